Source: an optimization exercise on an open RTL-to-GDS flow (aim: small area). Production flows keep margins and buffers that such runs may drop. At most, simulation tests tie the RTL to the original design; equivalence was not proved. Order is by start time. A run may have started before the one above it ended, and the first run may already hold edits. The series may have gaps, and a smaller design here may also do less where the tests do not look. The RTL of run 8 was laid out without a check of its function. Power is estimated from default activity; no workload was simulated.

==> design/flow/design.v <==
module weakcore(
	input wire clk, input wire rst,
	input wire [31:0] bus_in,
	output wire [31:0] bus_out,
	output wire [31:0] bus_addr,
	output wire bus_req,
	input wire bus_ack,
	output wire bus_wr,
	output wire [3:0] bus_wr_mask);
	reg [31:0] regs [0:31];
	always @ (posedge clk) begin
		if (~rst)
			regs[0] <= 32'h0;
	end
	reg [4:0] stage_state;
	wire stage_if = stage_state[0];
	wire stage_id = stage_state[2];
	wire stage_exe = stage_state[3];
	wire stage_wb = stage_state[4];
	wire ready_if;
	wire ready_exe;
	wire [4:0] stage_ready = { 1'b1, ready_exe, 1'b1, 1'b1, ready_if };
	always @ (posedge clk) begin
		if (~rst)
			stage_state <= 5'b0001;
		else if (|(stage_ready & stage_state))
			stage_state <= { stage_state[3:0], stage_state[4] };
	end
	reg [31:0] pc;
	reg [31:0] instr_pc;
	reg [31:0] instr;
	always @ (posedge clk) begin
		if (~rst) begin
			instr_pc <= 32'h0;
			instr <= 32'h0;
		end else if (stage_if & bus_ack) begin
			instr_pc <= pc;
			instr <= bus_in;
		end
	end
	assign ready_if	= bus_ack;
	wire [6:0] instr_opcode = instr[6:0];
	wire [2:0] instr_func3 = instr[14:12];
	wire [6:0] instr_func7 = instr[31:25];
	wire is_cond_branch	= instr_opcode == 7'b1100011;
	wire is_load		= instr_opcode == 7'b0000011;
	wire is_store		= instr_opcode == 7'b0100011;
	wire is_imm_arith	= instr_opcode == 7'b0010011;
	wire is_reg_arith	= instr_opcode == 7'b0110011;
	wire is_lui		= instr_opcode == 7'b0110111;
	wire is_auipc		= instr_opcode == 7'b0010111;
	wire is_jal		= instr_opcode == 7'b1101111;
	wire is_jalr		= instr_opcode == 7'b1100111;
	wire is_beq	= is_cond_branch && instr_func3 == 3'b000;
	wire is_bne	= is_cond_branch && instr_func3 == 3'b001;
	wire is_blt	= is_cond_branch && instr_func3 == 3'b100;
	wire is_bge	= is_cond_branch && instr_func3 == 3'b101;
	wire is_bltu	= is_cond_branch && instr_func3 == 3'b110;
	wire is_bgeu	= is_cond_branch && instr_func3 == 3'b111;
	wire is_addi	= is_imm_arith && instr_func3 == 3'b000;
	wire is_slti	= is_imm_arith && instr_func3 == 3'b010;
	wire is_sltiu	= is_imm_arith && instr_func3 == 3'b011;
	wire is_xori	= is_imm_arith && instr_func3 == 3'b100;
	wire is_ori	= is_imm_arith && instr_func3 == 3'b110;
	wire is_andi	= is_imm_arith && instr_func3 == 3'b111;
	wire is_slli	= is_imm_arith && instr_func3 == 3'b001;
	wire is_srli	= is_imm_arith && instr_func3 == 3'b101 &&
			  instr_func7 == 7'b0000000;
	wire is_srai	= is_imm_arith && instr_func3 == 3'b101 &&
			  instr_func7 == 7'b0100000;
	wire is_imm_shift = is_slli | is_srli | is_srai;
	wire is_add	= is_reg_arith && instr_func3 == 3'b000 &&
			  instr_func7 == 7'b0000000;
	wire is_sub	= is_reg_arith && instr_func3 == 3'b000 &&
			  instr_func7 == 7'b0100000;
	wire is_sll	= is_reg_arith && instr_func3 == 3'b001 &&
			  instr_func7 == 7'b0000000;
	wire is_slt	= is_reg_arith && instr_func3 == 3'b010 &&
			  instr_func7 == 7'b0000000;
	wire is_sltu	= is_reg_arith && instr_func3 == 3'b011 &&
			  instr_func7 == 7'b0000000;
	wire is_xor	= is_reg_arith && instr_func3 == 3'b100 &&
			  instr_func7 == 7'b0000000;
	wire is_srl	= is_reg_arith && instr_func3 == 3'b101 &&
			  instr_func7 == 7'b0000000;
	wire is_sra	= is_reg_arith && instr_func3 == 3'b101 &&
			  instr_func7 == 7'b0100000;
	wire is_or	= is_reg_arith && instr_func3 == 3'b110 &&
			  instr_func7 == 7'b0000000;
	wire is_and	= is_reg_arith && instr_func3 == 3'b111 &&
			  instr_func7 == 7'b0000000;
	wire is_reg_shift = is_sll | is_srl | is_sra;
	wire is_lb	= is_load && instr_func3 == 3'b000;
	wire is_lh	= is_load && instr_func3 == 3'b001;
	wire is_lw	= is_load && instr_func3 == 3'b010;
	wire is_lbu	= is_load && instr_func3 == 3'b100;
	wire is_lhu	= is_load && instr_func3 == 3'b101;
	wire is_sb	= is_store && instr_func3 == 3'b000;
	wire is_sh	= is_store && instr_func3 == 3'b001;
	wire is_sw	= is_store && instr_func3 == 3'b010;
	wire [4:0] instr_rd	= instr[11:7];
	wire [4:0] instr_rs1	= instr[19:15];
	wire [4:0] instr_rs2	= instr[24:20];
	wire [31:0] instr_i_imm = {{20{instr[31]}}, instr[31:20]};
	wire [31:0] instr_s_imm = {{20{instr[31]}}, instr[31:25], instr_rd};
	wire [31:0] instr_b_imm =
		{{19{instr[31]}},
		 instr[31], instr[7], instr[30:25], instr[11:8],
		 1'b0 };
	wire [31:0] instr_u_imm = {instr[31:12], 12'b0};
	wire [31:0] instr_j_imm =
		{{11{instr[31]}},
		 instr[31], instr[19:12], instr[20], instr[30:21],
		 1'b0};
	wire [4:0] instr_shift_shamt = instr_rs2;
	wire is_r_type = is_reg_arith | is_imm_shift;
	wire is_s_type = is_store;
	wire is_b_type = is_cond_branch;
	wire is_i_type = (is_imm_arith & ~is_imm_shift) | is_load | is_jalr;
	wire is_u_type = is_lui | is_auipc;
	wire is_j_type = is_jal;
	wire is_reg_arg1 = is_r_type | is_s_type | is_b_type | is_i_type;
	wire is_reg_arg2 = is_r_type | is_s_type | is_b_type;
	wire is_with_imm = is_i_type | is_u_type | is_j_type;
	wire [31:0] instr_imm = ({32{is_s_type}} & instr_s_imm) |
				({32{is_b_type}} & instr_b_imm) |
				({32{is_i_type}} & instr_i_imm) |
				({32{is_u_type}} & instr_u_imm) |
				({32{is_j_type}} & instr_j_imm);
	wire op_add_tmp		= is_add | is_addi | is_lui | is_auipc;
	wire op_sub_tmp		= is_sub;
	wire op_load_tmp	= is_load;
	wire op_store_tmp	= is_store;
	wire op_cmp_less_tmp	= is_blt | is_slti | is_slt |
				  is_bge;
	wire op_cmp_less_u_tmp	= is_sltiu | is_sltu | is_bltu |
				  is_bgeu;
	wire op_cmp_eq_tmp	= is_beq |
				  is_bne;
	wire op_xor_tmp		= is_xori | is_xor;
	wire op_or_tmp		= is_ori | is_or;
	wire op_and_tmp		= is_andi | is_and;
	wire op_shift_left_tmp	= is_slli | is_sll;
	wire op_shift_right_l_tmp = is_srli | is_srl;
	wire op_shift_right_a_tmp = is_srai | is_sra;
	wire [31:0] op_arg1_tmp = ({32{is_reg_arg1}} & regs[instr_rs1]) |
				  ({32{is_auipc}} & instr_pc);
	wire [31:0] op_arg2_tmp = ({32{is_reg_arg2}} & regs[instr_rs2]) |
				  ({32{is_with_imm}} & instr_imm);
	wire [4:0] op_shamt_tmp = ({5{is_imm_shift}} & instr_shift_shamt) |
				  ({5{is_reg_shift}} & regs[instr_rs2][4:0]);
	wire op_mem_1b_tmp = is_lb | is_lbu | is_sb;
	wire op_mem_2b_tmp = is_lh | is_lhu | is_sh;
	wire op_mem_4b_tmp = is_lw | is_sw;
	wire op_mem_signext_tmp = is_lb | is_lh;
	wire [31:0] op_addr_base_tmp = ({32{is_load}} & regs[instr_rs1])  |
				       ({32{is_store}} & regs[instr_rs1]) |
				       ({32{is_jalr}} & regs[instr_rs1])  |
				       ({32{is_cond_branch}} & instr_pc)  |
				       ({32{is_jal}} & instr_pc);
	wire [31:0] op_addr_disp_tmp = instr_imm;
	wire [31:0] op_addr_tmp = op_addr_base_tmp + op_addr_disp_tmp;
	wire op_wb_tmp = is_imm_arith | is_reg_arith | is_load |
			 is_lui | is_auipc;
	wire op_cond_jump_tmp = is_cond_branch;
	wire op_expected_res_tmp = is_bne | is_bge | is_bgeu ? 1'b0 : 1'b1;
	wire op_jump_tmp = is_jal | is_jalr;
	reg op_add, op_sub;
	reg op_load, op_store;
	reg op_cmp_less, op_cmp_less_u, op_cmp_eq;
	reg op_xor, op_or, op_and;
	reg op_shift_left, op_shift_right_l, op_shift_right_a;
	reg [31:0] op_arg1;
	reg [31:0] op_arg2;
	reg [4:0] op_shamt;
	reg op_mem_1b, op_mem_2b, op_mem_4b;
	reg op_mem_signext;
	reg [31:0] op_addr;
	reg op_wb, op_cond_jump, op_expected_res, op_jump;
	always @ (posedge clk) begin
		if (~rst) begin
			op_add <= 1'b0;
			op_sub <= 1'b0;
			op_load <= 1'b0;
			op_store <= 1'b0;
			op_cmp_less <= 1'b0;
			op_cmp_less_u <= 1'b0;
			op_cmp_eq <= 1'b0;
			op_xor <= 1'b0;
			op_or <= 1'b0;
			op_and <= 1'b0;
			op_shift_left <= 1'b0;
			op_shift_right_l <= 1'b0;
			op_shift_right_a <= 1'b0;
			op_arg1 <= 32'b0;
			op_arg2 <= 32'b0;
			op_shamt <= 5'b0;
			op_mem_1b <= 1'b0;
			op_mem_2b <= 1'b0;
			op_mem_4b <= 1'b0;
			op_mem_signext <= 1'b0;
			op_addr <= 32'b0;
			op_wb <= 1'b0;
			op_cond_jump <= 1'b0;
			op_expected_res <= 1'b0;
			op_jump <= 1'b0;
		end else if (stage_id) begin
			op_add <= op_add_tmp;
			op_sub <= op_sub_tmp;
			op_load <= op_load_tmp;
			op_store <= op_store_tmp;
			op_cmp_less <= op_cmp_less_tmp;
			op_cmp_less_u <= op_cmp_less_u_tmp;
			op_cmp_eq <= op_cmp_eq_tmp;
			op_xor <= op_xor_tmp;
			op_or <= op_or_tmp;
			op_and <= op_and_tmp;
			op_shift_left <= op_shift_left_tmp;
			op_shift_right_l <= op_shift_right_l_tmp;
			op_shift_right_a <= op_shift_right_a_tmp;
			op_arg1 <= op_arg1_tmp;
			op_arg2 <= op_arg2_tmp;
			op_shamt <= op_shamt_tmp;
			op_mem_1b <= op_mem_1b_tmp;
			op_mem_2b <= op_mem_2b_tmp;
			op_mem_4b <= op_mem_4b_tmp;
			op_mem_signext <= op_mem_signext_tmp;
			op_addr <= op_addr_tmp;
			op_wb <= op_wb_tmp;
			op_cond_jump <= op_cond_jump_tmp;
			op_expected_res <= op_expected_res_tmp;
			op_jump <= op_jump_tmp;
		end
	end
	reg [31:0] op_result;
	wire exe_adder_submode = op_cmp_less | op_cmp_less_u | op_sub;
	wire [31:0] exe_adder_src1 = op_arg1;
	wire [31:0] exe_adder_src2 = ({32{op_add}} & op_arg2)		|
				     ({32{exe_adder_submode}} & ~op_arg2);
	wire exe_adder_cin = exe_adder_submode;
	wire exe_adder_cout;
	wire [31:0] exe_adder_res;
	assign {exe_adder_cout, exe_adder_res} =
		exe_adder_src1 + exe_adder_src2 + {{31'b0, exe_adder_cin}};
	wire exe_cmp_less =
		(op_arg1[31] & ~op_arg2[31])	|
		(~(op_arg1[31] ^ op_arg2[31]) & exe_adder_res[31]);
	wire exe_cmp_less_u = ~exe_adder_cout;
	wire exe_cmp_eq = op_arg1 == op_arg2;
	wire [31:0] exe_xor = op_arg1 ^ op_arg2;
	wire [31:0] exe_or = op_arg1 | op_arg2;
	wire [31:0] exe_and = op_arg1 & op_arg2;
	wire [31:0] exe_shift_left	= op_arg1 << op_shamt;
	wire [31:0] exe_shift_right_l	= op_arg1 >> op_shamt;
	wire [31:0] exe_shift_right_a	= $signed(op_arg1) >>> op_shamt;
	wire exe_bus_req = op_load | op_store;
	wire exe_bus_wr = op_store;
	wire [31:0] exe_load_mask = ({24'b0, {8{op_mem_1b}}})	|
				    ({16'b0, {16{op_mem_2b}}})	|
				    ({32{op_mem_4b}});
	wire [4:0] exe_mem_shift = {op_addr[1:0], 3'b000};
	wire [31:0] exe_load_data = (bus_in >> exe_mem_shift) & exe_load_mask;
	wire [31:0] exe_load_res = exe_load_data | (op_mem_signext ?
		{{24{op_mem_1b & exe_load_data[7]}}, 8'b0}	|
		{{16{op_mem_2b & exe_load_data[15]}}, 16'b0} : 0);
	wire [31:0] exe_bus_out = op_arg2 << exe_mem_shift;
	wire [3:0] exe_bus_wr_mask =
		({3'b0, op_mem_1b}		|
		 {2'b0, {2{op_mem_2b}}}		|
		 {4{op_mem_4b}}) << op_addr[1:0];
	wire [31:0] op_tmp_result =
		({32{op_add}} & exe_adder_res)				|
		({32{op_sub}} & exe_adder_res)				|
		({32{op_cmp_less}} & {{31'b0, exe_cmp_less}})		|
		({32{op_load}} & exe_load_res)				|
		({32{op_cmp_less_u}} & {{31'b0, exe_cmp_less_u}})	|
		({32{op_xor}} & exe_xor)				|
		({32{op_or}} & exe_or)					|
		({32{op_and}} & exe_and)				|
		({32{op_shift_left}} & exe_shift_left)			|
		({32{op_shift_right_l}} & exe_shift_right_l)		|
		({32{op_shift_right_a}} & exe_shift_right_a)		|
		({32{op_cmp_eq}} & {{31'b0, exe_cmp_eq}});
	assign ready_exe = (~op_load & ~op_store) | bus_ack;
	always @ (posedge clk) begin
		if (~rst)
			op_result <= 32'h0;
		else if (stage_exe)
			op_result <= op_tmp_result;
	end
	always @ (posedge clk) begin
		if (stage_wb & op_wb & (|instr_rd)) begin
			regs[instr_rd] <= op_result;
		end
	end
	always @ (posedge clk) begin
		if (~rst) begin
			pc <= 32'h0;
		end else if (stage_if & bus_ack) begin
			pc <= pc + 32'd4;
		end else if (stage_wb & op_cond_jump &
			 op_result[0] == op_expected_res) begin
			pc <= op_addr;
		end else if (stage_wb & op_jump) begin
			if (|instr_rd)
				regs[instr_rd] <= pc;	 
			pc <= op_addr;
		end
	end
	assign bus_req	= stage_if | (stage_exe & exe_bus_req);
	assign bus_addr	= ({32{stage_if}} & pc) |
			  ({32{stage_exe & exe_bus_req}} & op_addr & ~32'b11);
	assign bus_wr	= stage_exe & exe_bus_wr;
	assign bus_out	= {32{stage_exe & exe_bus_req}} & exe_bus_out;
	assign bus_wr_mask = exe_bus_wr_mask;
endmodule
==> design/flow/run.sh <==
#!/bin/bash
# synth_recipe.tcl (not shown) runs the flow's synth.tcl, then flattens the netlist and writes it again
# the make line also repeats each setting of config.mk as NAME=value (left out here)
make -C /OpenROAD-flow-scripts/flow DESIGN_CONFIG=/design/flow/config.mk WORK_HOME=/design/flow/orfs CLKGATE_MAP_FILE= SYNTH_SCRIPT=/design/flow/synth_recipe.tcl finish
==> design/flow/config.mk <==
export PLATFORM = sky130hd
export DESIGN_NAME = weakcore
export DESIGN_NICKNAME = weakcore
export VERILOG_FILES = /design/flow/design.v
export SDC_FILE = /design/flow/constraint.sdc
export NUM_CORES = 4
export LEC_CHECK = 0
export CAP_MARGIN = 20
export CORE_MARGIN = 2
export CORE_UTILIZATION = 40
export SLEW_MARGIN = 20
==> design/flow/constraint.sdc <==
create_clock -name core_clock -period 10.0 [get_ports {clk}]
set_input_delay 2.0000 -clock core_clock [delete_from_list [all_inputs] [get_ports {clk}]]
set_output_delay 2.0000 -clock core_clock [all_outputs]
set_load 0.01 [all_outputs]
==> flow_metrics.tcl, run 1 <==
set metrics [dict create \
    num_vias 47300 \
    place_ws_ps 3220 \
    max_stage_delay_ps 710 \
    path_cells "buf_4 -> mux4_2 -> mux4_2 -> mux2_2 -> a32o_1 -> ha_1 -> fa_1 -> a211o_1 -> a2111oi_2 -> nor2_1 -> a2111oi_1 -> o21ai_1 -> a2111oi_2 -> o21bai_1 -> a31oi_1 -> xor2_1 -> o21ai_1" \
    viasPerCell 6.59 \
    fin_crit_ps 6520 \
    tightest_slew_ps 1210 \
    place_congestion 1.03 \
    antenna_found_initial 9 \
    hpwl_um 160000 \
    initial_utilization 0.403 \
    die_x_um 418 \
    drc_errors 0 \
    drt-pass1-iter-count 9 \
    cts-resized-gates 0 \
    synth_common_cells "edfxtp_1, mux4_2, nor2_1" \
    setup_viol_count_final 0 \
    yosysUniqueCellTypes 84 \
    power.internal_w 0.00924 \
    layout_setup_ws_ps 3480 \
    yosysMostFrequentCell "edfxtp_1" \
    timing.fmax_mhz 153 \
    maxCapViolCount 0 \
    critical_path_arrival_ps 7180 \
    cp_max_fo 45 \
    pwr_density_cell_nw_per_um2 164 \
    groute.usage.overall 0.279 \
    critPathKind "flip-flop to flip-flop" \
    grt_pass1_wl_um 346000 \
    synth_area_sq_um 68500 \
    dieHeight_um 418 \
    clk_pin_slew_worst_paths_ps 60 \
    layout.nets 5003 \
    comb_power_share 0.111 \
    startpoint_type "flip-flop" \
    synthFlopType "edfxtp_1" \
    tritoncts "done" \
    synth_warnings 1 \
    seq_power_share 0.473 \
    sw_frac_of_total 0.266 \
    ys_ff_latch 1289 \
    leakage_nw 25.5 \
    p_total_w 0.0126 \
    core-area_sq_um 170000 \
    clock-root-buffer "clkbuf_16" \
    io_buffers 104 \
    fin_worst_skew_ps 64.5 \
    design.portCount 105 \
    clock_path_buffers 3 \
    grt_max_degree 103 \
    clock-sinks 1289 \
    cts_max_level 4 \
    gr-total-overflow 0 \
    ant_nets 0 \
    slowest_stage "dfxtp_4" \
    hold_buffers 0 \
    placed_cells 6911 \
    hold_viol 0 \
    tns_ps 0 \
    relSlewSlack 0.195 \
    drv_slew 0 \
    drive_above_1_share 0.244 \
    insertion_delay_ps 830 \
    die-area_sq_um 175000 \
    wire_per_inst_um 34.3 \
    syn_area_per_cell_sq_um 14.1 \
    clockPowerShare 0.416 \
    netlist_top_cells_area "edfxtp_1, mux4_2, dfxtp_1, mux2i_1, ha_1" \
    synth_seq_area_share 0.522 \
    drt_iter0_markers 6443 \
    first_global_vias 45300 \
    rsz0062_at_grt "no" \
    async_flop_share 0 \
    synth_top_cell_area_share 0.435 \
    required_ps 10660 \
    placementRows 151 \
    synth_edf_count 992 \
    synth_top_cell_by_area "edfxtp_1" \
    p_sw_w 0.00335 \
    outcome "complete, no violations" \
    syn_inst 4856 \
    period_share 0.652 \
    utilization 0.452 \
    final_cells 7172 \
    num-fill-cells 14900 \
    peakVddDrop_uv 154 \
    cts_made_buffers 139 \
    hp-class "flip-flop to flip-flop" \
    area_delta_synth_final_pct 12.1 \
    finalWirelength_um 246000 \
    post_cts_buffers 0 \
    cp-end-kind "flip-flop" \
]
sequential cells by signal, summed over array words and instances, names as in the netlist, 5 cells and up, named ones only:
name	count
regs	1024
instr	32
instr_pc	32
op_addr	32
op_arg1	32
op_arg2	32
op_result	32
pc	32
op_shamt	5
stage_state	5
per-layer routing:
metal	vias to the layer above	wire length, um	track usage
met4	2	15100	0.149
met5	-	8	0
met3	506	24200	0.0588
li1	19400	-	-
met1	24600	98300	0.391
met2	2748	108000	0.408
kinds of logic (layout without fill, tap and decap cells):
family / Yosys count / in the layout / share of synthesized area
flip-flops: 1289 / 1289 / 0.522
AO/OA/AOI/OAI: 994 / 994 / 0.0969
multiplexers: 955 / 955 / 0.262
AND/OR/NAND/NOR: 952 / 952 / 0.0617
buffers and inverters: 486 / 582 / 0.0277
adder cells (fa/ha/maj): 131 / 131 / 0.0243
XOR/XNOR: 49 / 49 / 0.00626
other: 0 / 2 / 0
final cells by class:
type | instances | area, sq um | share of cell area
Inverter | 103 | 392 | 0.00510
Sequential cell | 1289 | 35800 | 0.466
Antenna cell | 2 | 5.00 | 0.0000652
Multi-Input combinational cell | 3081 | 31200 | 0.406
Tap cell | 2218 | 2780 | 0.0361
Timing Repair Buffer | 223 | 2010 | 0.0261
Clock buffer | 187 | 3890 | 0.0506
Clock inverter | 69 | 752 | 0.00979
metrics by stage:
step	area (sq um)	hold slack, ps
2_1_floorplan	68500	425
3_3_place_gp	72100	447
3_5_place_dp	72100	452
4_1_cts	76700	466
5_1_grt	76800	493
6_report	76800	471
power groups by stage:
stage | Sequential [W] | Combinational, W | Clock (W)
after floorplan | 0.00594 | 0.000967 | 0
after detailed placement | 0.00607 | 0.00137 | 0
after global routing | 0.00595 | 0.00147 | 0.00551
final | 0.00595 | 0.00140 | 0.00524
after global placement | 0.00607 | 0.00136 | 0
after CTS | 0.00595 | 0.00137 | 0.00529
cells in the final DEF, fill, tap and decap left out, types with 48 or more instances in the layout:
cell / synthesis / layout
dfxtp_1: 297 / 279
edfxtp_1: 992 / 992
inv_1: 99 / 99
mux2i_1: 193 / 192
ha_1: 128 / 128
mux4_2: 658 / 658
nand2_1: 321 / 320
a211oi_1: 106 / 106
nor2_1: 361 / 327
o21ai_0: 213 / 213
a22oi_1: 48 / 48
a21oi_1: 264 / 263
mux2_2: 104 / 104
buf_4: 0 / 113
clkbuf_16: 0 / 143
clkdlybuf4s50_1: 0 / 103
worst paths after layout:
path	slack, ps	startpoint	cells past startpoint	endpoint
max	3480	flip-flop	17	op_addr[30]$_SDFFE_PN0P_
max reg2reg	3480	flip-flop	17	op_addr[30]$_SDFFE_PN0P_
min	470	op_or$_SDFFE_PN0P_	2	op_or$_SDFFE_PN0P_
min reg2reg	470	op_or$_SDFFE_PN0P_	2	op_or$_SDFFE_PN0P_
worst max-delay path, delay by kind of cell (launching register included):
kind            cells  cell delay, ps
flops               1             710
mux                 3            1190
simple gates        1             120
fa+ha+maj           2             740
buf+inv             1             700
compound gates      9            2600
xor+xnor            1             190
==> run 2: changes to the inputs <==
==> design/flow/design.v (replaced) <==
module weakcore(
	input wire clk, input wire rst,
	input wire [31:0] bus_in,
	output wire [31:0] bus_out,
	output wire [31:0] bus_addr,
	output wire bus_req,
	input wire bus_ack,
	output wire bus_wr,
	output wire [3:0] bus_wr_mask);
	reg s_if, s_idle, s_id, s_exe, s_wb;
	reg [31:2] ir;
	reg [31:2] pc;
	reg [31:0] A;
	reg tk;
	wire [2:0] f3 = ir[14:12];
	wire [4:0] rd = ir[11:7];
	wire [4:0] rs1 = ir[19:15];
	wire [4:0] rs2 = ir[24:20];
	wire is_u	= ir[4] & ir[2];		 
	wire is_auipc	= is_u & ~ir[5];
	wire is_alu	= ir[4] & ~ir[2];		 
	wire is_op	= is_alu & ir[5];
	wire is_jump	= ir[6] & ir[2];		 
	wire is_jal	= ir[3];
	wire is_jalr	= is_jump & ~ir[3];
	wire is_br	= ir[6] & ~ir[2];
	wire is_mem	= ~ir[6] & ~ir[4];		 
	wire is_ld	= is_mem & ~ir[5];
	wire is_st	= is_mem & ir[5];
	wire no_wb	= ir[5] & ~ir[4] & ~ir[2];	 
	wire [4:0] ra = s_id ? rs1 : rs2;
	wire [31:0] wdata;
	wire exe_done = ~is_mem | bus_ack;
	wire we = s_exe & ~no_wb & exe_done;
	wire [31:0] rfq [1:31];
	genvar g;
	generate
		for (g = 1; g < 32; g = g + 1) begin : R
			reg [31:0] q;
			always @ (posedge clk)
				if (we && rd == g)
					q <= wdata;
			assign rfq[g] = q;
		end
	endgenerate
	reg [31:0] port;
	integer k;
	always @ (*) begin
		port = 32'b0;
		for (k = 1; k < 32; k = k + 1)
			port = port | (rfq[k] & {32{ra == k}});
	end
	wire [31:0] imm_i = {{21{ir[31]}}, ir[30:20]};
	wire [31:0] imm_s = {{21{ir[31]}}, ir[30:25], ir[11:7]};
	wire [31:0] imm_b = {{20{ir[31]}}, ir[7], ir[30:25], ir[11:8], 1'b0};
	wire [31:0] imm_u = {ir[31:12], 12'b0};
	wire [31:0] imm_j = {{12{ir[31]}}, ir[19:12], ir[20], ir[30:21], 1'b0};
	wire sel_i = (s_exe & ((is_alu & ~is_op) | is_ld)) |
		     (s_wb & is_jalr);
	wire sel_s = s_exe & is_st;
	wire sel_b = s_wb & is_br & tk;
	wire sel_u = s_exe & is_u;
	wire sel_j = s_wb & is_jal;
	wire sel_4 = (s_exe & is_jump) |
		     (s_wb & ~is_jump & ~(is_br & tk));
	wire sel_p = s_exe & (is_op | is_br);
	wire [31:0] imm = ({32{sel_i}} & imm_i) |
			  ({32{sel_s}} & imm_s) |
			  ({32{sel_b}} & imm_b) |
			  ({32{sel_u}} & imm_u) |
			  ({32{sel_j}} & imm_j) |
			  {29'b0, sel_4, 2'b0};
	wire [31:0] opb = ({32{sel_p}} & port) | imm;
	wire sub = s_exe & (is_br |
		(is_alu & ((f3[2:1] == 2'b01) |
			   (is_op & ir[30] & f3 == 3'b000))));
	wire sel_a = (s_exe & ~is_u & ~is_jump) | (s_wb & is_jalr);
	wire sel_pc = s_if | (s_exe & (is_auipc | is_jump)) |
		      (s_wb & ~is_jalr);
	wire [31:0] op1 = ({32{sel_a}} & A) | ({32{sel_pc}} & {pc, 2'b00});
	wire [31:0] op2 = opb ^ {32{sub}};
	wire [32:0] sum = {1'b0, op1} + {1'b0, op2} + {32'b0, sub};
	wire lt = (A[31] ^ opb[31]) ? A[31] : sum[31];
	wire ltu = ~sum[32];
	wire [31:0] x_xor = A ^ opb;
	wire eq = ~|x_xor;
	wire br_cond = f3[2] ? (f3[1] ? ltu : lt) : eq;
	wire taken = br_cond ^ f3[0];
	wire sh_left = ~f3[2];
	wire [31:0] a_rev;
	generate
		for (g = 0; g < 32; g = g + 1) begin : REV
			assign a_rev[g] = A[31 - g];
		end
	endgenerate
	wire [31:0] sh_in = sh_left ? a_rev : A;
	wire sh_fill = ~sh_left & ir[30] & A[31];
	wire [32:0] sh_ext = {sh_fill, sh_in};
	wire [32:0] sh_out = $signed(sh_ext) >>> opb[4:0];
	wire [31:0] sh_rev;
	generate
		for (g = 0; g < 32; g = g + 1) begin : REV2
			assign sh_rev[g] = sh_out[31 - g];
		end
	endgenerate
	reg [31:0] alu;
	always @ (*) begin
		case (f3)
		3'b000: alu = sum[31:0];
		3'b001: alu = sh_rev;
		3'b010: alu = {31'b0, lt};
		3'b011: alu = {31'b0, ltu};
		3'b100: alu = x_xor;
		3'b101: alu = sh_out[31:0];
		3'b110: alu = A | opb;
		default: alu = A & opb;
		endcase
	end
	wire [1:0] ea = sum[1:0];
	wire [15:0] ld_h = ea[1] ? bus_in[31:16] : bus_in[15:0];
	wire [7:0] ld_b = ea[0] ? ld_h[15:8] : ld_h[7:0];
	wire ld_sign = ~f3[2] & (f3[0] ? ld_h[15] : ld_b[7]);
	wire [31:0] ld = {f3[1] ? bus_in[31:16] : {16{ld_sign}},
			  (f3[1:0] == 2'b00) ? {8{ld_sign}} : ld_h[15:8],
			  (f3[1:0] == 2'b00) ? ld_b : ld_h[7:0]};
	assign wdata = is_ld ? ld : (is_alu ? alu : sum[31:0]);
	always @ (posedge clk) begin
		if (~rst) begin
			s_if <= 1'b1;
			s_idle <= 1'b0;
			s_id <= 1'b0;
			s_exe <= 1'b0;
			s_wb <= 1'b0;
		end else begin
			s_if <= s_wb | (s_if & ~bus_ack);
			s_idle <= s_if & bus_ack;
			s_id <= s_idle;
			s_exe <= s_id | (s_exe & ~exe_done);
			s_wb <= s_exe & exe_done;
		end
	end
	always @ (posedge clk) begin
		if (~rst)
			pc <= 30'b0;
		else if (s_wb)
			pc <= sum[31:2];
	end
	always @ (posedge clk) begin
		if (s_if)
			ir <= bus_in[31:2];
		if (s_id)
			A <= port;
		tk <= taken;
	end
	assign bus_req = s_if | (s_exe & is_mem);
	assign bus_wr = s_exe & is_st;
	assign bus_addr = {sum[31:2], 2'b00};
	assign bus_out = {f3[1] ? port[31:24] : (f3[0] ? port[15:8] : port[7:0]),
			  f3[1] ? port[23:16] : port[7:0],
			  (f3[1] | f3[0]) ? port[15:8] : port[7:0],
			  port[7:0]};
	assign bus_wr_mask = f3[1] ? 4'b1111 :
			     f3[0] ? (ea[1] ? 4'b1100 : 4'b0011) :
			     (4'b0001 << ea);
endmodule
==> flow_metrics.tcl, run 2 <==
set metrics [dict create \
    clk_pin_slew_worst_paths_ps 60 \
    largestRegisters "R.q x992, A x32" \
    rsz0062_at_grt "no" \
    reg2reg_depth 26 \
    relSlewSlack 0.169 \
    synth_compound_area_frac 0.167 \
    critPathKind "flip-flop to output port" \
    timing.fmax_mhz 103 \
    min-delay-start "pc[2]$_SDFFE_PN0P_" \
    hp-class "flip-flop to flip-flop" \
    synth_xor_area_frac 0.0103 \
    die-area_sq_um 126000 \
    hold_end "pc[2]$_SDFFE_PN0P_" \
    viasPerCell 6.77 \
    groute.usage.overall 0.341 \
    r2r_setup_slack_ps 1820 \
    synth_seq_area_share 0.657 \
    final_cells 5562 \
    synth_area_sq_um 49200 \
    slowest_stage "or3_1" \
    max_stage_delay_ps 540 \
    synth_warnings 1 \
    finalWirelength_um 222000 \
    cts_max_level 3 \
    first_global_vias 34800 \
    tightest_slew_ps 1240 \
    synth_edf_count 1054 \
    clock-root-buffer "clkbuf_16" \
    synth_top_cell_by_area "edfxtp_1" \
    top_register "R.q" \
    maxCapViolCount 0 \
    die_x_um 355 \
    synth_adder_area_share 0.0245 \
    syn_inst 3641 \
    path_buf_inv 5 \
    ys_ff_latch 1090 \
    cp-end-kind "output port" \
    netlist_top_cells_area "edfxtp_1, a22oi_1, ha_1, a22o_1, mux2i_1" \
    r2r-end "R[28].q[0]$_DFFE_PP_" \
    tns_ps 0 \
    yosysMostFrequentCell "edfxtp_1" \
    core-area_sq_um 122000 \
    fin_worst_skew_ps 63.2 \
    synthSimpleGateAreaFrac 0.0832 \
    clock-sinks 1090 \
    place_congestion 1.02 \
    largest_register_ffs 992 \
    design.portCount 105 \
    grt_max_degree 66 \
    cts_made_buffers 109 \
    synth_top_cell_area_share 0.643 \
    io_buffers 102 \
    cp_max_fo 19 \
    placed_cells 5320 \
    hpwl_um 144000 \
    placementRows 128 \
    fin_crit_ps 9720 \
    grt_pass1_wl_um 295000 \
    clock_path_buffers 3 \
    num_vias 37600 \
    dieHeight_um 355 \
    syn_area_per_cell_sq_um 13.5 \
    ant_nets 0 \
    critical_path_arrival_ps 7720 \
    min_path_cells 1 \
    hold_viol 0 \
    async_flop_share 0 \
    synthMuxAreaShare 0.0288 \
    required_ps 8000 \
    rr_startpoint "ir[18]$_DFFE_PP_" \
    insertion_delay_ps 750 \
    layout.nets 3972 \
    critical-path-top-delay-family "compound AO/OA/AOI/OAI gates" \
    synth_common_cells "edfxtp_1, a22oi_1, nand2_1" \
    antenna_found_initial 8 \
    leakage_nw 19.5 \
    yosysUniqueCellTypes 104 \
    peakVddDrop_uv 170 \
    initial_utilization 0.404 \
    drive_above_1_share 0.152 \
    gr-total-overflow 0 \
    drv_slew 0 \
    startpoint_type "flip-flop" \
    synth_top_family_by_area "compound AO/OA/AOI/OAI gates" \
    pwr_density_cell_nw_per_um2 184 \
    synthFlopType "edfxtp_1" \
    drt-pass1-iter-count 8 \
    drt_iter0_markers 6170 \
    tritoncts "done" \
    hold_buffers 0 \
    path_common_cell "buf_4" \
    area_delta_synth_final_pct 17.0 \
    wire_per_inst_um 39.9 \
    layout.cells.most_common_list "edfxtp_1, a22oi_1, buf_4" \
    outcome "complete, no violations" \
    period_share 0.972 \
    setup_viol_count_final 0 \
    final_common_cell "edfxtp_1" \
    drc_errors 0 \
]
[run 2: cell families (layout without fill, tap and decap cells)]
group	Yosys count	after routing
AOI/OAI and AO/OA	1124	1124
DFF	1090	1090
and+or+nand+nor	804	808
buffers and inverters	346	632
muxes	122	122
adders and majority gates	96	96
xor gates and xnor gates	58	58
other	1	7
[run 2: per-layer routing]
layer	up-vias	GRT usage	routed length, um
met5	-	0	28
met1	19200	0.439	82400
met2	2765	0.538	101000
met3	623	0.0666	22800
li1	15000	-	-
met4	4	0.198	15700
[run 2: layout make-up]
cell class / count / area [sq um]
fillers: 10800 / 64400
flip-flops and latches: 1090 / 32400
multi-input cells: 2210 / 16300
repair buffers: 340 / 3030
clock buffers: 119 / 2770
well taps: 1625 / 2030
clock inverters: 83 / 713
inverters: 90 / 352
diodes: 5 / 12.5
[run 2: power by group]
group          internal, W  switching, W  leakage [nW]  total [W]
clock              0.00219       0.00183          1.68    0.00403
sequential         0.00515     0.0000410          9.96    0.00519
combinational     0.000387       0.00101          7.86    0.00140
[run 2: repair_timing]
| action | in CTS | in global routing |
|---|---|---|
| pin swaps | 0 | 10 |
| endpoints found under the setup margin | 2 | 8 |
| setup buffers | 0 | 29 |
| gates resized for setup | 2 | 27 |
| cloned | 0 | 4 |
[run 2: metrics by stage]
| stage | worst slack (ps) | hold slack, ps | utilization | total power [W] | cell area (sq um) |
|---|---|---|---|---|---|
| 5_1_grt | 7.64 | 503 | 0.472 | 0.0108 | 57600 |
| 6_report | 280 | 481 | 0.472 | 0.0106 | 57600 |
| 3_3_place_gp | 603 | 462 | 0.439 | 0.00659 | 53600 |
| 4_1_cts | 19.3 | 483 | 0.468 | 0.0106 | 57100 |
| 3_5_place_dp | 616 | 463 | 0.439 | 0.00659 | 53600 |
| 2_1_floorplan | 1560 | 412 | - | 0.00586 | 49200 |
[run 2: how the worst max path moves through the flow]
stage | startpoint | endpoint | slack [ps] | cells after the start
final | ir[18]$_DFFE_PP_ | bus_addr[30] | 280 | 25
after floorplan | s_id$_SDFF_PN0_ | bus_addr[30] | 1560 | 27
after global placement | s_id$_SDFF_PN0_ | bus_addr[30] | 600 | 22
after CTS | ir[22]$_DFFE_PP_ | bus_addr[30] | 20 | 25
after detailed placement | s_id$_SDFF_PN0_ | bus_addr[30] | 620 | 22
after global routing | ir[18]$_DFFE_PP_ | bus_addr[30] | 8 | 24
==> run 3: changes to the inputs <==
==> design/flow/flow/run.sh (new file) <==
#!/bin/bash
set -e
cp standard.sh standard_sh_copy.log
export BUFFER_PORTS_ARGS="-buffer_cell sky130_fd_sc_hd__buf_1"
export CTS_ARGS="-sink_clustering_enable -repair_clock_nets -dont_use_dummy_load"
bash standard.sh finish > standard.log 2>&1
==> design/flow/standard.sh (new file) <==
#!/bin/bash
# synth_recipe.tcl (not shown) runs the flow's synth.tcl, then flattens the netlist and writes it again
# the make line also repeats each setting of config.mk as NAME=value (left out here)
make -C /OpenROAD-flow-scripts/flow DESIGN_CONFIG=/design/flow/config.mk WORK_HOME=/design/flow/orfs CLKGATE_MAP_FILE= SYNTH_SCRIPT=/design/flow/synth_recipe.tcl "${@:-finish}"
removed: design/flow/run.sh
==> flow_metrics.tcl, run 3 <==
set metrics [dict create \
    placementRows 128 \
    synth_edf_count 1054 \
    critical_path_arrival_ps 7750 \
    finalWirelength_um 219000 \
    timing.fmax_mhz 103 \
    synth_top_cell_by_area "edfxtp_1" \
    ys_ff_latch 1090 \
    period_share 0.975 \
    crit_cells 24 \
    hpwl_um 145000 \
    core-area_sq_um 122000 \
    drt-pass1-iter-count 6 \
    drt_iter0_markers 6182 \
    max_stage_delay_ps 700 \
    rsz0062_at_grt "no" \
    reg2reg_depth 22 \
    cp-end-kind "output port" \
    p_total_w 0.0100 \
    final_common_cell "edfxtp_1" \
    syn_area_per_cell_sq_um 13.5 \
    critPathKind "flip-flop to output port" \
    io_buffers 102 \
    tightest_slew_ps 1260 \
    yosysMostFrequentCell "edfxtp_1" \
    place_congestion 1.08 \
    leakage_nw 18.9 \
    cts_max_level 3 \
    dieHeight_um 355 \
    drc_errors 0 \
    top_register "R.q" \
    async_flop_share 0 \
    grt_pass1_wl_um 296000 \
    largest_register_ffs 992 \
    insertion_delay_ps 730 \
    hold_viol 0 \
    cts_made_buffers 110 \
    num_vias 37400 \
    synthFlopType "edfxtp_1" \
    drv_slew 0 \
    pwr_density_cell_nw_per_um2 179 \
    synth_warnings 1 \
    tritoncts "done" \
    hold_buffers 0 \
    setup_viol_count_final 0 \
    clock-sinks 1090 \
    synth_seq_area_share 0.657 \
    die_x_um 355 \
    syn_inst 3641 \
    synth_common_cells "edfxtp_1, a22oi_1, nand2_1" \
    drive_above_1_share 0.139 \
    startpoint_type "flip-flop" \
    path_cells "buf_4 -> nor4bb_1 -> nor2_2 -> nor2_4 -> buf_4 -> a22o_1 -> nor3_1 -> nand4_1 -> a221oi_2 -> xnor2_1 -> ha_1 -> a21o_1 -> a21o_1 -> a21o_1 -> a21o_1 -> a211oi_1 -> o41a_1 -> o21ai_0 -> a41o_1 -> a31oi_1 -> nor2b_1 -> mux2i_1 -> or2_2 -> buf_1" \
    maxCapViolCount 0 \
    initial_utilization 0.404 \
    die-area_sq_um 126000 \
    area_delta_synth_final_pct 13.7 \
    slowest_stage "nor2_4" \
    path_common_cell "a21o_1" \
    viasPerCell 6.84 \
    layout.nets 3968 \
    critical-path-top-delay-family "compound AO/OA/AOI/OAI gates" \
    layout.cells.most_common_list "edfxtp_1, a22oi_1, buf_4" \
    path_buf_inv 3 \
    antenna_found_initial 11 \
    yosysUniqueCellTypes 104 \
    design.portCount 105 \
    groute.usage.overall 0.342 \
    utilization 0.459 \
    first_global_vias 34900 \
    gr-total-overflow 0 \
    min_path_cells 1 \
    synth_top_cell_area_share 0.643 \
    wire_per_inst_um 40.2 \
    clock-root-buffer "clkbuf_16" \
    outcome "complete, no violations" \
    clock_path_buffers 3 \
    required_ps 8000 \
    grt_max_degree 54 \
    synth_area_sq_um 49200 \
    cp_max_fo 13 \
    clk_pin_slew_worst_paths_ps 60 \
    fin_crit_ps 9750 \
    ant_nets 0 \
    fin_worst_skew_ps 95.0 \
    relSlewSlack 0.162 \
    hp-class "flip-flop to flip-flop" \
    largestRegisters "R.q x992, A x32" \
    netlist_top_cells_area "edfxtp_1, a22oi_1, ha_1, a22o_1, mux2i_1" \
    peakVddDrop_uv 126 \
    tns_ps 0 \
    num-fill-cells 10900 \
]
[run 3: cell counts after synthesis]
No cell type changed its count.
[run 3: area by class of cell]
| class | instances | area, sq um | area share |
|---|---|---|---|
| flip-flops and latches | 1090 | 32400 | 0.578 |
| multi-input cells | 2206 | 16200 | 0.290 |
| clock buffers | 110 | 2750 | 0.0492 |
| repair buffers | 339 | 2210 | 0.0395 |
| well taps | 1625 | 2030 | 0.0363 |
| inverters | 90 | 355 | 0.00635 |
| diodes | 3 | 7.51 | 0.000134 |
[run 3: cells by family (layout without fill, tap and decap cells)]
kind of cell,count (synthesis),after routing,share of synthesized area
multiplexers,122,122,0.0288
XOR/XNOR,58,58,0.0103
buffers and inverters,346,539,0.0291
flip-flops,1090,1090,0.657
AND/OR/NAND/NOR,804,804,0.0832
AO/OA/AOI/OAI,1124,1124,0.167
other,1,5,0.0000762
adder cells (fa/ha/maj),96,96,0.0245
[run 3: power by group]
group	internal [W]	leakage, nW	switching (W)
sequential	0.00515	9.96	0.0000441
clock	0.00191	1.36	0.00159
combinational	0.000321	7.53	0.00102
[run 3: repair_timing]
item,in CTS,in global routing
buffers inserted,0,22
resized for setup,1,12
endpoints found under the setup margin,1,9
pin swaps,0,2
[run 3: routing by layer]
metal,global-route usage,share of wire,vias up
met1,0.437,0.37,18900
met3,0.0718,0.11,640
met2,0.531,0.45,2830
met4,0.213,0.076,8
met5,0,0.00025,-
li1,-,-,15000
[run 3: path summary, 6_finish.rpt]
path                     endpoint         startpoint  slack, ps
min reg2reg       s_id$_SDFF_PN0_  s_idle$_SDFF_PN0_        440
max                  bus_addr[30]   ir[19]$_DFFE_PP_        250
min               s_id$_SDFF_PN0_  s_idle$_SDFF_PN0_        440
max reg2reg  R[13].q[0]$_DFFE_PP_   ir[21]$_DFFE_PP_       1210
[run 3: through the flow]
stage	area [sq um]	worst slack, ps	hold WS, ps	cells
after detailed placement	52900	732	428	5325
after floorplan	49200	1560	412	3642
after global routing	56000	7.23	465	5462
after global placement	52900	733	451	5325
after CTS	55700	30.8	443	5435
final	56000	249	436	5463
==> run 4: changes to the inputs <==
==> design/flow/run.sh (new file) <==
#!/bin/bash
# synth_recipe.tcl (not shown) runs the flow's synth.tcl, then flattens the netlist and writes it again
# the make line also repeats each setting of config.mk as NAME=value (left out here)
make -C /OpenROAD-flow-scripts/flow DESIGN_CONFIG=/design/flow/config.mk WORK_HOME=/design/flow/orfs CLKGATE_MAP_FILE= SYNTH_SCRIPT=/design/flow/synth_recipe.tcl finish
--- a/design/flow/config.mk
+++ b/design/flow/config.mk
@@ -8,4 +8,5 @@
 export CAP_MARGIN = 20
 export CORE_MARGIN = 2
 export CORE_UTILIZATION = 40
+export CTS_BUF_LIST = sky130_fd_sc_hd__clkbuf_4 sky130_fd_sc_hd__clkbuf_8
 export SLEW_MARGIN = 20
removed: design/flow/flow/run.sh
removed: design/flow/standard.sh
==> flow_metrics.tcl, run 4 <==
set metrics [dict create \
    ant_nets 0 \
    cts_made_buffers 178 \
    tightest_slew_ps 1160 \
    leakage_nw 19.7 \
    layout.cells.most_common_list "edfxtp_1, a22oi_1, buf_4" \
    syn_area_per_cell_sq_um 13.5 \
    clockPowerShare 0.368 \
    dieHeight_um 355 \
    use_met2 0.541 \
    ys_ff_latch 1090 \
    pwr_density_cell_nw_per_um2 181 \
    clock-root-buffer "clkbuf_8" \
    yosysUniqueCellTypes 104 \
    seq_power_share 0.498 \
    hp-class "flip-flop to flip-flop" \
    num-fill-cells 10800 \
    utilization 0.473 \
    syn_inst 3641 \
    top_usage_layer "met2" \
    insertion_delay_ps 900 \
    setup_viol_count_final 0 \
    drv_slew 0 \
    hpwl_um 144000 \
    netlist_top_cells_area "edfxtp_1, a22oi_1, ha_1, a22o_1, mux2i_1" \
    cts_max_level 4 \
    timing.fmax_mhz 102 \
    holdWs_ps 480 \
    synth_common_cells "edfxtp_1, a22oi_1, nand2_1" \
    grt_pass1_wl_um 299000 \
    drt-pass1-iter-count 6 \
    place_congestion 1.02 \
    peakVddDrop_uv 130 \
    synth_area_sq_um 49200 \
    p_total_w 0.0104 \
    maxCapViolCount 0 \
    cp-end-kind "output port" \
    final_common_cell "edfxtp_1" \
    relSlewSlack 0.213 \
    comb_power_share 0.135 \
    viasPerCell 6.69 \
    synth_edf_count 1054 \
    drc_errors 0 \
    design.portCount 105 \
    synth_top_cell_area_share 0.643 \
    critPathKind "flip-flop to output port" \
    grt_max_degree 66 \
    synth_top_cell_by_area "edfxtp_1" \
    placementRows 128 \
    synth_warnings 1 \
    required_ps 8000 \
    outcome "complete, no violations" \
    wire_per_inst_um 39.3 \
    cp_max_fo 21 \
    largestRegisters "R.q x992, A x32" \
    yosysMostFrequentCell "edfxtp_1" \
    synth_seq_area_share 0.657 \
    largest_register_ffs 992 \
    gr-total-overflow 0 \
    antenna_found_initial 8 \
    drive_above_1_share 0.180 \
    drt_iter0_markers 5840 \
    critical_path_arrival_ps 7770 \
    layout.nets 4054 \
    synthFlopType "edfxtp_1" \
    die-area_sq_um 126000 \
    core-area_sq_um 122000 \
    first_global_vias 35500 \
    clk_pin_slew_worst_paths_ps 60 \
    hold_viol 0 \
    startpoint_type "flip-flop" \
    num_vias 38000 \
    area_delta_synth_final_pct 17.1 \
    clock_path_buffers 3 \
    clock-sinks 1090 \
    initial_utilization 0.404 \
    hold_buffers 0 \
    grt_util_met3 0.0724 \
    p_sw_w 0.00292 \
    post-route-cell-area_sq_um 57700 \
    power.internal_w 0.00751 \
    fin_crit_ps 9770 \
    sw_frac_of_total 0.280 \
    die_x_um 355 \
    grt_util_met1 0.441 \
    tritoncts "done" \
    period_share 0.977 \
    postPlaceCellArea_sq_um 53600 \
    fin_worst_skew_ps 61.1 \
    io_buffers 102 \
    top_register "R.q" \
    async_flop_share 0 \
    groute.usage.overall 0.345 \
    finalWirelength_um 223000 \
]
==> run 4: cell families (layout without fill, tap and decap cells) <==
kind of cell | count (synthesis) | in the layout | share of synthesized area
muxes | 122 | 122 | 0.0288
other | 1 | 6 | 0.0000762
and+or+nand+nor | 804 | 808 | 0.0832
xor gates and xnor gates | 58 | 58 | 0.0103
AOI/OAI and AO/OA | 1124 | 1124 | 0.167
buffers and inverters | 346 | 754 | 0.0291
DFF | 1090 | 1090 | 0.657
adders and majority gates | 96 | 96 | 0.0245
==> run 4: worst max-delay path, stage by stage (launching register included) <==
cell             delay, ps
edfxtp_1               360
buf_4                  200
or4b_2                 730
a2bb2oi_4              500
buf_4                  510
a22oi_1                160
nand4_1                150
nor2_1                  80
nand4_1                250
a221oi_2               150
xnor2_1                190
ha_1                   430
a21o_1                 210
a21o_1                 170
a21o_1                 180
a21o_1                 190
a211oi_1               230
o41a_1                 240
o21ai_0                110
buf_4                  150
a41o_1                 270
a31oi_2                290
nor2b_1                100
mux2i_1                160
or2_2                  320
clkdlybuf4s50_1        510
==> run 4: per-layer routing <==
layer,part of all wire,vias up
li1,-,15200
met1,0.37,19400
met2,0.45,2718
met3,0.10,618
met4,0.072,10
met5,0.00029,-
==> run 4: through the flow <==
stage	setup TNS, ps	cells	setup slack [ps]
2_1_floorplan	0	3642	1560
3_5_place_dp	0	5320	616
5_1_grt	-24.6	5680	-24.6
4_1_cts	0	5641	1.29
6_report	0	5683	234
3_3_place_gp	0	5320	603
==> run 4: repair_timing <==
action / 4_1_cts / 5_1_grt
cloned: 2 / 2
pin swaps: 5 / 13
setup endpoints to repair: 7 / 8
gates resized for setup: 15 / 24
buffers inserted: 8 / 33
endpoints found under the hold margin: 0 / 0
==> run 4: area by class of cell <==
class | instances | area (sq um) | area share
inverter | 90 | 352 | 0.00610
multi-input combinational | 2210 | 16400 | 0.284
antenna | 4 | 10.0 | 0.000174
sequential | 1090 | 32400 | 0.561
clock inverter | 72 | 509 | 0.00883
clock buffer | 239 | 2920 | 0.0506
tap | 1625 | 2030 | 0.0352
timing repair buffer | 353 | 3100 | 0.0538
==> run 4: power by group through the flow <==
stage               combinational, W  clock [W]  sequential (W)
floorplan                   0.000589          0         0.00527
global placement             0.00130          0         0.00529
detailed placement           0.00130          0         0.00529
CTS                          0.00132    0.00386         0.00519
global route                 0.00143    0.00406         0.00519
finish                       0.00140    0.00383         0.00519
==> run 4: path summary, 6_finish.rpt <==
| path | startpoint | end | slack (ps) | cells after the start |
|---|---|---|---|---|
| worst max-delay path | ir[20]$_DFFE_PP_ | bus_addr[30] | 230 | 25 |
| worst max register to register | ir[18]$_DFFE_PP_ | R[28].q[0]$_DFFE_PP_ | 1810 | 24 |
| worst min-delay path | pc[2]$_SDFFE_PN0P_ | pc[2]$_SDFFE_PN0P_ | 480 | 1 |
| worst min register to register | pc[2]$_SDFFE_PN0P_ | pc[2]$_SDFFE_PN0P_ | 480 | 1 |
==> run 5: changes to the inputs <==
--- a/design/flow/design.v
+++ b/design/flow/design.v
@@ -74,10 +74,19 @@
 	wire sub = s_exe & (is_br |
 		(is_alu & ((f3[2:1] == 2'b01) |
 			   (is_op & ir[30] & f3 == 3'b000))));
-	wire sel_a = (s_exe & ~is_u & ~is_jump) | (s_wb & is_jalr);
+	wire sh_left = ~f3[2];
+	wire sel_r = s_exe & is_alu & (f3[1:0] == 2'b01) & sh_left;
+	wire sel_a = (s_exe & ~is_u & ~is_jump & ~sel_r) | (s_wb & is_jalr);
+	wire [31:0] a_rev;
+	generate
+		for (g = 0; g < 32; g = g + 1) begin : REV
+			assign a_rev[g] = A[31 - g];
+		end
+	endgenerate
 	wire sel_pc = s_if | (s_exe & (is_auipc | is_jump)) |
 		      (s_wb & ~is_jalr);
-	wire [31:0] op1 = ({32{sel_a}} & A) | ({32{sel_pc}} & {pc, 2'b00});
+	wire [31:0] op1 = ({32{sel_a}} & A) | ({32{sel_pc}} & {pc, 2'b00}) |
+			  ({32{sel_r}} & a_rev);
 	wire [31:0] op2 = opb ^ {32{sub}};
 	wire [32:0] sum = {1'b0, op1} + {1'b0, op2} + {32'b0, sub};
 	wire lt = (A[31] ^ opb[31]) ? A[31] : sum[31];
@@ -86,14 +95,7 @@
 	wire eq = ~|x_xor;
 	wire br_cond = f3[2] ? (f3[1] ? ltu : lt) : eq;
 	wire taken = br_cond ^ f3[0];
-	wire sh_left = ~f3[2];
-	wire [31:0] a_rev;
-	generate
-		for (g = 0; g < 32; g = g + 1) begin : REV
-			assign a_rev[g] = A[31 - g];
-		end
-	endgenerate
-	wire [31:0] sh_in = sh_left ? a_rev : A;
+	wire [31:0] sh_in = op1;
 	wire sh_fill = ~sh_left & ir[30] & A[31];
 	wire [32:0] sh_ext = {sh_fill, sh_in};
 	wire [32:0] sh_out = $signed(sh_ext) >>> opb[4:0];
==> design/flow/flow/run.sh (new file) <==
#!/bin/bash
# Layout flow: the standard ORFS flow (standard.sh) with these changes:
#  - synthesis: the standard script (synth_recipe.tcl) with only ABC's script
#    replaced by flow/area.abc, and no pre-mapped adder cells / Kogge-Stone
#    adder map, so ABC maps the adder logic itself (registers are unchanged);
#  - port buffers use sky130_fd_sc_hd__buf_1;
#  - CTS: clkbuf_16 leaf clusters of up to 25 sinks, no dummy loads.
# Each tool's log is in orfs/logs/; make's output is in flow_make.log.
set -euo pipefail
here=$(pwd)

# synthesis script = synth_recipe.tcl plus an override of the abc command
{
  head -n 1 synth_recipe.tcl
  cat <<'EOT'
proc abc {args} {
  set i [lsearch -exact $args -script]
  if {$i >= 0} { lset args [expr {$i + 1}] $::env(MY_ABC_SCRIPT) }
  yosys abc {*}$args
}
EOT
  tail -n +2 synth_recipe.tcl
} > my_synth.tcl

export MY_ABC_SCRIPT=$here/flow/area.abc
export BUFFER_PORTS_ARGS="-buffer_cell sky130_fd_sc_hd__buf_1"
export CTS_ARGS="-sink_clustering_enable -repair_clock_nets -dont_use_dummy_load -buf_list sky130_fd_sc_hd__clkbuf_16 -sink_clustering_size 25 -sink_clustering_max_diameter 80"

sed -e "s#SYNTH_SCRIPT=[^ ]*#SYNTH_SCRIPT=$here/my_synth.tcl ADDER_MAP_FILE= SYNTH_OPERATIONS_ARGS=-nofsm#" standard.sh > my_standard.sh
bash my_standard.sh finish > flow_make.log 2>&1
==> design/flow/flow/area.abc (new file) <==
strash
&get -n
&st
&dch -f
&nf
&put
buffer -c
topo
stime -c
upsize -c
dnsize -c
==> design/flow/standard.sh (new file) <==
#!/bin/bash
# synth_recipe.tcl (not shown) runs the flow's synth.tcl, then flattens the netlist and writes it again
# the make line also repeats each setting of config.mk as NAME=value (left out here)
make -C /OpenROAD-flow-scripts/flow DESIGN_CONFIG=/design/flow/config.mk WORK_HOME=/design/flow/orfs CLKGATE_MAP_FILE= SYNTH_SCRIPT=/design/flow/synth_recipe.tcl "${@:-finish}"
--- a/design/flow/config.mk
+++ b/design/flow/config.mk
@@ -8,5 +8,4 @@
 export CAP_MARGIN = 20
 export CORE_MARGIN = 2
 export CORE_UTILIZATION = 40
-export CTS_BUF_LIST = sky130_fd_sc_hd__clkbuf_4 sky130_fd_sc_hd__clkbuf_8
 export SLEW_MARGIN = 20
removed: design/flow/run.sh
==> flow_metrics.tcl, run 5 <==
set metrics [dict create \
    outcome "complete, no violations" \
    relSlewSlack 0.208 \
    synthFlopType "edfxtp_1" \
    yosysUniqueCellTypes 84 \
    setup_viol_count_final 0 \
    maxCapViolCount 0 \
    top_register "R.q" \
    insertion_delay_ps 720 \
    hold_buffers 0 \
    hold_viol 0 \
    drv_slew 0 \
    die-area_sq_um 117000 \
    final_cells 4924 \
    path_buf_inv 4 \
    placementRows 123 \
    synth_warnings 1 \
    core-area_sq_um 113000 \
    leakage_nw 16.1 \
    seq_power_share 0.606 \
    critical-path-top-delay-family "simple AND/OR/NAND/NOR gates" \
    comb_power_share 0.117 \
    area_delta_synth_final_pct 10.2 \
    grt_pass1_wl_um 238000 \
    drt_iter0_markers 5062 \
    io_buffers 102 \
    pwr_density_cell_nw_per_um2 169 \
    tns_ps 0 \
    place_congestion 1.01 \
    design.portCount 105 \
    viasPerCell 6.45 \
    first_global_vias 30000 \
    clock-root-buffer "clkbuf_16" \
    cp_max_fo 27 \
    ys_ff_latch 1090 \
    clk_pin_slew_worst_paths_ps 60 \
    grt_max_degree 58 \
    hpwl_um 116000 \
    synth_seq_area_share 0.709 \
    startpoint_type "flip-flop" \
    syn_area_per_cell_sq_um 13.8 \
    wire_per_inst_um 34.9 \
    drt-pass1-iter-count 10 \
    synth_edf_count 1054 \
    largest_register_ffs 992 \
    finalWirelength_um 172000 \
    sw_frac_of_total 0.258 \
    async_flop_share 0 \
    place_ws_ps 1260 \
    netlist_top_cells_area "edfxtp_1, a222oi_1, nand2_1, a22oi_1, o21ai_0" \
    postPlaceCellArea_sq_um 49000 \
    num-fill-cells 10100 \
    p_sw_w 0.00220 \
    drc_errors 0 \
    gr-total-overflow 0 \
    ant_nets 0 \
    antenna_found_initial 11 \
    num_vias 31800 \
    largestRegisters "R.q x992, A x32" \
    fin_worst_skew_ps 104 \
    tightest_slew_ps 1180 \
    synth_common_cells "edfxtp_1, nand2_1, nor2_1" \
    clock-sinks 1090 \
    critPathKind "flip-flop to output port" \
    layout.nets 3460 \
    layout_setup_ws_ps 371 \
    final_common_cell "edfxtp_1" \
    path_cells "buf_4 -> mux2_2 -> nand3_1 -> nor2_4 -> buf_4 -> a221oi_1 -> nand4_1 -> nor2_1 -> o21ai_0 -> xnor2_1 -> and2_1 -> maj3_1 -> a31oi_1 -> o21ai_0 -> a21oi_2 -> o31ai_2 -> and2_4 -> o21ai_2 -> xor2_1 -> inv_1 -> buf_1" \
    period_share 0.963 \
    cts-resized-gates 0 \
    syn_inst 3307 \
    tritoncts "done" \
    timing.fmax_mhz 104 \
    clock_path_buffers 3 \
    slowest_stage "nor2_4" \
    synth_area_sq_um 45700 \
    initial_utilization 0.404 \
    cts_max_level 2 \
    layout.cells.most_common_list "edfxtp_1, nand2_1, a21oi_1" \
    power.internal_w 0.00632 \
    hp-class "flip-flop to flip-flop" \
    peakVddDrop_uv 125 \
    synth_top_cell_area_share 0.693 \
    die_x_um 342 \
    drive_above_1_share 0.109 \
    cts_made_buffers 55 \
    critical_path_arrival_ps 7630 \
    post_cts_buffers 0 \
    fin_crit_ps 9630 \
    synth_top_cell_by_area "edfxtp_1" \
    placed_cells 4867 \
    dieHeight_um 342 \
    clockPowerShare 0.277 \
    rsz0062_at_grt "no" \
    required_ps 8000 \
    cp-end-kind "output port" \
    max_stage_delay_ps 900 \
    post-route-cell-area_sq_um 50400 \
    groute.usage.overall 0.289 \
    holdWs_ps 462 \
    yosysMostFrequentCell "edfxtp_1" \
]
run 5: cell count changes in the layout (fill, tap and decap cells not counted), sizes merged, moves of 32 or more:
cell	previous run	this run
a222oi	46	152
a22o	108	57
a22oi	285	153
clkbuf	239	55
clkdlybuf4s50	102	0
clkinv	64	0
ha	95	0
inv	95	63
mux2i	89	45
nand2	197	365
nand3	121	50
o21ai	133	184
run 5: area by class of cell:
class | count | area, sq um | share of cell area
clock buffer | 55 | 1380 | 0.0273
tap | 1500 | 1880 | 0.0373
inverter | 63 | 236 | 0.00470
timing repair buffer | 269 | 1640 | 0.0326
multi-input combinational | 1946 | 12900 | 0.255
sequential | 1090 | 32400 | 0.643
antenna | 1 | 2.50 | 0.0000497
run 5: stage by stage:
| step | utilization | total power (W) |
|---|---|---|
| 2_1_floorplan | - | 0.00572 |
| 3_3_place_gp | 0.433 | 0.00622 |
| 3_5_place_dp | 0.433 | 0.00622 |
| 4_1_cts | 0.446 | 0.00851 |
| 5_1_grt | 0.446 | 0.00872 |
| 6_report | 0.446 | 0.00851 |
run 5: cells by family (layout without fill, tap and decap cells):
kind of cell             Yosys count  in the layout  share of synthesized area
flip-flops                      1090           1090                      0.709
AO/OA/AOI/OAI                    919            919                      0.146
AND/OR/NAND/NOR                  851            851                     0.0849
buffers and inverters            272            387                     0.0237
XOR/XNOR                         107            107                     0.0211
multiplexers                      58             58                     0.0133
adder cells (fa/ha/maj)            9              9                    0.00208
other                              1              3                  0.0000821
run 5: per-layer routing:
layer  share of wire  track usage
met4           0.054        0.135
met1            0.39        0.391
met5         0.00026            0
met3            0.10       0.0591
met2            0.45        0.449
run 5: worst register-to-register path, delay by kind of cell (launching register included):
kind / cells / cell delay (ps)
and+or+nand+nor: 5 / 1960
adders and majority gates: 1 / 380
muxes: 1 / 570
DFF: 1 / 350
xor gates and xnor gates: 2 / 460
buffers and inverters: 4 / 1130
AOI/OAI and AO/OA: 11 / 3520
run 5: final timing paths:
check / from / to / slack, ps / cells after the start
setup / recovery: s_id$_SDFF_PN0_ / bus_addr[22] / 370 / 21
hold / removal: pc[31]$_SDFFE_PN0P_ / pc[31]$_SDFFE_PN0P_ / 460 / 2
setup reg to reg: s_id$_SDFF_PN0_ / R[16].q[27]$_DFFE_PP_ / 1350 / 24
hold reg to reg: pc[31]$_SDFFE_PN0P_ / pc[31]$_SDFFE_PN0P_ / 460 / 2
run 5: power groups by stage:
stage               logic, W  registers (W)  clock network, W
floorplan           0.000469        0.00525                 0
global placement    0.000958        0.00526                 0
detailed placement  0.000960        0.00526                 0
CTS                 0.000962        0.00516           0.00239
global route         0.00103        0.00516           0.00253
finish              0.000993        0.00516           0.00236
==> run 6: changes to the inputs <==
==> design/flow/config.mk (replaced) <==
export PLATFORM = sky130hd
export DESIGN_NAME = weakcore
export DESIGN_NICKNAME = weakcore
export VERILOG_FILES = /design/flow/design.v
export SDC_FILE = /design/flow/constraint.sdc
export NUM_CORES = 4
export LEC_CHECK = 0
export CAP_MARGIN = 5
export CORE_MARGIN = 2
export CORE_UTILIZATION = 60
export SLEW_MARGIN = 5
==> flow_metrics.tcl, run 6 <==
set metrics [dict create \
    outcome "complete, no violations" \
    tightest_slew_ps 1370 \
    holdWs_ps 456 \
    rr_startpoint "ir[22]$_DFFE_PP_" \
    fin_crit_ps 9460 \
    peakVddDrop_uv 170 \
    power.internal_w 0.00635 \
    netlist_top_cells_area "edfxtp_1, a222oi_1, nand2_1, a22oi_1, o21ai_0" \
    synth_seq_area_share 0.709 \
    timing.fmax_mhz 106 \
    drv_slew 0 \
    design.portCount 105 \
    viasPerCell 7.52 \
    ant_nets 0 \
    layout.cells.most_common_list "edfxtp_1, nand2_1, a21oi_1" \
    place_congestion 1.10 \
    sw_frac_of_total 0.257 \
    pwr_density_cell_nw_per_um2 172 \
    cp_max_fo 21 \
    drc_errors 0 \
    hold_viol 0 \
    largestRegisters "R.q x992, A x32" \
    cts-resized-gates 0 \
    reg2reg_depth 24 \
    yosysMostFrequentCell "edfxtp_1" \
    setup_viol_count_final 0 \
    synth_top_cell_area_share 0.693 \
    drt-pass1-iter-count 10 \
    p_sw_w 0.00219 \
    ys_ff_latch 1090 \
    core-area_sq_um 75700 \
    area_delta_synth_final_pct 8.70 \
    die-area_sq_um 78400 \
    synth_edf_count 1054 \
    tns_ps 0 \
    insertion_delay_ps 720 \
    clock-sinks 1090 \
    post-route-cell-area_sq_um 49700 \
    drive_above_1_share 0.105 \
    hpwl_um 113000 \
    num-fill-cells 5217 \
    groute.usage.overall 0.432 \
    synthFlopType "edfxtp_1" \
    synth_warnings 1 \
    die_x_um 280 \
    dieHeight_um 280 \
    postPlaceCellArea_sq_um 48200 \
    period_share 0.946 \
    clock-root-buffer "clkbuf_16" \
    required_ps 8000 \
    relSlewSlack 0.0882 \
    finalWirelength_um 169000 \
    comb_power_share 0.118 \
    final_common_cell "edfxtp_1" \
    synth_area_sq_um 45700 \
    rsz0062_at_grt "no" \
    clk_pin_slew_worst_paths_ps 50 \
    placed_cells 4329 \
    synth_common_cells "edfxtp_1, nand2_1, nor2_1" \
    min_path_cells 2 \
    min-delay-start "pc[18]$_SDFFE_PN0P_" \
    antenna_found_initial 9 \
    clockPowerShare 0.277 \
    maxCapViolCount 0 \
    worstSetupStartpoint "ir[22]$_DFFE_PP_" \
    seq_power_share 0.605 \
    largest_register_ffs 992 \
    cts_made_buffers 57 \
    wire_per_inst_um 38.6 \
    cp-end-kind "output port" \
    post_cts_buffers 0 \
    p_total_w 0.00854 \
    num_vias 33000 \
    critical_path_arrival_ps 7460 \
    final_cells 4392 \
    async_flop_share 0 \
    cts_max_level 2 \
    syn_inst 3307 \
    placementRows 101 \
    hold_buffers 0 \
    io_buffers 102 \
    top_register "R.q" \
    initial_utilization 0.604 \
    yosysUniqueCellTypes 84 \
    critPathKind "flip-flop to output port" \
    tritoncts "done" \
    hp-class "flip-flop to flip-flop" \
    clock_path_buffers 3 \
    grt_max_degree 54 \
    fin_worst_skew_ps 119 \
    first_global_vias 31200 \
    r2r_setup_slack_ps 1510 \
    leakage_nw 16.0 \
    startpoint_type "flip-flop" \
    grt_pass1_wl_um 236000 \
    gr-total-overflow 0 \
    layout.nets 3445 \
    drt_iter0_markers 5767 \
    synth_top_cell_by_area "edfxtp_1" \
    syn_area_per_cell_sq_um 13.8 \
]
## run 6: cell types whose count changed in the layout (fill, tap and decap cells not counted), moves of 2 or more
| cell | change |
|---|---|
| o21ai_1 | -3 |
| buf_4 | -18 |
| clkbuf_16 | +2 |
| buf_12 | +2 |
| diode_2 | +5 |
| o21ai_0 | +2 |
## run 6: routing by layer
metal / share of wire / track usage / vias up
li1: - / - / 13300
met5: 0.00019 / 0 / -
met2: 0.44 / 0.658 / 3057
met3: 0.14 / 0.111 / 543
met1: 0.34 / 0.566 / 16200
met4: 0.073 / 0.256 / 4
## run 6: metrics by stage
step           setup slack [ps]  utilization
2_1_floorplan              2190            -
3_3_place_gp               1510        0.637
3_5_place_dp               1500        0.637
4_1_cts                     794        0.655
5_1_grt                     331        0.656
6_report                    545        0.656
## run 6: final cells by class
class                           instances  area, sq um  area share
Clock buffer                           57         1430      0.0287
Inverter                               63          236     0.00476
Sequential cell                      1090        32400       0.652
Multi-Input combinational cell       1946        12900       0.259
Antenna cell                            6         15.0    0.000302
Tap cell                              978         1220      0.0246
Timing Repair Buffer                  252         1530      0.0309
## run 6: cells by family (layout without fill, tap and decap cells)
logic type | after synthesis | after routing | synth area share
flops | 1090 | 1090 | 0.709
other cells | 1 | 8 | 0.0000821
xor+xnor | 107 | 107 | 0.0211
mux | 58 | 58 | 0.0133
compound gates | 919 | 919 | 0.146
fa+ha+maj | 9 | 9 | 0.00208
buf+inv | 272 | 372 | 0.0237
simple gates | 851 | 851 | 0.0849
## run 6: worst paths after layout
path	endpoint
setup / recovery	bus_addr[27]
hold reg to reg	pc[18]$_SDFFE_PN0P_
setup reg to reg	R[26].q[28]$_DFFE_PP_
hold / removal	pc[18]$_SDFFE_PN0P_
## run 6: worst max-delay path, cell delays in order, from the launching register on
cell,delay (ps)
edfxtp_1,550
mux2_4,360
nand2b_1,480
nor3_2,100
buf_4,280
buf_4,240
a22oi_1,190
nand3_1,90
a21oi_1,420
nand3_1,140
nor2_1,180
buf_4,240
o21ai_0,170
xnor2_1,980
xnor2_1,230
and2_1,240
a21oi_1,160
o21ai_0,160
a21o_2,280
a21oi_4,290
inv_2,70
a31oi_1,210
o21ai_1,100
xor2_1,370
buf_1,210
## run 6: power groups by stage
stage / Clock [W] / Combinational (W) / Sequential, W
final: 0.00237 / 0.00101 / 0.00516
after global routing: 0.00248 / 0.00103 / 0.00516
after CTS: 0.00235 / 0.000950 / 0.00516
after detailed placement: 0 / 0.000946 / 0.00526
after global placement: 0 / 0.000929 / 0.00526
after floorplan: 0 / 0.000469 / 0.00525
==> run 7: changes to the inputs <==
==> design/flow/flow/area.abc (replaced) <==
strash
&get -n
&st
&dch -f
&nf
&put
topo
stime -c
dnsize -c
==> design/flow/config.mk (replaced) <==
export PLATFORM = sky130hd
export DESIGN_NAME = weakcore
export DESIGN_NICKNAME = weakcore
export VERILOG_FILES = /design/flow/design.v
export SDC_FILE = /design/flow/constraint.sdc
export NUM_CORES = 4
export LEC_CHECK = 0
export CAP_MARGIN = 20
export CORE_MARGIN = 2
export CORE_UTILIZATION = 40
export SLEW_MARGIN = 20
==> flow_metrics.tcl, run 7 <==
set metrics [dict create \
    drt-pass1-iter-count 9 \
    clock-sinks 1090 \
    fin_crit_ps 9660 \
    hpwl_um 107000 \
    core-area_sq_um 111000 \
    io_buffers 102 \
    startpoint_type "flip-flop" \
    area_delta_synth_final_pct 12.9 \
    path_buf_inv 6 \
    fin_worst_skew_ps 151 \
    synth_top_cell_area_share 0.708 \
    dieHeight_um 338 \
    insertion_delay_ps 740 \
    yosysUniqueCellTypes 58 \
    cp_max_fo 23 \
    layout.cells.most_common_list "edfxtp_1, nand2_1, a21oi_1" \
    peakVddDrop_uv 158 \
    syn_inst 3108 \
    place_ws_ps 446 \
    synth_edf_count 1054 \
    synth_common_cells "edfxtp_1, nand2_1, nor2_1" \
    relSlewSlack 0.198 \
    groute.usage.overall 0.276 \
    grt_pass1_wl_um 227000 \
    setup_viol_count_final 0 \
    synth_area_sq_um 44700 \
    final_common_cell "edfxtp_1" \
    clock-root-buffer "clkbuf_16" \
    tritoncts "done" \
    yosysMostFrequentCell "edfxtp_1" \
    period_share 0.966 \
    synthFlopType "edfxtp_1" \
    ys_ff_latch 1090 \
    viasPerCell 6.45 \
    required_ps 8000 \
    place_congestion 1.02 \
    die_x_um 338 \
    die-area_sq_um 115000 \
    synth_seq_area_share 0.724 \
    hp-class "flip-flop to flip-flop" \
    maxCapViolCount 0 \
    tns_ps 0 \
    max_stage_delay_ps 730 \
    layout.nets 3463 \
    cts_max_level 2 \
    largestRegisters "R.q x992, A x32" \
    clk_pin_slew_worst_paths_ps 90 \
    netlist_top_cells_area "edfxtp_1, a222oi_1, nand2_1, a22oi_1, o21ai_0" \
    drt_iter0_markers 5034 \
    num_vias 31700 \
    top_register "R.q" \
    antenna_found_initial 3 \
    drc_errors 0 \
    hold_buffers 0 \
    critical_path_arrival_ps 7660 \
    drv_slew 0 \
    layout_setup_ws_ps 335 \
    async_flop_share 0 \
    cp-end-kind "output port" \
    grt_max_degree 53 \
    ant_nets 0 \
    gr-total-overflow 0 \
    timing.fmax_mhz 103 \
    finalWirelength_um 163000 \
    slowest_stage "nor2_1" \
    leakage_nw 15.8 \
    critical-path-top-delay-family "simple AND/OR/NAND/NOR gates" \
    largest_register_ffs 992 \
    rsz0062_at_grt "no" \
    tightest_slew_ps 1190 \
    drive_above_1_share 0.0981 \
    critPathKind "flip-flop to output port" \
    clock_path_buffers 3 \
    cts_made_buffers 56 \
    synth_top_cell_by_area "edfxtp_1" \
    outcome "complete, no violations" \
    hold_viol 0 \
    first_global_vias 29300 \
    num-fill-cells 9932 \
    wire_per_inst_um 33.1 \
    placementRows 122 \
    design.portCount 105 \
    initial_utilization 0.404 \
    syn_area_per_cell_sq_um 14.4 \
    pwr_density_cell_nw_per_um2 169 \
    synth_warnings 1 \
]
-- run 7: changes by cell type after synthesis, moves of 8 or more --
cell      before  now
and2_1        28    0
inv_1         61    0
and2_0         0   29
mux2_2        10    0
clkbuf_1     166    0
mux2_1         0   13
buf_1         25    0
o21ai_0      176  184
clkinv_1       0   63
-- run 7: worst register-to-register path, delay by kind of cell, from the launching register on --
kind / cells / cell delay (ps)
and+or+nand+nor: 6 / 1730
DFF: 1 / 380
xor gates and xnor gates: 2 / 310
muxes: 1 / 400
AOI/OAI and AO/OA: 12 / 3120
adders and majority gates: 1 / 390
buffers and inverters: 8 / 1760
-- run 7: metal layers --
layer | global-route usage | vias up | routed length (um)
met5 | 0 | - | 0
met4 | 0.113 | 0 | 7860
met3 | 0.0529 | 333 | 17000
met2 | 0.427 | 1928 | 73400
met1 | 0.385 | 16100 | 64400
li1 | - | 13300 | -
-- run 7: final cells by class --
class | instances | area [sq um] | share of cell area
Multi-Input combinational cell | 1946 | 12900 | 0.255
Sequential cell | 1090 | 32400 | 0.641
Clock buffer | 56 | 1400 | 0.0277
Timing Repair Buffer | 271 | 1760 | 0.0347
Tap cell | 1488 | 1860 | 0.0369
Inverter | 63 | 236 | 0.00468
Antenna cell | 2 | 5.00 | 0.0000991
-- run 7: path summary, 6_finish.rpt --
path	from	cells past startpoint	end	slack, ps
setup reg to reg	s_id$_SDFF_PN0_	30	R[20].q[27]$_DFFE_PP_	1560
setup / recovery	s_id$_SDFF_PN0_	25	bus_addr[22]	340
hold / removal	pc[17]$_SDFFE_PN0P_	2	pc[17]$_SDFFE_PN0P_	450
hold reg to reg	pc[17]$_SDFFE_PN0P_	2	pc[17]$_SDFFE_PN0P_	450
-- run 7: power by group --
group,internal [W],switching [W],total [W]
clock,0.000992,0.00139,0.00238
sequential,0.00512,0.0000270,0.00515
combinational,0.000227,0.000797,0.00102
total,0.00634,0.00221,0.00855
-- run 7: logic make-up (layout without fill, tap and decap cells) --
logic type,count (synthesis),after routing,synth area share
adders and majority gates,9,9,0.00201
buffers and inverters,73,390,0.00696
AOI/OAI and AO/OA,919,919,0.147
other,1,4,0.0000838
and+or+nand+nor,851,851,0.0858
xor gates and xnor gates,107,107,0.0209
muxes,58,58,0.0133
DFF,1090,1090,0.724
-- run 7: stage by stage --
| step | instances | total power, W | util | hold slack [ps] | cell area, sq um |
|---|---|---|---|---|---|
| floorplan | 3109 | 0.00570 | - | 413 | 44900 |
| global placement | 4858 | 0.00623 | 0.443 | 437 | 49000 |
| detailed placement | 4858 | 0.00624 | 0.443 | 443 | 49100 |
| CTS | 4914 | 0.00854 | 0.455 | 455 | 50500 |
| global route | 4914 | 0.00876 | 0.456 | 482 | 50500 |
| finish | 4916 | 0.00855 | 0.456 | 454 | 50500 |
-- run 7: what timing repair did --
action                     CTS  global route
setup buffers                0             0
setup endpoints to repair    6             9
gates resized for setup      2            14
cloned                       0             0
==> run 8: changes to the inputs <==
--- a/design/flow/design.v
+++ b/design/flow/design.v
@@ -31,25 +31,56 @@
 	wire [4:0] ra = s_id ? rs1 : rs2;
 	wire [31:0] wdata;
 	wire exe_done = ~is_mem | bus_ack;
-	wire we = s_exe & ~no_wb & exe_done;
+	wire wstart = s_exe & ~no_wb & exe_done;
+	reg [1:0] phi;
+	reg [31:0] W;
+	reg [4:0] wrd;
+	reg [3:0] wsh;
+	wire wact = |wsh;
+	always @ (posedge clk) begin
+		if (~rst)
+			phi <= 2'b00;
+		else
+			phi <= phi + 2'b01;
+		wsh <= {wsh[2:0], wstart};
+		if (wstart) begin
+			W <= wdata;
+			wrd <= rd;
+		end
+	end
+	wire [7:0] inj;
 	wire [31:0] rfq [1:31];
-	genvar g;
+	genvar g, j;
 	generate
+		for (j = 0; j < 8; j = j + 1) begin : INJ
+			assign inj[j] = W[4 * j + {~phi[1], ~phi[0]}];
+		end
 		for (g = 1; g < 32; g = g + 1) begin : R
 			reg [31:0] q;
+			wire wsel = wact & (wrd == g);
+			wire [31:0] q_next;
+			for (j = 0; j < 8; j = j + 1) begin : RING
+				assign q_next[4 * j + 3 -: 4] =
+					{q[4 * j + 2 -: 3], wsel ? inj[j] : q[4 * j + 3]};
+			end
 			always @ (posedge clk)
-				if (we && rd == g)
-					q <= wdata;
+				q <= q_next;
 			assign rfq[g] = q;
 		end
 	endgenerate
-	reg [31:0] port;
+	reg [31:0] port_phys;
 	integer k;
 	always @ (*) begin
-		port = 32'b0;
+		port_phys = 32'b0;
 		for (k = 1; k < 32; k = k + 1)
-			port = port | (rfq[k] & {32{ra == k}});
+			port_phys = port_phys | (rfq[k] & {32{ra == k}});
 	end
+	wire [31:0] port;
+	generate
+		for (j = 0; j < 32; j = j + 1) begin : UNROT
+			assign port[j] = port_phys[(j & ~3) + ((j + phi) & 3)];
+		end
+	endgenerate
 	wire [31:0] imm_i = {{21{ir[31]}}, ir[30:20]};
 	wire [31:0] imm_s = {{21{ir[31]}}, ir[30:25], ir[11:7]};
 	wire [31:0] imm_b = {{20{ir[31]}}, ir[7], ir[30:25], ir[11:8], 1'b0};
==> design/flow/flow/area.abc (replaced) <==
strash
&get -n
&st
&dch -f
&nf
&put
buffer -c
topo
stime -c
upsize -c
dnsize -c
==> design/flow/config.mk (replaced) <==
export PLATFORM = sky130hd
export DESIGN_NAME = weakcore
export DESIGN_NICKNAME = weakcore
export VERILOG_FILES = /design/flow/design.v
export SDC_FILE = /design/flow/constraint.sdc
export NUM_CORES = 4
export LEC_CHECK = 0
export CAP_MARGIN = 5
export CORE_MARGIN = 2
export CORE_UTILIZATION = 60
export SLEW_MARGIN = 5
==> flow_metrics.tcl, run 8 <==
set metrics [dict create \
    gr-total-overflow 0 \
    p_total_w 0.00786 \
    critical_path_arrival_ps 7880 \
    grt_max_degree 55 \
    max_stage_delay_ps 470 \
    antenna_found_initial 3 \
    timing.fmax_mhz 101 \
    required_ps 8000 \
    io_buffers 102 \
    cp_max_fo 8 \
    r2r_setup_slack_ps 870 \
    netlist_top_cells_area "dfxtp_1, nand2_1, edfxtp_1, a21oi_1, o21ai_0" \
    multi_input_area_sq_um 17600 \
    area_delta_synth_final_pct 12.0 \
    relSlewSlack 0.0787 \
    drt_iter0_markers 4571 \
    synth_seq_area_share 0.572 \
    clock_path_buffers 3 \
    ys_ff_latch 1133 \
    synth_common_cells "dfxtp_1, nand2_1, nor2_1" \
    drc_errors 0 \
    leakage_nw 17.5 \
    clock-root-buffer "clkbuf_16" \
    clock-sinks 1133 \
    ant_nets 0 \
    pwr_density_cell_nw_per_um2 169 \
    startpoint_type "flip-flop" \
    final_common_cell "dfxtp_1" \
    async_flop_share 0 \
    period_share 0.988 \
    outcome "complete, no violations" \
    synth_warnings 1 \
    top_register "R.q" \
    fin_worst_skew_ps 103 \
    critPathKind "flip-flop to output port" \
    first_global_vias 31600 \
    dieHeight_um 267 \
    synth_top_cell_area_share 0.500 \
    core-area_sq_um 68500 \
    regArea_sq_um 23700 \
    yosysUniqueCellTypes 84 \
    yosysMostFrequentCell "dfxtp_1" \
    cp-end-kind "output port" \
    num-fill-cells 5580 \
    syn_inst 4385 \
    synth_top_cell_by_area "dfxtp_1" \
    insertion_delay_ps 680 \
    viasPerCell 6.40 \
    layout.cells.most_common_list "dfxtp_1, nand2_1, nor2_1" \
    placementRows 96 \
    hpwl_um 102000 \
    die-area_sq_um 71100 \
    setup_viol_count_final 0 \
    layout_setup_ws_ps 117 \
    drt-pass1-iter-count 7 \
    place_congestion 1.09 \
    peakVddDrop_uv 171 \
    slowest_stage "a2111oi_2" \
    synth_area_sq_um 41400 \
    fin_crit_ps 9880 \
    largest_register_ffs 992 \
    synth_edf_count 99 \
    hp-class "flip-flop to flip-flop" \
    design.portCount 105 \
    largestRegisters "R.q x992, A x32, W x32" \
    cts_made_buffers 55 \
    cts_max_level 2 \
    antenna_cells 0 \
    die_x_um 267 \
    num_vias 34600 \
    syn_area_per_cell_sq_um 9.45 \
    clk_pin_slew_worst_paths_ps 100 \
    place_ws_ps 75.7 \
    grt_pass1_wl_um 203000 \
    tritoncts "done" \
    holdWs_ps 316 \
    drv_slew 0 \
    tightest_slew_ps 1380 \
    drive_above_1_share 0.120 \
    synthFlopType "dfxtp_1" \
    wire_per_inst_um 26.1 \
    maxCapViolCount 0 \
    layout.nets 4560 \
    finalWirelength_um 141000 \
    hold_viol 0 \
    initial_utilization 0.605 \
    groute.usage.overall 0.383 \
    path_common_cell "nand4_1" \
]
==> run 8: repair_timing <==
action,in CTS,in global routing
setup buffers,32,39
endpoints found under the setup margin,12,16
pin swaps,11,83
hold buffers,0,0
gates resized for setup,47,144
gates cloned,0,1
==> run 8: metal layers <==
metal | vias up | track usage | part of all wire
li1 | 15700 | - | -
met1 | 16500 | 0.524 | 0.40
met2 | 1965 | 0.584 | 0.43
met3 | 448 | 0.0686 | 0.10
met4 | 8 | 0.197 | 0.062
met5 | - | 0 | 0.00033
==> run 8: layout make-up <==
type / count / area share
multi-input combinational: 2919 / 0.380
sequential: 1133 / 0.510
tap: 882 / 0.0238
clock buffer: 55 / 0.0297
inverter: 59 / 0.00477
timing repair buffer: 357 / 0.0511
==> run 8: critical path, delay by kind of cell, from the launching register on <==
kind                   cells  cell delay, ps
flip-flops                 1             460
AO/OA/AOI/OAI              7            1950
buffers and inverters      5             660
multiplexers               2             730
XOR/XNOR                   2             370
AND/OR/NAND/NOR           13            3010
==> run 8: power breakdown <==
group | leakage (nW) | internal (W) | switching (W) | total (W)
clock | 0.678 | 0.000978 | 0.00138 | 0.00236
sequential | 9.32 | 0.00471 | 0.0000953 | 0.00481
combinational | 7.52 | 0.000213 | 0.000472 | 0.000685
==> run 8: kinds of logic after synthesis <==
| group | after synthesis | share of synthesized area |
|---|---|---|
| AOI/OAI and AO/OA | 988 | 0.153 |
| xor gates and xnor gates | 109 | 0.0230 |
| adders and majority gates | 5 | 0.00121 |
| buffers and inverters | 335 | 0.0322 |
| DFF | 1133 | 0.572 |
| muxes | 115 | 0.0310 |
| other | 1 | 0.0000905 |
| and+or+nand+nor | 1699 | 0.188 |
==> run 8: final timing paths <==
kind,from,to,depth (start not counted)
worst max-delay path,s_id$_SDFF_PN0_,bus_addr[31],29
worst min-delay path,R[26].q[0]$_DFF_P_,R[26].q[1]$_DFF_P_,0
worst max register to register,s_id$_SDFF_PN0_,W[0]$_DFFE_PP_,44
worst min register to register,R[26].q[0]$_DFF_P_,R[26].q[1]$_DFF_P_,0
==> run 8: through the flow <==
stage / std cells / instance area [sq um] / TNS (ps) / utilization
after floorplan: 4386 / 41400 / 0 / -
after global placement: 5278 / 43600 / 0 / 0.636
after detailed placement: 5278 / 43600 / 0 / 0.636
after CTS: 5365 / 45400 / -4.68 / 0.663
after global routing: 5405 / 46400 / -276 / 0.677
final: 5405 / 46400 / 0 / 0.677
==> run 9: changes to the inputs <==
--- a/design/flow/design.v
+++ b/design/flow/design.v
@@ -28,32 +28,30 @@
 	wire is_ld	= is_mem & ~ir[5];
 	wire is_st	= is_mem & ir[5];
 	wire no_wb	= ir[5] & ~ir[4] & ~ir[2];	 
-	wire [4:0] ra = s_id ? rs1 : rs2;
+	reg [4:0] ra;
 	wire [31:0] wdata;
 	wire exe_done = ~is_mem | bus_ack;
 	wire wstart = s_exe & ~no_wb & exe_done;
 	reg [1:0] phi;
-	reg [31:0] W;
 	reg [4:0] wrd;
 	reg [3:0] wsh;
 	wire wact = |wsh;
 	always @ (posedge clk) begin
+		ra <= (s_idle | (s_exe & exe_done)) ? rs1 : rs2;
 		if (~rst)
 			phi <= 2'b00;
 		else
 			phi <= phi + 2'b01;
 		wsh <= {wsh[2:0], wstart};
-		if (wstart) begin
-			W <= wdata;
+		if (wstart)
 			wrd <= rd;
-		end
 	end
 	wire [7:0] inj;
 	wire [31:0] rfq [1:31];
 	genvar g, j;
 	generate
 		for (j = 0; j < 8; j = j + 1) begin : INJ
-			assign inj[j] = W[4 * j + {~phi[1], ~phi[0]}];
+			assign inj[j] = A[4 * j + {~phi[1], ~phi[0]}];
 		end
 		for (g = 1; g < 32; g = g + 1) begin : R
 			reg [31:0] q;
@@ -68,13 +66,25 @@
 			assign rfq[g] = q;
 		end
 	endgenerate
-	reg [31:0] port_phys;
-	integer k;
-	always @ (*) begin
-		port_phys = 32'b0;
-		for (k = 1; k < 32; k = k + 1)
-			port_phys = port_phys | (rfq[k] & {32{ra == k}});
-	end
+	wire [31:0] rsel;
+	assign rsel[0] = 1'b0;
+	generate
+		for (g = 1; g < 32; g = g + 1) begin : RSEL
+			assign rsel[g] = (ra == g);
+		end
+	endgenerate
+	wire [31:0] t3 [0:10];
+	generate
+		for (g = 0; g < 10; g = g + 1) begin : G3
+			assign t3[g] = (rfq[3 * g + 1] & {32{rsel[3 * g + 1]}}) |
+				       (rfq[3 * g + 2] & {32{rsel[3 * g + 2]}}) |
+				       (rfq[3 * g + 3] & {32{rsel[3 * g + 3]}});
+		end
+	endgenerate
+	assign t3[10] = rfq[31] & {32{rsel[31]}};
+	wire [31:0] port_phys = ((t3[0] | t3[1]) | (t3[2] | t3[3])) |
+				((t3[4] | t3[5]) | (t3[6] | t3[7])) |
+				((t3[8] | t3[9]) | t3[10]);
 	wire [31:0] port;
 	generate
 		for (j = 0; j < 32; j = j + 1) begin : UNROT
@@ -107,7 +117,8 @@
 			   (is_op & ir[30] & f3 == 3'b000))));
 	wire sh_left = ~f3[2];
 	wire sel_r = s_exe & is_alu & (f3[1:0] == 2'b01) & sh_left;
-	wire sel_a = (s_exe & ~is_u & ~is_jump & ~sel_r) | (s_wb & is_jalr);
+	wire sel_a = s_exe & ~is_u & ~is_jump & ~sel_r;
+	wire sel_q = s_wb & is_jalr;	 
 	wire [31:0] a_rev;
 	generate
 		for (g = 0; g < 32; g = g + 1) begin : REV
@@ -117,7 +128,7 @@
 	wire sel_pc = s_if | (s_exe & (is_auipc | is_jump)) |
 		      (s_wb & ~is_jalr);
 	wire [31:0] op1 = ({32{sel_a}} & A) | ({32{sel_pc}} & {pc, 2'b00}) |
-			  ({32{sel_r}} & a_rev);
+			  ({32{sel_r}} & a_rev) | ({32{sel_q}} & port);
 	wire [31:0] op2 = opb ^ {32{sub}};
 	wire [32:0] sum = {1'b0, op1} + {1'b0, op2} + {32'b0, sub};
 	wire lt = (A[31] ^ opb[31]) ? A[31] : sum[31];
@@ -183,6 +194,8 @@
 			ir <= bus_in[31:2];
 		if (s_id)
 			A <= port;
+		else if (wstart)
+			A <= wdata;
 		tk <= taken;
 	end
 	assign bus_req = s_if | (s_exe & is_mem);
==> design/flow/flow/area.abc (replaced) <==
strash
&get -n
&st
&dch -f
&nf
&put
buffer -c
topo
stime -c
dnsize -c
==> design/flow/config.mk (replaced) <==
export PLATFORM = sky130hd
export DESIGN_NAME = weakcore
export DESIGN_NICKNAME = weakcore
export VERILOG_FILES = /design/flow/design.v
export SDC_FILE = /design/flow/constraint.sdc
export NUM_CORES = 4
export LEC_CHECK = 0
export CAP_MARGIN = 20
export CORE_MARGIN = 2
export CORE_UTILIZATION = 45
export SLEW_MARGIN = 20
==> flow_metrics.tcl, run 9 <==
set metrics [dict create \
    outcome "complete, no violations" \
    postPlaceCellArea_sq_um 41500 \
    dr_wl_met2_um 59300 \
    synth_top_cell_by_area "dfxtp_1" \
    dr_wl_met3_um 16500 \
    fin_worst_skew_ps 79.5 \
    slowest_stage "dfxtp_1" \
    cp-end-kind "output port" \
    worstSetupStartpoint "ra[1]$_DFF_P_" \
    first_global_vias 30400 \
    p_sw_w 0.00194 \
    post-route-cell-area_sq_um 43000 \
    cts_made_buffers 56 \
    hold_viol 0 \
    finalWirelength_um 146000 \
    relSlewSlack 0.246 \
    area_delta_synth_final_pct 9.12 \
    pwr_density_cell_nw_per_um2 179 \
    path_common_cell "buf_4" \
    groute.usage.overall 0.314 \
    cts_max_level 2 \
    clockPowerShare 0.306 \
    yosysMostFrequentCell "dfxtp_1" \
    grt_max_degree 65 \
    required_ps 8000 \
    place_congestion 1.06 \
    synthFlopType "dfxtp_1" \
    sw_frac_of_total 0.252 \
    layout.cells.most_common_list "dfxtp_1, nand2_1, a222oi_1" \
    drt-pass1-iter-count 10 \
    clock-sinks 1106 \
    grt_pass1_wl_um 209000 \
    peakVddDrop_uv 146 \
    wl_met1_um 61100 \
    place_ws_ps 285 \
    drc_errors 0 \
    synth_common_cells "dfxtp_1, nand2_1, a222oi_1" \
    maxCapViolCount 0 \
    timing.fmax_mhz 103 \
    largest_register_ffs 992 \
    clock-root-buffer "clkbuf_16" \
    tritoncts "done" \
    yosysUniqueCellTypes 67 \
    synth_top_cell_area_share 0.528 \
    r2r_setup_slack_ps 1980 \
    io_buffers 102 \
    placementRows 108 \
    reg2reg_depth 26 \
    netlist_top_cells_area "dfxtp_1, a222oi_1, edfxtp_1, a21oi_1, mux2i_1" \
    critical_path_arrival_ps 7720 \
    synth_edf_count 67 \
    antenna_found_initial 11 \
    clk_pin_slew_worst_paths_ps 100 \
    viasPerCell 6.49 \
    top_layer "met5" \
    synth_seq_area_share 0.579 \
    startpoint_type "flip-flop" \
    top_register "R.q" \
    ys_ff_latch 1106 \
    fin_crit_ps 9720 \
    layout.nets 3874 \
    final_common_cell "dfxtp_1" \
    leakage_nw 15.9 \
    num-fill-cells 8161 \
    die_x_um 300 \
    power.internal_w 0.00576 \
    rsz0062_at_grt "no" \
    async_flop_share 0 \
    utilization 0.496 \
    syn_area_per_cell_sq_um 10.3 \
    tns_ps 0 \
    critPathCapture "bus_addr[31]" \
    hpwl_um 105000 \
    seq_power_share 0.610 \
    wire_per_inst_um 29.1 \
    design.portCount 105 \
    largestRegisters "R.q x992, A x32" \
    syn_inst 3809 \
    layout_setup_ws_ps 283 \
    synth_warnings 1 \
    core-area_sq_um 86800 \
    rr_startpoint "ra[1]$_DFF_P_" \
    comb_power_share 0.084 \
    synth_area_sq_um 39400 \
    drt_iter0_markers 5227 \
    clock_path_buffers 3 \
    hp-class "flip-flop to flip-flop" \
    die-area_sq_um 90000 \
    r2r-end "A[31]$_DFFE_PP_" \
    critPathKind "flip-flop to output port" \
    max_stage_delay_ps 660 \
    insertion_delay_ps 660 \
    setup_viol_count_final 0 \
    initial_utilization 0.454 \
    num_vias 32400 \
    drv_slew 0 \
    gr-total-overflow 0 \
    dieHeight_um 300 \
    ant_nets 0 \
    path_cells "and4b_1 -> and2_1 -> buf_4 -> a222oi_1 -> nand4_1 -> or3_1 -> o21ai_0 -> mux2i_1 -> buf_4 -> a221oi_1 -> xnor2_1 -> o31ai_2 -> a311oi_1 -> buf_4 -> o31a_1 -> o21ai_1 -> buf_4 -> a31oi_1 -> o31ai_2 -> a21oi_1 -> xnor2_2 -> buf_1" \
    hold_buffers 0 \
    period_share 0.972 \
    drive_above_1_share 0.0784 \
    cp_max_fo 17 \
    tightest_slew_ps 1100 \
]
## run 9: power by group through the flow
stage,logic (W),registers [W],clock network (W)
5_1_grt,0.000666,0.00471,0.00254
3_3_place_gp,0.000608,0.00479,0
6_report,0.000647,0.00469,0.00236
4_1_cts,0.000612,0.00469,0.00238
3_5_place_dp,0.000609,0.00479,0
2_1_floorplan,0.000354,0.00474,0
## run 9: per-layer routing
layer | vias to the layer above | track usage
li1 | 14200 | -
met1 | 15600 | 0.439
met2 | 2050 | 0.444
met3 | 493 | 0.0830
met4 | 8 | 0.160
met5 | - | 0
## run 9: cell families (layout without fill, tap and decap cells)
group                      count (synthesis)  count (layout)  share of synthesized area
buffers and inverters                    334             361                     0.0320
DFF                                     1106            1106                      0.579
AOI/OAI and AO/OA                       1086            1086                      0.197
muxes                                    165             165                     0.0452
other                                      1               4                  0.0000952
adders and majority gates                 13              13                    0.00330
and+or+nand+nor                          990             990                      0.118
xor gates and xnor gates                 114             114                     0.0253
## run 9: area by class of cell
class / count / area, sq um / area share
Antenna cell: 2 / 5.00 / 0.000116
Multi-Input combinational cell: 2370 / 15600 / 0.363
Inverter: 51 / 191 / 0.00445
Timing Repair Buffer: 254 / 1530 / 0.0355
Tap cell: 1155 / 1450 / 0.0336
Sequential cell: 1106 / 22800 / 0.531
Clock buffer: 56 / 1400 / 0.0326
## run 9: critical path: cells and delay by family (launching register included)
family                    cells  cell delay (ps)
muxes                         1              140
buffers and inverters         5             1110
AOI/OAI and AO/OA            10             3420
and+or+nand+nor               4             1230
DFF                           1              660
xor gates and xnor gates      2              480
## run 9: worst min-delay path by stage
stage                                    from                   to  slack [ps]  cells after the start
after CTS                  R[9].q[13]$_DFF_P_   R[9].q[14]$_DFF_P_         310                      0
after global routing       R[9].q[13]$_DFF_P_   R[9].q[14]$_DFF_P_         310                      0
after floorplan            R[16].q[0]$_DFF_P_   R[16].q[1]$_DFF_P_         320                      0
after detailed placement  R[12].q[12]$_DFF_P_  R[12].q[13]$_DFF_P_         340                      0
final                     R[13].q[29]$_DFF_P_  R[13].q[30]$_DFF_P_         310                      0
after global placement    R[31].q[20]$_DFF_P_  R[31].q[21]$_DFF_P_         330                      0
## run 9: timing repair
action                     4_1_cts  5_1_grt
pin swaps                        0        2
setup endpoints to repair        2        4
resized for setup                7       10
setup buffers                    0        2
## run 9: stage by stage
step / hold WS, ps / power [W] / instances
after floorplan: 323 / 0.00510 / 3810
after global placement: 331 / 0.00539 / 4933
after detailed placement: 335 / 0.00540 / 4934
after CTS: 307 / 0.00768 / 4990
after global routing: 307 / 0.00791 / 4992
final: 306 / 0.00770 / 4994
==> run 10: changes to the inputs <==
==> design/flow/flow/area.abc (replaced) <==
strash
&get -n
&st
&dch -f
&nf
&put
buffer -c
topo
stime -c
upsize -c
dnsize -c
--- a/design/flow/config.mk
+++ b/design/flow/config.mk
@@ -7,5 +7,5 @@
 export LEC_CHECK = 0
 export CAP_MARGIN = 20
 export CORE_MARGIN = 2
-export CORE_UTILIZATION = 45
+export CORE_UTILIZATION = 40
 export SLEW_MARGIN = 20
==> flow_metrics.tcl, run 10 <==
set metrics [dict create \
    outcome "complete, no violations" \
    post_cts_buffers 0 \
    clock-sinks 1106 \
    fin_worst_skew_ps 89.9 \
    tritoncts "done" \
    largest_register_ffs 992 \
    timing.fmax_mhz 102 \
    holdWs_ps 293 \
    yosysMostFrequentCell "dfxtp_1" \
    syn_inst 3809 \
    rsz0062_at_grt "no" \
    synth_top_cell_by_area "dfxtp_1" \
    layout.cells.most_common_list "dfxtp_1, nand2_1, a222oi_1" \
    insertion_delay_ps 680 \
    r2r_setup_slack_ps 1910 \
    finalWirelength_um 146000 \
    netlist_top_cells_area "dfxtp_1, a222oi_1, edfxtp_1, a21oi_1, mux2i_1" \
    gr-total-overflow 0 \
    io_buffers 102 \
    num_vias 32200 \
    regArea_sq_um 22800 \
    drv_slew 0 \
    design.portCount 105 \
    synth_seq_area_share 0.574 \
    tns_ps 0 \
    relSlewSlack 0.153 \
    clk_pin_slew_worst_paths_ps 100 \
    first_global_vias 30000 \
    grt_pass1_wl_um 209000 \
    ys_ff_latch 1106 \
    synth_top_cell_area_share 0.523 \
    layout.nets 3839 \
    groute.usage.overall 0.275 \
    drc_errors 0 \
    largestRegisters "R.q x992, A x32" \
    critical_path_arrival_ps 7780 \
    slowest_stage "and2_1" \
    hpwl_um 104000 \
    placementRows 115 \
    cp_max_fo 17 \
    num-fill-cells 9473 \
    viasPerCell 6.33 \
    layout_setup_ws_ps 217 \
    drt-pass1-iter-count 14 \
    peakVddDrop_uv 150 \
    path_cells "nor4b_1 -> and2_1 -> buf_4 -> a222oi_1 -> nand4_1 -> or3_1 -> mux2i_1 -> mux2i_2 -> a22oi_1 -> xnor2_1 -> xor2_1 -> nand2_1 -> or3_1 -> o31a_2 -> o21ai_4 -> a31oi_4 -> o31ai_4 -> a21oi_2 -> xnor2_2 -> buf_1" \
    final_cells 5090 \
    final_common_cell "dfxtp_1" \
    maxCapViolCount 0 \
    clock-root-buffer "clkbuf_16" \
    ant_nets 0 \
    synth_warnings 1 \
    setup_viol_count_final 0 \
    antenna_found_initial 3 \
    max_stage_delay_ps 870 \
    cts-resized-gates 0 \
    synthFlopType "dfxtp_1" \
    drive_above_1_share 0.0784 \
    startpoint_type "flip-flop" \
    hp-class "flip-flop to flip-flop" \
    yosysUniqueCellTypes 88 \
    async_flop_share 0 \
    place_congestion 0.997 \
    drt_iter0_markers 5656 \
    cts_max_level 2 \
    required_ps 8000 \
    cp-end-kind "output port" \
    area_delta_synth_final_pct 8.28 \
    die_x_um 319 \
    hold_buffers 0 \
    clock_path_buffers 3 \
    top_register "R.q" \
    multi_input_area_sq_um 15800 \
    period_share 0.978 \
    place_ws_ps 865 \
    synth_area_sq_um 39800 \
    synth_common_cells "dfxtp_1, nand2_1, a222oi_1" \
    fin_crit_ps 9780 \
    initial_utilization 0.404 \
    critPathKind "flip-flop to output port" \
    placed_cells 5034 \
    syn_area_per_cell_sq_um 10.4 \
    wire_per_inst_um 28.6 \
    tightest_slew_ps 1240 \
    leakage_nw 15.8 \
    path_common_cell "or3_1" \
    synth_edf_count 67 \
    grt_max_degree 65 \
    dieHeight_um 319 \
    die-area_sq_um 102000 \
    pwr_density_cell_nw_per_um2 178 \
    cts_made_buffers 55 \
    hold_viol 0 \
    core-area_sq_um 98400 \
]
[run 10: cell types whose count changed in the layout (fill, tap and decap cells not counted), sizes merged]
cell    before  now
inv         50   49
clkinv       1    2
nor4bb       5    1
buf        254  220
and4bb       0    4
diode        2    1
clkbuf      56   55
[run 10: layout make-up]
type | count | area share
flip-flops and latches | 1106 | 0.530
multi-input cells | 2370 | 0.367
well taps | 1287 | 0.0374
diodes | 1 | 0.0000581
inverters | 51 | 0.00445
repair buffers | 220 | 0.0295
clock buffers | 55 | 0.0320
[run 10: through the flow]
stage                      util  power [W]  cell area [sq um]
after floorplan               -    0.00511              39800
after global placement    0.423    0.00540              41600
after detailed placement  0.423    0.00540              41600
after CTS                 0.437    0.00767              43000
after global routing      0.437    0.00789              43100
final                     0.437    0.00768              43100
[run 10: worst paths after layout]
check	start	end	cells past startpoint
worst max-delay path	ra[2]$_DFF_P_	bus_addr[31]	20
worst min register to register	R[2].q[2]$_DFF_P_	R[2].q[3]$_DFF_P_	0
worst min-delay path	R[2].q[2]$_DFF_P_	R[2].q[3]$_DFF_P_	0
worst max register to register	ra[3]$_DFF_P_	A[15]$_DFFE_PP_	20
[run 10: power breakdown]
group / internal, W / leakage (nW) / total (W) / switching [W]
Clock: 0.000977 / 0.678 / 0.00235 / 0.00137
Sequential: 0.00459 / 9.07 / 0.00469 / 0.000102
Combinational: 0.000177 / 6.03 / 0.000648 / 0.000471
[run 10: logic make-up (layout without fill, tap and decap cells)]
kind of cell,Yosys count,after routing,share of synthesized area
buffers and inverters,334,326,0.0352
AO/OA/AOI/OAI,1086,1086,0.199
flip-flops,1106,1106,0.574
other,1,3,0.0000943
adder cells (fa/ha/maj),13,13,0.00337
AND/OR/NAND/NOR,990,990,0.118
multiplexers,165,165,0.0450
XOR/XNOR,114,114,0.0253
[run 10: worst max-delay path, delay by kind of cell, from the launching register on]
kind	cells	cell delay (ps)
buffers and inverters	2	580
DFF	1	610
AOI/OAI and AO/OA	7	1760
muxes	2	830
xor gates and xnor gates	3	950
and+or+nand+nor	6	2390
[run 10: per-layer routing]
layer	global-route usage	routed length, um	up-vias	part of all wire
met3	0.0592	15100	426	0.10
met1	0.380	61300	15700	0.42
met5	0	39	-	0.00027
met4	0.151	9420	6	0.065
met2	0.400	59800	1978	0.41
li1	-	-	14200	-
==> run 11: changes to the inputs <==
--- a/design/flow/flow/run.sh
+++ b/design/flow/flow/run.sh
@@ -4,7 +4,7 @@
 #    replaced by flow/area.abc, and no pre-mapped adder cells / Kogge-Stone
 #    adder map, so ABC maps the adder logic itself (registers are unchanged);
 #  - port buffers use sky130_fd_sc_hd__buf_1;
-#  - CTS: clkbuf_16 leaf clusters of up to 25 sinks, no dummy loads.
+#  - CTS: clkbuf_16 leaf clusters of up to 28 sinks, no dummy loads.
 # Each tool's log is in orfs/logs/; make's output is in flow_make.log.
 set -euo pipefail
 here=$(pwd)
@@ -24,7 +24,7 @@
 
 export MY_ABC_SCRIPT=$here/flow/area.abc
 export BUFFER_PORTS_ARGS="-buffer_cell sky130_fd_sc_hd__buf_1"
-export CTS_ARGS="-sink_clustering_enable -repair_clock_nets -dont_use_dummy_load -buf_list sky130_fd_sc_hd__clkbuf_16 -sink_clustering_size 25 -sink_clustering_max_diameter 80"
+export CTS_ARGS="-sink_clustering_enable -repair_clock_nets -dont_use_dummy_load -buf_list sky130_fd_sc_hd__clkbuf_16 -sink_clustering_size 28 -sink_clustering_max_diameter 85"
 
 sed -e "s#SYNTH_SCRIPT=[^ ]*#SYNTH_SCRIPT=$here/my_synth.tcl ADDER_MAP_FILE= SYNTH_OPERATIONS_ARGS=-nofsm#" standard.sh > my_standard.sh
 bash my_standard.sh finish > flow_make.log 2>&1
==> design/flow/flow/area.abc (replaced) <==
strash
&get -n
&st
&dch -f
&nf
&put
buffer -c
topo
stime -c
dnsize -c
==> flow_metrics.tcl, run 11 <==
set metrics [dict create \
    rsz0062_at_grt "no" \
    outcome "complete, no violations" \
    critical_path_arrival_ps 7780 \
    place_congestion 1.03 \
    largestRegisters "R.q x992, A x32" \
    critical-path-top-delay-family "compound AO/OA/AOI/OAI gates" \
    core-area_sq_um 98000 \
    design.portCount 105 \
    layout.nets 3865 \
    cts_made_buffers 51 \
    reg2reg_depth 27 \
    drt-pass1-iter-count 12 \
    yosysMostFrequentCell "dfxtp_1" \
    syn_area_per_cell_sq_um 10.3 \
    die-area_sq_um 101000 \
    ys_ff_latch 1106 \
    cp-end-kind "output port" \
    area_delta_synth_final_pct 9.20 \
    cts_max_level 2 \
    grt_max_degree 65 \
    top_register "R.q" \
    period_share 0.978 \
    cp_max_fo 25 \
    required_ps 8000 \
    min-delay-start "R[14].q[10]$_DFF_P_" \
    synth_edf_count 67 \
    syn_inst 3809 \
    netlist_top_cells_area "dfxtp_1, a222oi_1, edfxtp_1, a21oi_1, mux2i_1" \
    drt_iter0_markers 5647 \
    r2r-end "A[31]$_DFFE_PP_" \
    setup_viol_count_final 0 \
    p_total_w 0.00760 \
    maxCapViolCount 0 \
    synth_area_sq_um 39400 \
    async_flop_share 0 \
    multi_input_area_sq_um 15600 \
    drv_slew 0 \
    clk_pin_slew_worst_paths_ps 110 \
    wire_per_inst_um 28.1 \
    synth_common_cells "dfxtp_1, nand2_1, a222oi_1" \
    clock_path_buffers 3 \
    largest_register_ffs 992 \
    path_common_cell "buf_4" \
    critPathKind "flip-flop to output port" \
    clock-root-buffer "clkbuf_16" \
    pwr_density_cell_nw_per_um2 177 \
    utilization 0.439 \
    hold_end "R[14].q[11]$_DFF_P_" \
    ant_nets 0 \
    r2r_setup_slack_ps 1960 \
    tightest_slew_ps 1210 \
    regArea_sq_um 22800 \
    fin_worst_skew_ps 108 \
    groute.usage.overall 0.274 \
    timing.fmax_mhz 102 \
    hold_buffers 0 \
    viasPerCell 6.26 \
    placementRows 115 \
    hpwl_um 105000 \
    io_buffers 102 \
    num-fill-cells 9375 \
    leakage_nw 15.8 \
    synth_top_cell_by_area "dfxtp_1" \
    rr_startpoint "ra[0]$_DFF_P_" \
    first_global_vias 30000 \
    synthFlopType "dfxtp_1" \
    hp-class "flip-flop to flip-flop" \
    drc_errors 0 \
    antenna_found_initial 6 \
    startpoint_type "flip-flop" \
    synth_warnings 1 \
    slowest_stage "a222oi_1" \
    synth_seq_area_share 0.579 \
    tns_ps 0 \
    dieHeight_um 318 \
    final_common_cell "dfxtp_1" \
    initial_utilization 0.402 \
    path_cells "and4b_1 -> and2_1 -> buf_4 -> a222oi_1 -> nand4_1 -> or3_4 -> mux2i_2 -> mux2i_1 -> buf_4 -> a221oi_1 -> buf_4 -> xnor2_1 -> xnor2_1 -> or2_2 -> or3_1 -> o31a_1 -> o21ai_2 -> buf_4 -> a31oi_1 -> o31ai_1 -> a21oi_1 -> xnor2_2 -> buf_1" \
    die_x_um 318 \
    fin_crit_ps 9780 \
    grt_pass1_wl_um 206000 \
    yosysUniqueCellTypes 67 \
    insertion_delay_ps 720 \
    peakVddDrop_uv 124 \
    clock-sinks 1106 \
    synth_top_cell_area_share 0.528 \
    finalWirelength_um 144000 \
    relSlewSlack 0.193 \
    gr-total-overflow 0 \
    min_path_cells 0 \
    max_stage_delay_ps 600 \
    tritoncts "done" \
    layout.cells.most_common_list "dfxtp_1, nand2_1, a222oi_1" \
    drive_above_1_share 0.0789 \
    num_vias 32000 \
    hold_viol 0 \
    path_buf_inv 5 \
]
## run 11: changes by cell type after synthesis, moves of 6 or more
| cell | previous run | this run |
|---|---|---|
| a221oi_2 | 11 | 0 |
| and2_4 | 6 | 0 |
| clkbuf_1 | 195 | 261 |
| buf_2 | 54 | 0 |
| o21ai_1 | 7 | 0 |
| a221oi_1 | 51 | 62 |
| buf_4 | 11 | 2 |
| o21ai_0 | 227 | 236 |
## run 11: metal layers
metal	up-vias	wire, um	GRT usage
li1	14200	-	-
met2	1920	61800	0.418
met1	15500	60100	0.377
met5	-	25	0
met4	4	7070	0.118
met3	353	14500	0.0541
## run 11: timing repair
| action | in CTS | in global routing |
|---|---|---|
| pin swaps | 0 | 5 |
| resized for setup | 10 | 20 |
| setup buffers | 0 | 2 |
| endpoints found under the setup margin | 5 | 5 |
## run 11: kinds of logic after synthesis
kind of cell	Yosys count	synth area share
flip-flops	1106	0.579
multiplexers	165	0.0452
XOR/XNOR	114	0.0253
other	1	0.0000952
buffers and inverters	334	0.0320
AND/OR/NAND/NOR	990	0.118
AO/OA/AOI/OAI	1086	0.197
adder cells (fa/ha/maj)	13	0.00330
## run 11: cell type report
class / instances / area share
diodes: 1 / 0.0000582
flip-flops and latches: 1106 / 0.530
inverters: 51 / 0.00445
multi-input cells: 2370 / 0.363
clock buffers: 51 / 0.0297
repair buffers: 250 / 0.0347
well taps: 1287 / 0.0374
## run 11: worst max path at each step
stage / from / end / slack, ps / cells past startpoint
2_1_floorplan: ra[1]$_DFF_P_ / bus_addr[31] / 2100 / 21
3_3_place_gp: ra[1]$_DFF_P_ / bus_addr[31] / 230 / 21
3_5_place_dp: ra[1]$_DFF_P_ / bus_addr[31] / 90 / 21
4_1_cts: ra[1]$_DFF_P_ / bus_addr[31] / 10 / 22
5_1_grt: ra[0]$_DFF_P_ / bus_addr[31] / 10 / 23
6_report: ra[0]$_DFF_P_ / bus_addr[31] / 220 / 23
## run 11: stage by stage
stage | worst slack [ps] | instances | hold WS (ps) | area [sq um]
4_1_cts | 10.0 | 5113 | 269 | 43000
3_5_place_dp | 94.1 | 5062 | 335 | 41600
6_report | 224 | 5116 | 275 | 43000
5_1_grt | 12.6 | 5115 | 276 | 43000
3_3_place_gp | 225 | 5062 | 332 | 41600
2_1_floorplan | 2100 | 3810 | 323 | 39400
## run 11: worst reg2reg max path: cells and delay by family (launching register included)
family,cells,cell delay [ps]
AOI/OAI and AO/OA,11,3050
DFF,1,500
muxes,2,440
xor gates and xnor gates,3,540
buffers and inverters,5,1040
and+or+nand+nor,6,2210
## run 11: report_power, final
part / internal (W) / switching (W)
registers: 0.00459 / 0.000102
clock network: 0.000912 / 0.00136
logic: 0.000177 / 0.000465
==> run 12: changes to the inputs <==
--- a/design/flow/flow/run.sh
+++ b/design/flow/flow/run.sh
@@ -4,7 +4,7 @@
 #    replaced by flow/area.abc, and no pre-mapped adder cells / Kogge-Stone
 #    adder map, so ABC maps the adder logic itself (registers are unchanged);
 #  - port buffers use sky130_fd_sc_hd__buf_1;
-#  - CTS: clkbuf_16 leaf clusters of up to 28 sinks, no dummy loads.
+#  - CTS: clkbuf_16 leaf clusters of up to 25 sinks, no dummy loads.
 # Each tool's log is in orfs/logs/; make's output is in flow_make.log.
 set -euo pipefail
 here=$(pwd)
@@ -24,7 +24,7 @@
 
 export MY_ABC_SCRIPT=$here/flow/area.abc
 export BUFFER_PORTS_ARGS="-buffer_cell sky130_fd_sc_hd__buf_1"
-export CTS_ARGS="-sink_clustering_enable -repair_clock_nets -dont_use_dummy_load -buf_list sky130_fd_sc_hd__clkbuf_16 -sink_clustering_size 28 -sink_clustering_max_diameter 85"
+export CTS_ARGS="-sink_clustering_enable -repair_clock_nets -dont_use_dummy_load -buf_list sky130_fd_sc_hd__clkbuf_16 -sink_clustering_size 25 -sink_clustering_max_diameter 80"
 
 sed -e "s#SYNTH_SCRIPT=[^ ]*#SYNTH_SCRIPT=$here/my_synth.tcl ADDER_MAP_FILE= SYNTH_OPERATIONS_ARGS=-nofsm#" standard.sh > my_standard.sh
 bash my_standard.sh finish > flow_make.log 2>&1
==> design/flow/flow/area.abc (replaced) <==
strash
&get -n
&st
&dch -f
&nf -R 1000
&put
buffer -c
topo
stime -c
dnsize -c
==> flow_metrics.tcl, run 12 <==
set metrics [dict create \
    clock_path_buffers 3 \
    hold_viol 0 \
    dieHeight_um 316 \
    critPathKind "flip-flop to output port" \
    die-area_sq_um 100000 \
    viasPerCell 6.27 \
    tns_ps 0 \
    largest_register_ffs 992 \
    fin_worst_skew_ps 96.2 \
    groute.usage.overall 0.266 \
    first_global_vias 29700 \
    holdWs_ps 294 \
    synth_warnings 1 \
    pwr_density_cell_nw_per_um2 178 \
    p_sw_w 0.00189 \
    period_share 0.967 \
    clock-root-buffer "clkbuf_16" \
    synthFlopType "dfxtp_1" \
    yosysUniqueCellTypes 63 \
    rsz0062_at_grt "no" \
    synth_edf_count 67 \
    drc_errors 0 \
    ant_nets 0 \
    synth_top_cell_area_share 0.533 \
    clockPowerShare 0.302 \
    gr-total-overflow 0 \
    required_ps 8000 \
    drv_slew 0 \
    grt_pass1_wl_um 199000 \
    place_congestion 0.992 \
    r2r_setup_slack_ps 1810 \
    final_common_cell "dfxtp_1" \
    ys_ff_latch 1106 \
    num_vias 31500 \
    top_register "R.q" \
    synth_seq_area_share 0.585 \
    sw_frac_of_total 0.249 \
    netlist_top_cells_area "dfxtp_1, a222oi_1, edfxtp_1, mux2i_1, a21oi_1" \
    placementRows 114 \
    cp-end-kind "output port" \
    insertion_delay_ps 670 \
    final_cells 5031 \
    hp-class "flip-flop to flip-flop" \
    critical_path_arrival_ps 7670 \
    peakVddDrop_uv 132 \
    layout.cells.most_common_list "dfxtp_1, a222oi_1, nor2_1" \
    grt_max_degree 65 \
    comb_power_share 0.080 \
    regArea_sq_um 22800 \
    hold_buffers 0 \
    antenna_found_initial 3 \
    power.internal_w 0.00570 \
    relSlewSlack 0.160 \
    cts_max_level 2 \
    drt_iter0_markers 5519 \
    maxCapViolCount 0 \
    clock-sinks 1106 \
    area_delta_synth_final_pct 9.03 \
    initial_utilization 0.403 \
    antenna_cells 0 \
    design.portCount 105 \
    cp_max_fo 21 \
    synth_top_cell_by_area "dfxtp_1" \
    async_flop_share 0 \
    timing.fmax_mhz 103 \
    setup_viol_count_final 0 \
    synth_common_cells "dfxtp_1, nor2_1, a222oi_1" \
    clk_pin_slew_worst_paths_ps 100 \
    placed_cells 4978 \
    largestRegisters "R.q x992, A x32" \
    cts-resized-gates 0 \
    num-fill-cells 9238 \
    seq_power_share 0.618 \
    tightest_slew_ps 1250 \
    drt-pass1-iter-count 13 \
    drive_above_1_share 0.0716 \
    finalWirelength_um 137000 \
    syn_inst 3754 \
    leakage_nw 15.7 \
    yosysMostFrequentCell "dfxtp_1" \
    layout.nets 3792 \
    post_cts_buffers 0 \
    outcome "complete, no violations" \
    syn_area_per_cell_sq_um 10.4 \
    fin_crit_ps 9670 \
    tritoncts "done" \
    startpoint_type "flip-flop" \
    io_buffers 102 \
    wire_per_inst_um 27.3 \
    multi_input_area_sq_um 15300 \
    synth_area_sq_um 39000 \
    core-area_sq_um 96700 \
    cts_made_buffers 53 \
    hpwl_um 99100 \
    die_x_um 316 \
]
[run 12: cell types whose count changed in the layout (fill, tap and decap cells not counted), moves of 17 or more]
cell      delta
nand3_1     -53
nor2_1      +37
buf_4       -18
or3_1       -20
xnor2_1     -23
nand4_1     +18
mux2i_1     +25
and2_1      -17
a222oi_1    +20
xor2_1      +21
[run 12: worst paths after layout]
path | startpoint | end | depth (start not counted)
min reg2reg | R[11].q[21]$_DFF_P_ | R[11].q[22]$_DFF_P_ | 0
max reg2reg | ra[4]$_DFF_P_ | A[0]$_DFFE_PP_ | 33
min | R[11].q[21]$_DFF_P_ | R[11].q[22]$_DFF_P_ | 0
max | ra[4]$_DFF_P_ | bus_addr[31] | 26
[run 12: power by group through the flow]
stage / clock [W] / sequential [W] / combinational [W]
after floorplan: 0 / 0.00474 / 0.000342
after global routing: 0.00247 / 0.00470 / 0.000632
after CTS: 0.00232 / 0.00469 / 0.000586
after global placement: 0 / 0.00479 / 0.000581
after detailed placement: 0 / 0.00479 / 0.000584
final: 0.00229 / 0.00469 / 0.000608
[run 12: cell type report]
class	instances	area share
Multi-Input combinational cell	2330	0.360
Tap cell	1276	0.0375
Timing Repair Buffer	233	0.0324
Clock buffer	53	0.0312
Inverter	33	0.00291
Sequential cell	1106	0.536
[run 12: per-stage QoR]
step	power [W]	util	worst slack, ps	area, sq um
floorplan	0.00508	-	2500	39000
global placement	0.00537	0.426	1320	41200
detailed placement	0.00537	0.426	1210	41200
CTS	0.00759	0.440	490	42500
global route	0.00781	0.440	147	42500
finish	0.00759	0.440	326	42500
[run 12: logic make-up (layout without fill, tap and decap cells)]
| family | count (synthesis) | count (layout) | share of synthesized area |
|---|---|---|---|
| flops | 1106 | 1106 | 0.585 |
| other cells | 1 | 2 | 0.0000961 |
| mux | 183 | 183 | 0.0478 |
| fa+ha+maj | 11 | 11 | 0.00282 |
| compound gates | 1080 | 1080 | 0.200 |
| buf+inv | 319 | 319 | 0.0309 |
| xor+xnor | 111 | 111 | 0.0249 |
| simple gates | 943 | 943 | 0.109 |
[run 12: critical path, cell delays in order (launching register included)]
cell and delay (ps):
dfxtp_2 420, or3_1 480, nor2_2 610, buf_4 390, a22o_1 190, a21oi_1 50, nand4_1 270, nor2_1 150
nand4_1 140, mux2i_1 100, mux2i_1 750, a22oi_1 300, xnor2_1 310, nand2_1 110, maj3_1 350, o31ai_1 70
a21oi_1 140, o2111ai_2 350, nand4b_1 140, nand2_1 260, a31oi_1 190, or3_1 390, o211ai_1 150, a21oi_1 150
xnor2_1 180, buf_4 160, buf_1 160
[run 12: per-layer routing]
| layer | GRT usage | routed length, um | vias up |
|---|---|---|---|
| met3 | 0.0485 | 14000 | 409 |
| met2 | 0.408 | 58800 | 1949 |
| met5 | 0 | 27 | - |
| met4 | 0.143 | 8720 | 4 |
| li1 | - | - | 14000 |
| met1 | 0.357 | 55800 | 15100 |

## what the ideal ports hide
The flow's constraints put no driver on any port. The routed layouts listed below were extracted and timed again, unchanged, in two steps. Step 1 (the two cells are an assumption about what drives the block):
set clk [get_ports {clk}]
set_driving_cell -lib_cell sky130_fd_sc_hd__clkbuf_16 $clk
set_driving_cell -lib_cell sky130_fd_sc_hd__buf_2 [delete_from_list [all_inputs] $clk]
Step 2 also shifts input and output timing later by t, the mid clock arrival at the registers, as if the neighbouring blocks saw the same clock. a / b / c = ideal / step 1 / step 2; a / b = the first two.
| run | t, ns | setup slack, ns | worst setup path after step 2 | pins driven straight from the clock port |
|---|---|---|---|---|
| run 1 | 0.875 | 3.481 / 3.481 / 3.275 | input to register | 1 |
| run 2 | 0.807 | 0.280 / 0.195 / 1.002 | register to output | 1 |
| run 3 | 0.772 | 0.249 / 0.161 / 0.933 | register to output | 1 |
| run 4 | 0.953 | 0.234 / 0.153 / 1.106 | register to output | 1 |
| run 5 | 0.742 | 0.371 / 0.300 / 1.042 | register to output | 1 |
| run 6 | 0.729 | 0.545 / 0.476 / 1.204 | register to output | 1 |
| run 7 | 0.729 | 0.335 / 0.269 / 0.997 | register to output | 1 |
| run 8 | 0.695 | 0.117 / 0.050 / 0.745 | register to output | 1 |
| run 9 | 0.692 | 0.283 / 0.210 / 0.902 | register to output | 1 |
| run 10 | 0.710 | 0.217 / 0.146 / 0.856 | register to output | 1 |
| run 11 | 0.739 | 0.224 / 0.146 / 0.885 | register to output | 1 |
| run 12 | 0.699 | 0.326 / 0.252 / 0.951 | register to output | 1 |
After both steps setup and hold are still met in every run listed. The setup slack of run 1, which loses most, moves by 0.000 ns with the drivers and by -0.206 ns with both steps.
